Source: an optimization exercise on an open RTL-to-GDS flow (aim: small area, a short achievable clock period and few clock cycles). Production flows keep margins and buffers that such runs may drop. At most, simulation tests tie the RTL to the original design; equivalence was not proved. The runs stand in the order in which they began. Some may have run side by side, so a run need not build on the results above it, and the first need not be the original design. The series may have gaps, and a smaller design here may also do less where the tests do not look. Function not checked in runs 3 and 4: the RTL went through the layout flow alone. Power figures rest on the tool's default switching activity, not on a simulated workload.

[design.v]
module fp32_fma (
    input         clk,
    input  [31:0] a,
    input  [31:0] b,
    input  [31:0] c,
    output [31:0] result
);
wire        sa = a[31], sb = b[31], sc = c[31];
wire [7:0]  ea = a[30:23], eb = b[30:23], ec = c[30:23];
wire [22:0] fa = a[22:0],  fb = b[22:0],  fc = c[22:0];
wire a_zero = (ea == 8'd0);
wire b_zero = (eb == 8'd0);
wire c_zero = (ec == 8'd0);
wire sp  = sa ^ sb;
wire sub = sp ^ sc;
wire [23:0] x = {1'b1, fa};
wire [23:0] y = {1'b1, fb};
wire [25:0] yy = {2'b00, y};
wire [47:0] row [0:12];
genvar gi;
generate
    for (gi = 0; gi < 12; gi = gi + 1) begin : g_booth
        wire y2 = yy[2*gi+1];
        wire y1 = yy[2*gi];
        wire y0 = (gi == 0) ? 1'b0 : yy[2*gi-1];
        wire one = y1 ^ y0;
        wire two = (y2 & ~y1 & ~y0) | (~y2 & y1 & y0);
        wire neg = y2;
        wire [24:0] mag = ({25{one}} & {1'b0, x}) | ({25{two}} & {x, 1'b0});
        wire [24:0] ppx = mag ^ {25{neg}};
        wire [27:0] r0 = (gi == 0) ? {~neg, neg, neg, ppx} : {1'b1, ~neg, ppx};
        wire        pn = (gi == 0) ? 1'b0 : yy[2*gi-1];
        wire [47:0] rr = ({20'd0, r0} << (2*gi)) | ({47'd0, pn} << ((gi == 0) ? 0 : 2*gi-2));
        assign row[gi] = rr;
    end
endgenerate
assign row[12] = ({24'd0, x & {24{y[23]}}} << 24) | ({47'd0, y[23]} << 22);
function [95:0] csa;
    input [47:0] p, q, r;
    reg [47:0] s, k;
    begin
        s = p ^ q ^ r;
        k = (p & q) | (p & r) | (q & r);
        csa = {k[46:0], 1'b0, s};
    end
endfunction
wire [95:0] t1a = csa(row[0], row[1], row[2]);
wire [95:0] t1b = csa(row[3], row[4], row[5]);
wire [95:0] t1c = csa(row[6], row[7], row[8]);
wire [95:0] t1d = csa(row[9], row[10], row[11]);
wire [95:0] t2a = csa(t1a[47:0], t1a[95:48], t1b[47:0]);
wire [95:0] t2b = csa(t1b[95:48], t1c[47:0], t1c[95:48]);
wire [95:0] t2c = csa(t1d[47:0], t1d[95:48], row[12]);
wire [95:0] t3a = csa(t2a[47:0], t2a[95:48], t2b[47:0]);
wire [95:0] t3b = csa(t2b[95:48], t2c[47:0], t2c[95:48]);
wire [95:0] t4a = csa(t3a[47:0], t3a[95:48], t3b[47:0]);
wire [95:0] t5a = csa(t4a[47:0], t4a[95:48], t3b[95:48]);
wire [9:0] rs_full = {2'b00, ea} + {2'b00, eb} - {2'b00, ec} - 10'd100;
wire [6:0] rs0 = rs_full[9] ? 7'd0 : (rs_full > 10'd76) ? 7'd76 : rs_full[6:0];
reg [47:0] s1_ps, s1_pc;
reg [6:0]  s1_rs;
always @(posedge clk) begin
    s1_ps <= t5a[47:0];
    s1_pc <= t5a[95:48];
    s1_rs <= rs0;
end
wire [47:0] prod = s1_ps + s1_pc;
wire [23:0] mc = c_zero ? 24'd0 : {1'b1, fc};
wire [75:0] c_wide = {1'b0, mc, 51'd0} >> s1_rs;
reg  [23:0] lowmask;
integer j;
always @(*)
    for (j = 0; j < 24; j = j + 1)
        lowmask[j] = ({1'b0, s1_rs} >= 8'd51 + j);
wire c_stk = |(mc & lowmask);
reg [47:0] s2_p;
reg [75:0] s2_c;
always @(posedge clk) begin
    s2_p <= prod;
    s2_c <= {c_wide[75:1], c_stk};
end
wire [75:0] p_win = {27'd0, s2_p, 1'b0};
wire [76:0] sum1 = {1'b0, p_win} + ({1'b0, s2_c} ^ {77{sub}}) + {76'd0, sub};
wire [75:0] sum2 = s2_c - p_win;
wire        neg  = sub & sum1[76];
wire [75:0] mag  = neg ? sum2 : sum1[75:0];
reg [75:0] s3_m;
reg        s3_neg;
always @(posedge clk) begin
    s3_m   <= mag;
    s3_neg <= neg;
end
wire [79:0] v = {s3_m, 4'b0000};
wire [9:0]  gnz;
generate
    for (gi = 0; gi < 10; gi = gi + 1) begin : g_nz
        assign gnz[gi] = |v[8*gi +: 8];
    end
endgenerate
reg [3:0]  kc;     
reg [79:0] vs;
integer k;
always @(*) begin
    kc = 4'd9;
    for (k = 0; k < 9; k = k + 1)
        if (gnz[k + 1]) kc = 4'd8 - k[3:0];
    vs = v << {kc, 3'b000};
end
wire zero_sum = ~|s3_m;
reg [31:0] s4_v;
reg        s4_stk;
reg [3:0]  s4_kc;
reg        s4_zero;
reg        s4_neg;
always @(posedge clk) begin
    s4_v    <= vs[79:48];
    s4_stk  <= |vs[47:0];
    s4_kc   <= kc;
    s4_zero <= zero_sum;
    s4_neg  <= s3_neg;
end
reg [2:0] kf;      
always @(*) begin
    casez (s4_v[31:24])
        8'b1???????: kf = 3'd0;
        8'b01??????: kf = 3'd1;
        8'b001?????: kf = 3'd2;
        8'b0001????: kf = 3'd3;
        8'b00001???: kf = 3'd4;
        8'b000001??: kf = 3'd5;
        8'b0000001?: kf = 3'd6;
        default:     kf = 3'd7;
    endcase
end
wire [31:0] nv    = s4_v << kf;
wire [23:0] mant  = nv[31:8];
wire        guard = nv[7];
wire        stick = (|nv[6:0]) | s4_stk;
wire        inc   = guard & (stick | mant[0]);
wire [24:0] mant_r = {1'b0, mant} + {24'd0, inc};
wire [10:0] e_pre = {3'd0, ea} + {3'd0, eb} - 11'd99 - {4'd0, s4_kc, 3'd0} - {8'd0, kf};
reg [24:0] s5_m;
reg [10:0] s5_e;
reg        s5_zero;
reg        s5_neg;
always @(posedge clk) begin
    s5_m    <= mant_r;
    s5_e    <= e_pre;
    s5_zero <= s4_zero;
    s5_neg  <= s4_neg;
end
wire [10:0] e_r = s5_e + {10'd0, s5_m[24]};
wire rsign = s5_neg ? sc : sp;
wire a_inf = (ea == 8'hff) && (fa == 23'd0);
wire b_inf = (eb == 8'hff) && (fb == 23'd0);
wire c_inf = (ec == 8'hff) && (fc == 23'd0);
wire a_nan = (ea == 8'hff) && (fa != 23'd0);
wire b_nan = (eb == 8'hff) && (fb != 23'd0);
wire c_nan = (ec == 8'hff) && (fc != 23'd0);
wire prod_inf  = a_inf | b_inf;
wire prod_zero = a_zero | b_zero;
wire res_nan = a_nan | b_nan | c_nan |
               (a_inf & b_zero) | (a_zero & b_inf) |
               (prod_inf & c_inf & sub);
wire c_big = ~c_zero & rs_full[9];
reg [31:0] res;
always @(*) begin
    if (res_nan)
        res = 32'h7fc00000;
    else if (prod_inf)
        res = {sp, 8'hff, 23'd0};
    else if (c_inf)
        res = {sc, 8'hff, 23'd0};
    else if (prod_zero && c_zero)
        res = {sp & sc, 31'd0};
    else if (prod_zero || c_big)
        res = c;
    else if (s5_zero)
        res = 32'd0;
    else if (~e_r[10] && (e_r[9:0] >= 10'd255))
        res = {rsign, 8'hff, 23'd0};
    else if (e_r[10] || (e_r[9:0] == 10'd0))
        res = {rsign, 31'd0};
    else
        res = {rsign, e_r[7:0], s5_m[22:0]};
end
assign result = res;
endmodule
module core2float (
    input             clk_i,
    input             rst_i,
    input             strobe_i,
    input      [31:0] dev_addr_i,
    input             rw_i,
    input      [3:0]  byte_enable_i,
    input      [31:0] data_i,
    output reg        data_ready_o,
    output reg [31:0] data_o,
    output reg [31:0] float_a_data,
    output reg [31:0] float_b_data,
    output     [31:0] float_c_data,
    input      [31:0] float_result
);
wire [13:0] waddr = dev_addr_i[15:2];
wire raddr_status = (dev_addr_i[11:0] == 12'h8);
wire wr      = strobe_i & rw_i;
wire w_go    = wr & (waddr == 14'h1);
wire w_clear = wr & (waddr == 14'h3);
wire w_a     = wr & (waddr[13:10] == 4'd0) & (waddr[9:2] != 8'd0);
wire w_b     = wr & (waddr[13:10] != 4'd0);
wire rd_res  = strobe_i & ~rw_i & ~raddr_status;
reg [3:0] lanes;
always @(*) begin
    case (byte_enable_i)
        4'b1111: lanes = 4'b1111;
        4'b0001: lanes = 4'b0001;
        4'b0010: lanes = 4'b0010;
        4'b0100: lanes = 4'b0100;
        4'b1000: lanes = 4'b1000;
        default: lanes = 4'b0000;
    endcase
end
reg [31:0] result_q;    
reg        acc_valid;   
reg        done;        
reg [3:0]  busy;        
integer l;
always @(posedge clk_i) begin
    if (rst_i) begin
        float_a_data <= 32'd0;
        float_b_data <= 32'd0;
    end else begin
        for (l = 0; l < 4; l = l + 1) begin
            if (w_a & lanes[l]) float_a_data[8*l +: 8] <= data_i[8*l +: 8];
            if (w_b & lanes[l]) float_b_data[8*l +: 8] <= data_i[8*l +: 8];
        end
    end
end
always @(posedge clk_i) begin
    if (rst_i) begin
        busy <= 4'd0;
        done <= 1'b0;
        acc_valid <= 1'b0;
        result_q <= 32'd0;
        data_ready_o <= 1'b0;
    end else begin
        busy <= {busy[2:0], w_go};
        data_ready_o <= strobe_i;
        if (busy[0]) done <= 1'b1;
        else if (rd_res) done <= 1'b0;
        if (busy[3]) begin
            result_q <= float_result;
            acc_valid <= 1'b1;
        end else if (w_clear) begin
            acc_valid <= 1'b0;
        end
    end
end
wire [31:0] result_next = busy[3] ? float_result : result_q;
always @(posedge clk_i)
    data_o <= raddr_status ? {31'd0, done} : result_next;
assign float_c_data = acc_valid ? result_q : 32'd0;
endmodule
module dsa_top (
    input         clk,
    input         rst,
    input         strobe_i,
    input  [31:0] dev_addr_i,
    input         rw_i,
    input  [3:0]  byte_enable_i,
    input  [31:0] data_i,
    output        data_ready_o,
    output [31:0] data_o
);
wire [31:0] f_a, f_b, f_c, f_result;
core2float Data_feeder (
    .clk_i(clk),
    .rst_i(rst),
    .strobe_i(strobe_i),
    .dev_addr_i(dev_addr_i),
    .rw_i(rw_i),
    .byte_enable_i(byte_enable_i),
    .data_i(data_i),
    .data_ready_o(data_ready_o),
    .data_o(data_o),
    .float_a_data(f_a),
    .float_b_data(f_b),
    .float_c_data(f_c),
    .float_result(f_result)
);
fp32_fma float (
    .clk(clk),
    .a(f_a),
    .b(f_b),
    .c(f_c),
    .result(f_result)
);
endmodule
[run.sh]
#!/bin/bash
# synth_recipe.tcl (not shown) runs the flow's synth.tcl, then flattens the netlist and writes it again
# the make line also repeats each setting of config.mk as NAME=value (left out here)
make -C /OpenROAD-flow-scripts/flow DESIGN_CONFIG=/design/flow/config.mk WORK_HOME=/design/flow/orfs CLKGATE_MAP_FILE= SYNTH_SCRIPT=/design/flow/synth_recipe.tcl finish
[config.mk]
export PLATFORM = sky130hd
export DESIGN_NAME = dsa_top
export DESIGN_NICKNAME = dsa_top
export VERILOG_FILES = /design/flow/design.v
export SDC_FILE = /design/flow/constraint.sdc
export NUM_CORES = 4
export LEC_CHECK = 0
export CAP_MARGIN = 20
export CORE_MARGIN = 2
export CORE_UTILIZATION = 40
export SLEW_MARGIN = 20
[constraint.sdc]
create_clock -name core_clock -period 12.5 [get_ports {clk}]
set_input_delay 2.5000 -clock core_clock [delete_from_list [all_inputs] [get_ports {clk}]]
set_output_delay 2.5000 -clock core_clock [all_outputs]
set_load 0.01 [all_outputs]
==> impl_results.md, run 1 <==
- First-pass GRT wire length: about 240000 µm
- Reg2reg path depth: 19
- # H-tree levels: 2
- Via total after detailed routing: 41823
- Setup Skew: 0.02885 ns
- Layout cells sized above 1: around 5.4%
- Hold path cells: 0
- Total track usage: 26.00%
- Worst path top cell family by delay: compound AO/OA/AOI/OAI gates
- CTS tree: built
- Final nets: ~6200
- P per Cell Area: 132.0 nW/µm²
- Routed wire per std cell: around 22 µm
- Most instantiated cells after synthesis: nand2_1, nor2_1, dfxtp_1, a21oi_1, inv_1
- Row count: 123
- Number of max-cap violations: 0
- Post-cts resize count: 0
- Final worst-path cycle share: 55.95%
- Minimum clock period: between 6 and 7 ns
- Sequential area share after synthesis: 22.47%
- Critical path startpoint category: register
- Starting Density: between 40% and 50%
- Final Cell Area: between 40000 and 50000 µm²
- Iter 0 DRT Violations: just over 4000
- Worst path max stage delay: 0.78 ns
- Final Worst Setup Slack: 5.506 ns
- Capturing point of the worst reg2reg path: float.s3_m[72]$_DFF_P_
- CP arrival: 7.60 ns
- CTS Hold Bufs: 0
- Final setup fails: 0
- Unrepaired setup endpoints after global routing: false
- Root Driver: clkbuf_16
- Synth Warn #: 2
- Post-Syn Area: 45250 µm²
- Clock Sinks: slightly above 500
- Worst r2r src: Data_feeder.float_a_data[31]$_SDFFE_PP0P_
- Largest net degree at the start of global routing: 65
- Die extent in x: 340.3 µm
- Crit. End Element: register
- Internal power: 3.927 mW
- FF-to-FF setup slack: 5.51 ns
- # IOs: roughly 110
- Residual DRC: 0
- Critical Path RT: 13.11 ns
- Max FO, Critical Path: 63
- Ys async rst share: 0%
- Leak pwr: 20.29 nW
- Area after DPL: 46980 µm²
- Initial antenna violation count: 4
- Switching Fraction: 39.42%
- Setup Fix Bufs, Post-CTS: 0
- Post-Syn Nets: 6420
- CTS max path bufs: 3
- EDFF count, synth: 0
- Slowest-stage cell, CP: or4_1
- Synth area leader: dfxtp_1
- Clock share of power: 28.5%
- CTS buffer count: 57
- HP Class: register to register
- Psw: 2.555 mW
- Fmax: 143.0 MHz
- TritonRoute pass-1 iters: 9
- Outcome: finished clean
- Dpl hpwl: 117100 µm
- Routed Antenna Nets: 0
- Die height: 340.3 µm
- Distinct cells, synth: 96
- Die area: 115800 µm²
- Slew Limit Fails: 0
- GPL Wtd Cong: 0.9830
- Total Wirelength: roughly 160000 µm
- Slew @ Worst Pin: 1.127 ns
- Share of the synthesized area in the top cell type: 22.47%
- Setup CP Type: register to register
- Core Area: ~110000 µm²
- Hold EP: float.s2_p[1]$_DFF_P_
- Sequential share of power: roughly 33%
- Via density: 5.835
- Yosys reg bits: 508
- Reg clk slew, reported paths: 0.06 ns
- Worst hold start: float.s1_ps[1]$_DFF_P_
- Pre-CTS setup slack: 5.573 ns
- Setup TNS: 0 ns
- Clk latency of the worst-skew pair: 0.68 ns
- Top FF cell, synth: dfxtp_1
- VDD IR max: between 0.00015 and 0.0002 V
- Logic pwr share: 38.4%
- Grt total ovfl: 0
- Buf/Inv on CP: 4
- Average size of a mapped cell: about 7.8 µm²
- Final Hold Fails: 0
- Area delta synth->final: 8.483%
- Rel. slew slack: 24.87%
- Port bufs: 88
- Top post-synthesis cells by area: dfxtp_1, fa_1, ha_1
- Critical path cell sequence: xnor2_1 -> inv_1 -> ha_4 -> buf_4 -> ha_1 -> fa_1 -> a211oi_1 -> o211ai_1 -> a22oi_1 -> a211oi_1 -> a41o_1 -> a21oi_1 -> or4_1 -> nand2_4 -> inv_2 -> buf_4 -> a31o_2 -> o211ai_1 -> xnor2_1
- Syn Inst Count: 5830
- Count leader, synth: nand2_1
- Vias in the first global route: 38809
[state kept, by name, summed over array words and instances, names as in the netlist, 7 cells and up]
name and cells:
float.s4_v 32, float.s1_pc 42, Data_feeder.float_a_data 32, float.s5_e 11, float.s1_ps 48, float.s5_m 24
Data_feeder.result_q 32, float.s3_m 76, Data_feeder.float_b_data 32, float.s2_p 48, float.s1_rs 7, Data_feeder.data_o 32
float.s2_c 75
[layout make-up]
type	count	area (µm²)
multi-input cells	4414	31660
flip-flops and latches	508	10190
well taps	1500	1877
clock buffers	68	1538
repair buffers	177	1567
fillers	11364	63260
inverters	458	1719
clock inverters	39	534.3
diodes	3	7.507
[routing by layer]
layer  wire, µm  share of wire, %  GRT usage (%)
met2      68940                44          40.59
met1      67700                44          36.15
met5         47             0.030              0
met3      10710               6.9          3.022
met4       7807               5.0          11.42
[layout by cell type, fill, tap and decap left out, types with 14 or more instances in the layout]
master / Yosys / layout
mux2i_1: 151 / 151
o21bai_1: 41 / 41
or3_1: 18 / 18
nor2_1: 624 / 615
a21o_1: 98 / 98
a22o_1: 26 / 26
nand4_1: 44 / 44
nand2b_1: 34 / 34
nor2b_1: 36 / 36
mux2_2: 15 / 15
a31oi_1: 39 / 39
and2_1: 43 / 43
xor2_1: 163 / 163
mux4_2: 33 / 33
ha_1: 256 / 255
dfxtp_2: 0 / 18
buf_4: 4 / 89
o22ai_1: 29 / 29
fa_1: 262 / 262
nor4_1: 43 / 43
o211ai_1: 21 / 21
inv_1: 455 / 454
a21oi_1: 461 / 461
o31ai_1: 21 / 21
clkbuf_16: 0 / 57
or4_1: 19 / 19
a211oi_1: 52 / 52
nand2_1: 665 / 665
and2_0: 14 / 14
and3_1: 27 / 27
a22oi_1: 150 / 150
xnor2_1: 130 / 130
o21ai_0: 389 / 388
clkdlybuf4s50_1: 0 / 87
o21a_1: 32 / 32
nand3_1: 93 / 93
nor3_1: 86 / 86
dfxtp_1: 508 / 490
o221ai_1: 18 / 18
a221oi_1: 118 / 118
[stage by stage]
step	util (%)	power [mW]	std cells	hold WS [ns]
floorplan	-	3.883	5830	0.3096
global placement	41.82	4.594	7056	0.3126
detailed placement	41.82	4.611	7056	0.3121
CTS	43.66	6.485	7163	0.3274
global route	43.69	6.842	7164	0.3340
finish	43.70	6.482	7167	0.3280
[how the worst max path moves through the flow]
stage,from,to,cells past startpoint
after floorplan,Data_feeder.acc_valid$_SDFFE_PP0P_,float.s3_m[73]$_DFF_P_,23
after global placement,Data_feeder.float_a_data[31]$_SDFFE_PP0P_,float.s3_m[72]$_DFF_P_,19
after detailed placement,Data_feeder.float_a_data[31]$_SDFFE_PP0P_,float.s3_m[72]$_DFF_P_,19
after CTS,Data_feeder.float_a_data[31]$_SDFFE_PP0P_,float.s3_m[72]$_DFF_P_,19
after global routing,Data_feeder.float_a_data[31]$_SDFFE_PP0P_,float.s3_m[72]$_DFF_P_,19
final,Data_feeder.float_a_data[31]$_SDFFE_PP0P_,float.s3_m[72]$_DFF_P_,19
[power by group through the flow]
stage	registers (mW)	clock network, mW	logic (mW)
finish	2.14	1.85	2.49
global route	2.16	1.96	2.72
global placement	2.17	0	2.42
CTS	2.14	1.89	2.45
floorplan	2.03	0	1.85
detailed placement	2.17	0	2.44
[cell families (layout without fill, tap and decap cells)]
logic type	count (synthesis)	after routing	share of synthesized area, %
muxes	199	199	5.356
xor gates and xnor gates	293	293	5.671
adders and majority gates	518	518	18.67
and+or+nand+nor	1793	1793	17.43
buffers and inverters	908	742	7.687
other	0	3	0
DFF	508	508	22.47
AOI/OAI and AO/OA	1611	1611	22.71
Testbench counts, summed over its fixed seeds: cycles 10,304.
==> run 2: changes to the inputs <==
--- a/design.v
+++ b/design.v
@@ -75,12 +75,12 @@
 wire c_stk = |(mc & lowmask);
 reg [47:0] s2_p;
-reg [75:0] s2_c;
+reg [75:0] s2_cx;
 always @(posedge clk) begin
-    s2_p <= prod;
-    s2_c <= {c_wide[75:1], c_stk};
+    s2_p  <= prod;
+    s2_cx <= {c_wide[75:1], c_stk} ^ {76{sub}};
 end
 wire [75:0] p_win = {27'd0, s2_p, 1'b0};
-wire [76:0] sum1 = {1'b0, p_win} + ({1'b0, s2_c} ^ {77{sub}}) + {76'd0, sub};
-wire [75:0] sum2 = s2_c - p_win;
+wire [76:0] sum1 = {1'b0, p_win} + {sub, s2_cx} + {76'd0, sub};
+wire [75:0] sum2 = ~(p_win + s2_cx);
 wire        neg  = sub & sum1[76];
 wire [75:0] mag  = neg ? sum2 : sum1[75:0];
@@ -140,16 +140,4 @@
 wire [24:0] mant_r = {1'b0, mant} + {24'd0, inc};
 wire [10:0] e_pre = {3'd0, ea} + {3'd0, eb} - 11'd99 - {4'd0, s4_kc, 3'd0} - {8'd0, kf};
-reg [24:0] s5_m;
-reg [10:0] s5_e;
-reg        s5_zero;
-reg        s5_neg;
-always @(posedge clk) begin
-    s5_m    <= mant_r;
-    s5_e    <= e_pre;
-    s5_zero <= s4_zero;
-    s5_neg  <= s4_neg;
-end
-wire [10:0] e_r = s5_e + {10'd0, s5_m[24]};
-wire rsign = s5_neg ? sc : sp;
 wire a_inf = (ea == 8'hff) && (fa == 23'd0);
 wire b_inf = (eb == 8'hff) && (fb == 23'd0);
@@ -164,24 +152,52 @@
                (prod_inf & c_inf & sub);
 wire c_big = ~c_zero & rs_full[9];
+wire x_nan  = res_nan;
+wire x_inf  = ~res_nan & (prod_inf | c_inf);
+wire x_sinf = prod_inf ? sp : sc;
+wire x_zero = ~res_nan & ~prod_inf & ~c_inf & prod_zero & c_zero;
+wire x_c    = ~res_nan & ~prod_inf & ~c_inf & ~c_zero & (prod_zero | c_big);
+reg [24:0] s5_m;
+reg [7:0]  s5_e;
+reg        s5_e_ovf0, s5_e_ovf1, s5_e_unf0, s5_e_unf1;
+reg        s5_zero, s5_neg;
+reg        s5_nan, s5_inf, s5_sinf, s5_z, s5_c;
+always @(posedge clk) begin
+    s5_m      <= mant_r;
+    s5_e      <= e_pre[7:0];
+    s5_e_ovf0 <= ~e_pre[10] & (e_pre[9:0] >= 10'd255);
+    s5_e_ovf1 <= ~e_pre[10] & (e_pre[9:0] >= 10'd254);
+    s5_e_unf0 <= e_pre[10] | (e_pre == 11'd0);
+    s5_e_unf1 <= e_pre[10];
+    s5_zero   <= s4_zero;
+    s5_neg    <= s4_neg;
+    s5_nan    <= x_nan;
+    s5_inf    <= x_inf;
+    s5_sinf   <= x_sinf;
+    s5_z      <= x_zero;
+    s5_c      <= x_c;
+end
+wire       rc    = s5_m[24];
+wire [7:0] e_r   = s5_e + {7'd0, rc};
+wire       e_ovf = rc ? s5_e_ovf1 : s5_e_ovf0;
+wire       e_unf = rc ? s5_e_unf1 : s5_e_unf0;
+wire       rsign = s5_neg ? sc : sp;
 reg [31:0] res;
 always @(*) begin
-    if (res_nan)
+    if (s5_nan)
         res = 32'h7fc00000;
-    else if (prod_inf)
-        res = {sp, 8'hff, 23'd0};
-    else if (c_inf)
-        res = {sc, 8'hff, 23'd0};
-    else if (prod_zero && c_zero)
+    else if (s5_inf)
+        res = {s5_sinf, 8'hff, 23'd0};
+    else if (s5_z)
         res = {sp & sc, 31'd0};
-    else if (prod_zero || c_big)
+    else if (s5_c)
         res = c;
     else if (s5_zero)
         res = 32'd0;
-    else if (~e_r[10] && (e_r[9:0] >= 10'd255))
+    else if (e_ovf)
         res = {rsign, 8'hff, 23'd0};
-    else if (e_r[10] || (e_r[9:0] == 10'd0))
+    else if (e_unf)
         res = {rsign, 31'd0};
     else
-        res = {rsign, e_r[7:0], s5_m[22:0]};
+        res = {rsign, e_r, s5_m[22:0]};
 end
 assign result = res;
--- a/config.mk
+++ b/config.mk
@@ -9,3 +9,4 @@
 export CORE_MARGIN = 2
 export CORE_UTILIZATION = 40
+export SETUP_SLACK_MARGIN = 5
 export SLEW_MARGIN = 20
==> run 2 against run 1 <==
Compared with the run above:
- still clean
- utilization hardly changed
- hold slack worse by 0.00073 ns
- die area is 0.74% lower
- non-clock buffer count is 11 lower
==> impl_results.md, run 2 <==
- Outcome: finished clean
- Internal power: 3.871 mW
- Root Driver: clkbuf_16
- Fmax: around 170 MHz
- Registers with the most flip-flops: float.s2_cx (76), float.s3_m (76)
- Reg2reg path depth: 17
- Critical path startpoint category: register
- Via density: 5.918
- TritonRoute pass-1 iters: 6
- CP arrival: 6.27 ns
- Sequential share of power: about a third
- Residual DRC: 0
- Rel. slew slack: ~22%
- Top FF cell, synth: dfxtp_1
- Largest net degree at the start of global routing: 61
- Post-cts resize count: 0
- Worst r2r src: Data_feeder.float_a_data[31]$_SDFFE_PP0P_
- Die area: 115000 µm²
- Clk latency of the worst-skew pair: between 0.6 and 0.7 ns
- Post-Syn Area: 44910 µm²
- EDFF count, synth: 0
- Leak pwr: approximately 20 nW
- CTS Hold Bufs: 0
- CTS tree: built
- Iter 0 DRT Violations: 4591
- CTS max path bufs: 3
- Final Hold Fails: 0
- # IOs: 105
- Clock share of power: around 28%
- Tot Pwr: 6.335 mW
- Minimum clock period: between 5 and 6 ns
- Final setup fails: 0
- Share of the synthesized area in the top cell type: between 20% and 30%
- Initial antenna violation count: 1
- Final worst-path cycle share: a little under half
- First-pass GRT wire length: around 240000 µm
- Distinct cells, synth: 91
- FILL cells: 11228
- Row count: between 100 and 150
- Multi-input logic area: 31310 µm²
- Ys async rst share: 0%
- Starting Density: between 40% and 50%
- Crit. End Element: register
- Crit path from: Data_feeder.float_a_data[31]$_SDFFE_PP0P_
- CTS buffer count: 57
- Area delta synth->final: 7.984%
- Syn Inst Count: 5704
- Reg clk slew, reported paths: 0.06 ns
- Layout cells sized above 1: 5.643%
- VDD IR max: between 0.0001 and 0.00015 V
- Logic pwr share: 37.4%
- Top post-synthesis cells by area: dfxtp_1, fa_1, ha_1
- Slew Limit Fails: 0
- Area after DPL: 46470 µm²
- Post-Syn Nets: 6248
- Commonest non-fill, non-tap cells in the layout: nand2_1, dfxtp_1, nor2_1
- Number of max-cap violations: 0
- Core Area: 111000 µm²
- Port bufs: 88
- Unrepaired setup endpoints after global routing: false
- Count leader, synth: nand2_1
- Setup TNS: 0 ns
- Max FO, Critical Path: 53
- Vias in the first global route: 38876
- Hold path cells: 0
- Final nets: 6007
- Commonest non-fill, non-tap cell in the layout: nand2_1
- Total track usage: 26.37%
- Worst hold slack: 0.3273 ns
- Critical Path RT: 13.04 ns
- GPL Wtd Cong: 1.014
- Most instantiated cells after synthesis: nand2_1, dfxtp_1, nor2_1, a21oi_1, inv_1
- Setup Skew: 0.02200 ns
- Clock Sinks: 515
- Setup Fix Bufs, Post-CTS: 0
- Average size of a mapped cell: 7.874 µm²
- Die extent in x: between 300 and 400 µm
- Yosys reg bits: about 520
- Setup CP Type: register to register
- Total Wirelength: 155800 µm
- Synth Warn #: 2
- P per Cell Area: 130.6 nW/µm²
- Routed Antenna Nets: 0
- HP Class: register to register
- Reg area: a little over 10000 µm²
- Die height: 339.1 µm
- Via total after detailed routing: 41423
- Sequential area share after synthesis: 22.96%
- Switching Fraction: 38.89%
- Psw: 2.464 mW
- Slew @ Worst Pin: about 1.2 ns
- Final Cell Area: 48500 µm²
- Synth area leader: dfxtp_1
- Dpl hpwl: 116300 µm
- Routed wire per std cell: 22.26 µm
- # H-tree levels: 2
- Worst hold start: float.s4_neg$_DFF_P_
- Grt total ovfl: 0
-- run 2: cell types whose count changed after synthesis, sizes merged, moves of 32 or more --
cell and delta:
o21ai -78, buf +32, mux2i +52, xor2 -56, ha -46, inv -57, xnor2 +41, nor2 -118
nand2 +34
-- run 2: metrics by stage --
step | setup slack [ns] | utilization, % | cells
finish | 6.777 | 43.70 | 7000
global route | 6.590 | 43.70 | 6999
CTS | 6.840 | 43.70 | 6999
detailed placement | 6.857 | 41.88 | 6892
global placement | 6.929 | 41.86 | 6890
floorplan | 7.986 | - | 5704
-- run 2: logic make-up (layout without fill, tap and decap cells) --
kind of cell	count (synthesis)	in the layout	share of synthesized area (%)
xor+xnor	278	278	5.421
mux	247	247	6.405
compound gates	1550	1550	22.01
flops	515	515	22.96
simple gates	1756	1756	17.74
other cells	0	1	0
buf+inv	866	673	7.494
fa+ha+maj	492	492	17.97
-- run 2: area by class of cell --
class                      count  area share, %
multi-input combinational   4323          64.55
tap                         1488          3.839
sequential                   515          21.31
inverter                     400          3.096
timing repair buffer         166          3.034
clock inverter                38         0.9597
antenna                        1       0.005160
clock buffer                  69          3.199
-- run 2: layer usage --
layer | vias to the layer above | part of all wire, % | track usage [%]
li1 | 19362 | - | -
met1 | 19995 | 43 | 36.45
met2 | 1773 | 45 | 41.54
met3 | 293 | 7.4 | 3.662
met4 | 0 | 4.3 | 10.14
met5 | - | 0 | 0
-- run 2: critical path: stages (launching register included) --
cell and delay (ns):
dfxtp_1 0.32, xnor2_1 0.38, inv_1 0.16, ha_4 0.79, ha_1 0.45, inv_1 0.10, fa_1 0.45, nor2b_1 0.15
o21a_1 0.17, o21ai_0 0.13, a21oi_1 0.31, o2111ai_1 0.27, a21o_1 0.28, a311o_1 0.28, nand2_1 0.11, buf_4 0.50
o21ai_0 0.26, xnor2_1 0.40
-- run 2: worst paths after layout --
kind	endpoint	slack, ns
max	float.s3_m[45]$_DFF_P_	6.78
min	float.s5_neg$_DFF_P_	0.33
max reg2reg	float.s3_m[45]$_DFF_P_	6.78
min reg2reg	float.s5_neg$_DFF_P_	0.33
-- run 2: power by group through the flow --
stage	sequential [mW]	clock (mW)	combinational (mW)
after floorplan	2.06	0	1.77
after global placement	2.19	0	2.32
after detailed placement	2.19	0	2.33
after CTS	2.16	1.84	2.35
after global routing	2.19	1.90	2.60
final	2.17	1.80	2.37
Testbench counts for the RTL of run 2, summed over its fixed seeds: cycles 10,304.
==> run 3: changes to the inputs <==
--- a/design.v
+++ b/design.v
@@ -81,8 +81,31 @@
 end
 wire [75:0] p_win = {27'd0, s2_p, 1'b0};
-wire [76:0] sum1 = {1'b0, p_win} + {sub, s2_cx} + {76'd0, sub};
-wire [75:0] sum2 = ~(p_win + s2_cx);
-wire        neg  = sub & sum1[76];
-wire [75:0] mag  = neg ? sum2 : sum1[75:0];
+wire [75:0] hh = p_win ^ s2_cx;
+wire [75:0] gg = p_win & s2_cx;
+wire [75:0] pg_g [0:7];
+wire [75:0] pg_p [0:7];
+assign pg_g[0] = gg;
+assign pg_p[0] = hh;
+generate
+    for (gi = 0; gi < 7; gi = gi + 1) begin : g_pfx
+        genvar bi;
+        for (bi = 0; bi < 76; bi = bi + 1) begin : g_bit
+            if ((bi >> gi) & 1) begin : g_op
+                localparam integer J = ((bi >> gi) << gi) - 1;
+                assign pg_g[gi+1][bi] = pg_g[gi][bi] | (pg_p[gi][bi] & pg_g[gi][J]);
+                assign pg_p[gi+1][bi] = pg_p[gi][bi] & pg_p[gi][J];
+            end else begin : g_pass
+                assign pg_g[gi+1][bi] = pg_g[gi][bi];
+                assign pg_p[gi+1][bi] = pg_p[gi][bi];
+            end
+        end
+    end
+endgenerate
+wire [75:0] cg = pg_g[7];
+wire [75:0] cp = pg_p[7];
+wire [75:0] sum0 = hh ^ {cg[74:0], 1'b0};
+wire [75:0] sum1 = hh ^ ({cg[74:0], 1'b1} | {cp[74:0], 1'b1});
+wire        neg  = sub & ~(cg[75] | cp[75]);
+wire [75:0] mag  = ~sub ? sum0 : neg ? ~sum0 : sum1;
 reg [75:0] s3_m;
 reg        s3_neg;
@@ -158,15 +181,10 @@
 wire x_c    = ~res_nan & ~prod_inf & ~c_inf & ~c_zero & (prod_zero | c_big);
 reg [24:0] s5_m;
-reg [7:0]  s5_e;
-reg        s5_e_ovf0, s5_e_ovf1, s5_e_unf0, s5_e_unf1;
+reg [10:0] s5_e;
 reg        s5_zero, s5_neg;
 reg        s5_nan, s5_inf, s5_sinf, s5_z, s5_c;
 always @(posedge clk) begin
     s5_m      <= mant_r;
-    s5_e      <= e_pre[7:0];
-    s5_e_ovf0 <= ~e_pre[10] & (e_pre[9:0] >= 10'd255);
-    s5_e_ovf1 <= ~e_pre[10] & (e_pre[9:0] >= 10'd254);
-    s5_e_unf0 <= e_pre[10] | (e_pre == 11'd0);
-    s5_e_unf1 <= e_pre[10];
+    s5_e      <= e_pre;
     s5_zero   <= s4_zero;
     s5_neg    <= s4_neg;
@@ -178,7 +196,7 @@
 end
 wire       rc    = s5_m[24];
-wire [7:0] e_r   = s5_e + {7'd0, rc};
-wire       e_ovf = rc ? s5_e_ovf1 : s5_e_ovf0;
-wire       e_unf = rc ? s5_e_unf1 : s5_e_unf0;
+wire [10:0] e_r  = s5_e + {10'd0, rc};
+wire       e_ovf = ~e_r[10] & (e_r[9:0] >= 10'd255);
+wire       e_unf = e_r[10] | (e_r == 11'd0);
 wire       rsign = s5_neg ? sc : sp;
 reg [31:0] res;
@@ -199,5 +217,5 @@
         res = {rsign, 31'd0};
     else
-        res = {rsign, e_r, s5_m[22:0]};
+        res = {rsign, e_r[7:0], s5_m[22:0]};
 end
 assign result = res;
--- a/config.mk
+++ b/config.mk
@@ -8,5 +8,7 @@
 export CAP_MARGIN = 20
 export CORE_MARGIN = 2
-export CORE_UTILIZATION = 40
+export CORE_UTILIZATION = 65
+export GPL_TIMING_DRIVEN = 1
+export PLACE_DENSITY = 0.75
 export SETUP_SLACK_MARGIN = 5
 export SLEW_MARGIN = 20
==> run 3 against run 2 <==
Compared with the run above:
- combinational power is 14% lower
- synthesized cell count is 6.3% lower
- still clean
- clock power hardly changed
- die area is 41% lower
- final area is 5.7% lower
- largest power group is now sequential cells
- final cell count is 14% lower
- global-route usage is 12 points higher
==> impl_results.md, run 3 <==
- Rel. slew slack: 26.05%
- Grt total ovfl: 0
- Critical path startpoint category: register
- FILL cells: 5210
- Slew @ Worst Pin: 1.108 ns
- Reg area: between 10000 and 15000 µm²
- Max FO, Critical Path: 30
- Via density: 6.441
- First-pass GRT wire length: around 210000 µm
- CP arrival: 5.84 ns
- Post-Syn Nets: 5894
- Sequential area share after synthesis: 24.08%
- Count leader, synth: nand2_1
- Clock Sinks: approximately 500
- TritonRoute pass-1 iters: 8
- Top post-synthesis cells by area: dfxtp_1, fa_1, ha_1
- Outcome: finished clean
- Area delta synth->final: 7.087%
- Root Driver: clkbuf_16
- Layout cells sized above 1: 5.873%
- Sequential share of power: approximately 36%
- Final setup fails: 0
- Core Area: 64700 µm²
- Ys async rst share: 0%
- CTS tree: built
- Leak pwr: 18.54 nW
- Initial antenna violation count: 2
- Finished Layout Cells: 6048
- Psw: approximately 2.2 mW
- Commonest non-fill, non-tap cells in the layout: nand2_1, nor2_1, dfxtp_1
- Top FF cell, synth: dfxtp_1
- Mux contribution to synthesized area: between 6 and 7%
- # H-tree levels: 2
- Worst hold slack: 0.3284 ns
- # IOs: 105
- Setup Skew: around 0.060 ns
- Final worst-path cycle share: approximately 43%
- Internal power: 3.771 mW
- Distinct cells, synth: 87
- Synth Warn #: 2
- Crit. End Element: register
- Port bufs: between 80 and 90
- Average size of a mapped cell: 7.991 µm²
- Post-cts resize count: 0
- Number of max-cap violations: 0
- Adder-cell share of the synthesized area: 19.52%
- Clk latency of the worst-skew pair: 0.67 ns
- EDFF count, synth: 0
- Vias in the first global route: 36167
- Die height: 260.4 µm
- Post-Synth Simple-Gate Area: 16.02%
- Die area: 67800 µm²
- Reg clk slew, reported paths: 0.06 ns
- Multi-input logic area: roughly 29000 µm²
- Post-Syn Area: ~43000 µm²
- Largest family of logic cells by synthesized area: compound AO/OA/AOI/OAI gates
- Xor and xnor area share after synthesis: 5.740%
- Clock share of power: 30.0%
- Row count: 93
- Final Hold Fails: 0
- Cells after DPL: 5942
- Critical Path RT: 12.97 ns
- Most instantiated cells after synthesis: nand2_1, dfxtp_1, nor2_1, a21oi_1, inv_1
- Setup TNS: 0 ns
- Final nets: 5692
- Syn Inst Count: 5347
- Iter 0 DRT Violations: 4250
- Yosys reg bits: 514
- Die extent in x: 260.4 µm
- CTS max path bufs: 3
- Setup CP Type: register to register
- Residual DRC: 0
- P per Cell Area: 131.0 nW/µm²
- CTS Hold Bufs: 0
- GPL Wtd Cong: 0.9955
- Starting Density: 66.04%
- Registers with the most flip-flops: float.s2_cx (76), float.s3_m (76)
- Logic pwr share: 34.3%
- Unrepaired setup endpoints after global routing: false
- Slew Limit Fails: 0
- HP Class: register to register
- Routed Antenna Nets: 0
- Total track usage: 38.85%
- Largest net degree at the start of global routing: 99
- VDD IR max: around 0.00015 V
- Setup Fix Bufs, Post-CTS: 0
- Share of the synthesized area in the top cell type: 24.08%
- Switching Fraction: about 37%
- Fmax: between 150 and 200 MHz
- Routed wire per std cell: 22.14 µm
- Synth Area in Compound Gates: 20.93%
- Via total after detailed routing: between 30000 and 40000
- Antenna Cells: 0
- Synth area leader: dfxtp_1
- Total Wirelength: 133900 µm
- Commonest non-fill, non-tap cell in the layout: nand2_1
- Dpl hpwl: 96070 µm
- Minimum clock period: 5.370 ns
- CTS buffer count: 56
run 3: cell count changes after synthesis, moves of 20 or more:
cell | before | now
a21o_1 | 82 | 54
a21oi_1 | 489 | 411
a221oi_1 | 136 | 90
and2_1 | 53 | 28
buf_1 | 81 | 42
clkbuf_1 | 355 | 375
maj3_1 | 20 | 40
nand2_1 | 698 | 597
nand4_1 | 61 | 36
o21ai_0 | 315 | 361
o21bai_1 | 48 | 19
run 3: routing by layer:
| layer | vias to the layer above | global-route usage, % | routed length (µm) |
|---|---|---|---|
| met2 | 2140 | 63.47 | 61000 |
| met4 | 4 | 25.94 | 10570 |
| li1 | 18089 | - | - |
| met1 | 18219 | 47.89 | 50710 |
| met3 | 502 | 5.585 | 11590 |
| met5 | - | 0 | 25 |
run 3: final timing paths:
kind	from	to	slack, ns	cells after the start
worst max-delay path	Data_feeder.float_b_data[1]$_SDFFE_PP0P_	float.s1_ps[17]$_DFF_P_	7.13	14
worst min-delay path	float.s1_ps[4]$_DFF_P_	float.s2_p[4]$_DFF_P_	0.33	0
worst max register to register	Data_feeder.float_b_data[1]$_SDFFE_PP0P_	float.s1_ps[17]$_DFF_P_	7.13	14
worst min register to register	float.s1_ps[4]$_DFF_P_	float.s2_p[4]$_DFF_P_	0.33	0
run 3: cell families (layout without fill, tap and decap cells):
kind of cell,Yosys count,after routing
compound gates,1413,1413
xor+xnor,280,280
fa+ha+maj,515,515
buf+inv,831,677
flops,514,514
mux,241,241
simple gates,1553,1553
run 3: critical path, stage by stage, from the launching register on:
cell      delay, ns
dfxtp_1        0.31
buf_4          0.45
inv_1          0.35
nor2_2         0.88
nor2_1         0.08
a211oi_1       0.25
nor2_1         0.07
a221oi_1       0.30
fa_1           0.47
inv_1          0.07
fa_1           0.45
fa_1           0.50
inv_1          0.05
fa_1           0.40
fa_1           0.54
run 3: cell type report:
cell class | instances | share of cell area (%)
multi-input cells | 4002 | 64.07
flip-flops and latches | 514 | 22.55
repair buffers | 174 | 3.331
clock buffers | 66 | 3.320
inverters | 397 | 3.257
well taps | 855 | 2.338
clock inverters | 40 | 1.127
run 3: power by group through the flow:
stage / Combinational [mW] / Clock [mW] / Sequential, mW
floorplan: 1.55 / 0 / 2.04
global placement: 1.97 / 0 / 2.17
detailed placement: 1.99 / 0 / 2.17
CTS: 2.01 / 1.82 / 2.14
global route: 2.23 / 1.88 / 2.16
finish: 2.05 / 1.80 / 2.14
run 3: metrics by stage:
| step | setup WS (ns) | total power [mW] | util [%] | cell area [µm²] |
|---|---|---|---|---|
| 2_1_floorplan | 8.126 | 3.592 | - | 42730 |
| 3_3_place_gp | 7.253 | 4.135 | 67.57 | 43710 |
| 3_5_place_dp | 7.169 | 4.164 | 67.57 | 43710 |
| 4_1_cts | 7.219 | 5.971 | 70.71 | 45750 |
| 5_1_grt | 6.936 | 6.266 | 70.72 | 45760 |
| 6_report | 7.130 | 5.992 | 70.72 | 45760 |
==> run 4: changes to the inputs <==
--- a/config.mk
+++ b/config.mk
@@ -8,7 +8,5 @@
 export CAP_MARGIN = 20
 export CORE_MARGIN = 2
-export CORE_UTILIZATION = 65
-export GPL_TIMING_DRIVEN = 1
-export PLACE_DENSITY = 0.75
+export CORE_UTILIZATION = 40
 export SETUP_SLACK_MARGIN = 5
 export SLEW_MARGIN = 20
==> run 4 against run 3 <==
Compared with the run above:
- critical path type unchanged
- non-clock buffer count up 4
- final cell count is 9.0% higher
- sequential share of layout area decreased by 0.36 points
- combinational power is 2% lower
- register-to-register slack gained 0.05 ns
- clock-buffer cell count rose by 12
- clock power is 2% higher
- largest cell class unchanged
==> impl_results.md, run 4 <==
- Outcome: finished clean
- Routed wire per std cell: 21.45 µm
- First-pass GRT wire length: about 220000 µm
- Switching Fraction: 35.48%
- Post-Syn Area: approximately 43000 µm²
- Core Area: 105600 µm²
- Max FO, Critical Path: 30
- Grt peak-use layer: met2
- CTS max path bufs: 3
- Most instantiated cells after synthesis: nand2_1, dfxtp_1, nor2_1, a21oi_1, inv_1
- Largest net degree at the start of global routing: 95
- FILL cells: 10485
- Slew Limit Fails: 0
- EDFF count, synth: 0
- Buf/Inv on CP: 4
- GRT met3 Usage: between 3 and 4%
- Crit. End Element: register
- Synth Warn #: 2
- Clock share of power: 30.9%
- TritonRoute pass-1 iters: 8
- Root Driver: clkbuf_16
- Clk latency of the worst-skew pair: roughly 0.64 ns
- Worst path top cell family by delay: adder cells
- Setup TNS: 0 ns
- Vias in the first global route: 36193
- Share of the synthesized area in the top cell type: 24.08%
- Setup Fix Bufs, Post-CTS: 0
- Minimum clock period: 5.321 ns
- Commonest non-fill, non-tap cells in the layout: nand2_1, nor2_1, dfxtp_1
- Via total after detailed routing: 38197
- Average size of a mapped cell: approximately 8 µm²
- Logic pwr share: 33.7%
- Clock Sinks: 514
- Met1 Usage GRT: 33.64%
- Critical path cell sequence: buf_4 -> inv_1 -> nor2_2 -> nor2_1 -> a211oi_1 -> nor2_1 -> a221oi_1 -> fa_1 -> inv_1 -> fa_1 -> fa_1 -> inv_1 -> fa_1 -> fa_1
- CTS Hold Bufs: 0
- Worst path max stage delay: 0.87 ns
- Sequential area share after synthesis: 24.08%
- Die height: 330.8 µm
- CTS buffer count: 59
- Post-Syn Nets: 5894
- Final worst-path cycle share: 42.57%
- VDD IR max: 0.0001344 V
- Reg clk slew, reported paths: 0.06 ns
- CTS tree: built
- Distinct cells, synth: 87
- Via density: ~5.8
- Commonest non-fill, non-tap cell in the layout: nand2_1
- Routed Antenna Nets: 0
- Setup Skew: 0.01800 ns
- Final nets: ~5700
- Leak pwr: 18.60 nW
- Critical path startpoint category: register
- Yosys reg bits: 514
- Top post-synthesis cells by area: dfxtp_1, fa_1, ha_1
- Slew @ Worst Pin: 1.150 ns
- Ys async rst share: 0%
- Port bufs: 88
- Worst hold slack: 0.3265 ns
- Post-cts resize count: 0
- Critical Path RT: about 13 ns
- Count leader, synth: nand2_1
- CP arrival: 5.81 ns
- Top FF cell, synth: dfxtp_1
- Number of max-cap violations: 0
- Area delta synth->final: 8.855%
- Setup CP Type: register to register
- Die area: 109400 µm²
- Slowest-stage cell, CP: nor2_2
- # H-tree levels: 2
- Initial antenna violation count: 8
- Layout cells sized above 1: around 5.9%
- Fmax: 187.9 MHz
- Grt met2 use: 41.35%
- Grt total ovfl: 0
- Unrepaired setup endpoints after global routing: false
- Final setup fails: 0
- Rel. slew slack: 23.34%
- Sequential share of power: 35.4%
- Total track usage: 25.47%
- Iter 0 DRT Violations: 3758
- Synth area leader: dfxtp_1
- Dpl hpwl: 104100 µm
- Registers with the most flip-flops: float.s2_cx (76), float.s3_m (76)
- # IOs: 105
- Die extent in x: 330.8 µm
- Psw: 2.118 mW
- Starting Density: between 40 and 50%
- HP Class: register to register
- Total Wirelength: 141400 µm
- Residual DRC: 0
- Row count: 119
- Final Hold Fails: 0
- P per Cell Area: 128.4 nW/µm²
- GPL Wtd Cong: ~0.95
- Internal power: 3.852 mW
- Critical Path Most Common Cell: fa_1
- Syn Inst Count: ~5300
run 4: final cells by class:
type | count | area (µm²) | area share (%)
Inverter | 397 | 1490 | 3.204
Sequential cell | 514 | 10320 | 22.20
Antenna cell | 3 | 7.507 | 0.01614
Multi-Input combinational cell | 4002 | 29320 | 63.03
Clock inverter | 28 | 377.9 | 0.8124
Tap cell | 1391 | 1740 | 3.742
Clock buffer | 78 | 1700 | 3.656
Timing Repair Buffer | 178 | 1554 | 3.341
run 4: per-stage QoR:
step	utilization (%)	cells	instance area, µm²	power (mW)	worst slack (ns)
3_5_place_dp	42.08	6482	44420	4.129	7.108
6_report	44.06	6591	46510	5.970	7.179
4_1_cts	44.04	6588	46500	5.990	7.174
3_3_place_gp	42.07	6482	44420	4.115	7.141
2_1_floorplan	-	5347	42730	3.592	8.126
5_1_grt	44.06	6591	46510	6.297	6.877
run 4: metal layers:
layer | part of all wire [%] | wire (µm)
met4 | 4.9 | 6930
met5 | 0.024 | 34
met2 | 45 | 64120
met1 | 42 | 59700
met3 | 7.5 | 10620
run 4: final timing paths:
check	startpoint	to	slack, ns	cells past startpoint
worst max-delay path	Data_feeder.float_b_data[1]$_SDFFE_PP0P_	float.s1_ps[17]$_DFF_P_	7.18	14
worst max register to register	Data_feeder.float_b_data[1]$_SDFFE_PP0P_	float.s1_ps[17]$_DFF_P_	7.18	14
worst min register to register	float.s1_ps[1]$_DFF_P_	float.s2_p[1]$_DFF_P_	0.33	0
worst min-delay path	float.s1_ps[1]$_DFF_P_	float.s2_p[1]$_DFF_P_	0.33	0
run 4: power groups by stage:
stage               Combinational [mW]  Clock, mW  Sequential (mW)
finish                            2.01       1.84             2.11
CTS                               1.99       1.89             2.11
global placement                  1.97          0             2.14
detailed placement                1.98          0             2.15
global route                      2.21       1.95             2.14
floorplan                         1.55          0             2.04
run 4: kinds of logic after synthesis:
kind of cell | Yosys count | synth area share (%)
mux | 241 | 6.249
buf+inv | 831 | 7.456
simple gates | 1553 | 16.02
compound gates | 1413 | 20.93
fa+ha+maj | 515 | 19.52
flops | 514 | 24.08
xor+xnor | 280 | 5.740
==> run 5: changes to the inputs <==
--- a/design.v
+++ b/design.v
@@ -121,14 +121,40 @@
     end
 endgenerate
-reg [3:0]  kc;     
-reg [79:0] vs;
+wire [103:0] vp = {v, 24'd0};
+wire [9:0]   por;     
+assign por[0] = gnz[0];
+generate
+    for (gi = 1; gi < 10; gi = gi + 1) begin : g_por
+        assign por[gi] = por[gi-1] | gnz[gi];
+    end
+endgenerate
+wire [9:0] hot;
+generate
+    for (gi = 0; gi < 9; gi = gi + 1) begin : g_hot
+        if (gi == 8) begin : g_top
+            assign hot[gi] = gnz[9];
+        end else begin : g_mid
+            assign hot[gi] = gnz[gi+1] & ~|gnz[9:gi+2];
+        end
+    end
+endgenerate
+assign hot[9] = ~|gnz[9:1];
+reg [3:0]  kc;
+reg [31:0] vs;
+reg        vstk;
 integer k;
 always @(*) begin
-    kc = 4'd9;
-    for (k = 0; k < 9; k = k + 1)
-        if (gnz[k + 1]) kc = 4'd8 - k[3:0];
-    vs = v << {kc, 3'b000};
+    kc = 4'd0;
+    vs = 32'd0;
+    vstk = 1'b0;
+    for (k = 0; k < 9; k = k + 1) begin
+        if (hot[k]) kc = kc | (4'd8 - k[3:0]);
+        vs = vs | ({32{hot[k]}} & vp[8*k+8 +: 32]);
+        if (k >= 3) vstk = vstk | (hot[k] & por[k-3]);
+    end
+    if (hot[9]) kc = 4'd9;
+    vs = vs | ({32{hot[9]}} & vp[31:0]);
 end
-wire zero_sum = ~|s3_m;
+wire zero_sum = ~|gnz;
 reg [31:0] s4_v;
 reg        s4_stk;
@@ -137,6 +163,6 @@
 reg        s4_neg;
 always @(posedge clk) begin
-    s4_v    <= vs[79:48];
-    s4_stk  <= |vs[47:0];
+    s4_v    <= vs;
+    s4_stk  <= vstk;
     s4_kc   <= kc;
     s4_zero <= zero_sum;
--- a/config.mk
+++ b/config.mk
@@ -9,4 +9,3 @@
 export CORE_MARGIN = 2
 export CORE_UTILIZATION = 40
-export SETUP_SLACK_MARGIN = 5
 export SLEW_MARGIN = 20
==> run 5 against run 4 <==
Compared with the run above:
- critical path depth did not move
- final cell count decreased by 0.26%
- clock-buffer cell count down 5
- register-to-register slack gained 0.32 ns
- die area rose by 0.57%
- via count is 0.15% lower
- sequential cell count unchanged
- power fell by 1.8%
- synthesized cell count fell by 0.50%
- largest power group unchanged
==> impl_results.md, run 5 <==
- CTS buffer count: 56
- Unrepaired setup endpoints after global routing: false
- Reg clk slew, reported paths: 0.06 ns
- Registers with the most flip-flops: float.s2_cx (76), float.s3_m (76)
- Commonest non-fill, non-tap cells in the layout: nand2_1, nor2_1, dfxtp_1
- Hold path cells: 0
- Synth Warn #: 2
- Post-Syn Area: 42970 µm²
- Vias in the first global route: around 36000
- HP Class: register to register
- Via density: 5.802
- Post-cts resize count: 0
- Tot Pwr: ~6 mW
- Ys async rst share: 0%
- Setup TNS: 0 ns
- Top post-synthesis cells by area: dfxtp_1, fa_1, ha_1
- CTS Hold Bufs: 0
- Psw: 2.117 mW
- Final Worst Setup Slack: between 7 and 8 ns
- Slew @ Worst Pin: 1.134 ns
- Fmax: 199.8 MHz
- Sequential area share after synthesis: 23.94%
- Share of the synthesized area in the top cell type: 23.94%
- Rel. slew slack: between 20% and 30%
- VDD IR max: 0.0001254 V
- Worst path top cell family by delay: adder cells
- Outcome: finished clean
- Dpl hpwl: 100300 µm
- Synth area leader: dfxtp_1
- Port bufs: just under 90
- EDFF count, synth: 0
- Switching Fraction: 36.13%
- Buf/Inv on CP: 5
- Die height: 331.8 µm
- Area delta synth->final: 8.714%
- GPL Wtd Cong: between 0.9 and 1
- Layout cells sized above 1: 6.093%
- Total Wirelength: around 140000 µm
- Grt total ovfl: 0
- Final Hold Fails: 0
- Capturing point of the worst reg2reg path: float.s1_ps[14]$_DFF_P_
- FILL cells: approximately 11000
- Clock Sinks: between 500 and 600
- Via total after detailed routing: ~38000
- CP arrival: about 5.5 ns
- Critical path startpoint category: register
- Yosys reg bits: between 500 and 600
- Final nets: around 5700
- # IOs: 105
- Largest net degree at the start of global routing: 96
- P per Cell Area: 125.4 nW/µm²
- Root Driver: clkbuf_16
- TritonRoute pass-1 iters: 11
- Post-Synth Simple-Gate Area: 16.23%
- Iter 0 DRT Violations: 4216
- Worst r2r src: Data_feeder.float_b_data[9]$_SDFFE_PP0P_
- Clk latency of the worst-skew pair: 0.67 ns
- Slew Limit Fails: 0
- Die extent in x: 331.8 µm
- Routed Antenna Nets: 0
- Average size of a mapped cell: 8.078 µm²
- First-pass GRT wire length: 214300 µm
- Pre-CTS setup slack: around 7 ns
- Setup CP Type: register to register
- Slowest-stage cell, CP: dfxtp_1
- Synth Area in Compound Gates: 21.43%
- Max FO, Critical Path: 21
- Clock share of power: 30.0%
- Final setup fails: 0
- Row count: 120
- Total track usage: 24.40%
- Critical path cell sequence: buf_4 -> inv_1 -> nand2_1 -> o21ai_0 -> nand2_1 -> o221ai_1 -> fa_1 -> fa_1 -> inv_1 -> fa_1 -> inv_1 -> fa_1 -> inv_1 -> ha_1
- Worst hold start: float.s1_ps[3]$_DFF_P_
- Critical Path RT: 13.02 ns
- Top FF cell, synth: dfxtp_1
- Worst path max stage delay: 0.64 ns
- Core Area: 106800 µm²
- CTS tree: built
- Xor and xnor area share after synthesis: under 10%
- Minimum clock period: ~5 ns
- Commonest non-fill, non-tap cell in the layout: nand2_1
- Mux contribution to synthesized area: 5.940%
- Largest family of logic cells by synthesized area: compound AO/OA/AOI/OAI gates
- Adder-cell share of the synthesized area: roughly 19%
- Sequential share of power: a little under two fifths
- Logic pwr share: 33.4%
- Crit. End Element: register
- Die area: 110100 µm²
- Internal power: approximately 3.7 mW
- Distinct cells, synth: 88
- Hold EP: float.s2_p[3]$_DFF_P_
- Initial antenna violation count: 6
- Leak pwr: between 15 and 20 nW
- Worst hold slack: 0.3031 ns
- Routed wire per std cell: 20.91 µm
- Most instantiated cells after synthesis: nand2_1, nor2_1, dfxtp_1, inv_1, clkbuf_1
- # H-tree levels: 2
- Count leader, synth: nand2_1
- Setup Skew: 0.03999 ns
- Setup Fix Bufs, Post-CTS: 0
- Syn Inst Count: between 5000 and 6000
- Number of max-cap violations: 0
- Residual DRC: 0
- Final worst-path cycle share: 40.04%
- FF-to-FF setup slack: 7.49 ns
- Post-Syn Nets: 5869
- CTS max path bufs: 3
- Reg2reg path depth: 14
- Starting Density: 40.26%
[run 5: cell types whose count changed after synthesis, sizes merged, moves of 15 or more]
cell,before,now
xnor2,190,169
a222oi,0,24
mux2i,197,157
nand3,86,108
a221o,8,37
xor2,90,106
a21oi,412,367
nand2,597,574
nor3,65,50
o21ai,365,339
mux4,18,36
o22ai,42,58
a22oi,138,153
[run 5: metrics by stage]
stage                     area (µm²)  std cells  utilization, %
after floorplan                42970       5320               -
after global placement         44740       6469           41.91
after detailed placement       44740       6469           41.91
after CTS                      46720       6573           43.76
after global routing           46720       6573           43.76
final                          46720       6574           43.76
[run 5: power by group through the flow]
stage	clock (mW)	sequential (mW)	combinational, mW
finish	1.76	2.15	1.96
global route	1.87	2.17	2.17
CTS	1.80	2.14	1.95
detailed placement	0	2.18	1.94
global placement	0	2.17	1.92
floorplan	0	2.06	1.51
[run 5: layout make-up]
cell class	count	area, µm²	share of cell area, %
multi-input combinational	3975	29590	63.34
sequential	514	10320	22.10
tap	1403	1755	3.757
timing repair buffer	182	1584	3.391
clock buffer	73	1565	3.350
inverter	395	1485	3.179
clock inverter	31	412.9	0.8838
antenna	1	2.502	0.005356
[run 5: cell families (layout without fill, tap and decap cells)]
logic type / Yosys count / in the layout
AND/OR/NAND/NOR: 1563 / 1563
XOR/XNOR: 275 / 275
flip-flops: 514 / 514
AO/OA/AOI/OAI: 1413 / 1413
other: 0 / 1
multiplexers: 207 / 207
buffers and inverters: 831 / 681
adder cells (fa/ha/maj): 517 / 517
[run 5: how the worst max path moves through the flow]
stage / from / end / cells after the start
after floorplan: Data_feeder.float_b_data[17]$_SDFFE_PP0P_ / float.s1_ps[33]$_DFF_P_ / 16
after detailed placement: dev_addr_i[13] / Data_feeder.float_a_data[19]$_SDFFE_PP0P_ / 7
after global routing: Data_feeder.float_b_data[9]$_SDFFE_PP0P_ / float.s1_ps[14]$_DFF_P_ / 14
final: Data_feeder.float_b_data[9]$_SDFFE_PP0P_ / float.s1_ps[14]$_DFF_P_ / 14
after CTS: float.s4_v[29]$_DFF_P_ / float.s5_m[24]$_DFF_P_ / 13
after global placement: dev_addr_i[13] / Data_feeder.float_a_data[16]$_SDFFE_PP0P_ / 7
[run 5: layer usage]
layer	part of all wire [%]	wire, µm	vias up	track usage [%]
met1	43	59780	18255	33.09
li1	-	-	18145	-
met3	6.1	8367	264	2.446
met2	46	63680	1469	40.19
met5	0.041	57	-	0
met4	4.1	5589	8	9.055
Testbench counts for the RTL of run 5, summed over its fixed seeds: cycles 10,304.
==> run 6: changes to the inputs <==
==> flow/run.sh (new file) <==
#!/bin/bash
# Standard ORFS layout (standard.sh), with timing repair aimed at a
# slack margin, so that repair_timing works on paths that already meet the
# clock period. The SDC, clock period and every other setting are the standard flow's.
set -euo pipefail
export SETUP_SLACK_MARGIN=${MARGIN:-8.5}
bash standard.sh > standard.log 2>&1
==> standard.sh (new file) <==
#!/bin/bash
# synth_recipe.tcl (not shown) runs the flow's synth.tcl, then flattens the netlist and writes it again
# the make line also repeats each setting of config.mk as NAME=value (left out here)
make -C /OpenROAD-flow-scripts/flow DESIGN_CONFIG=/design/flow/config.mk WORK_HOME=/design/flow/orfs CLKGATE_MAP_FILE= SYNTH_SCRIPT=/design/flow/synth_recipe.tcl "${@:-finish}"
removed: run.sh
==> run 6 against run 5 <==
Compared with the run above:
- still clean
- sequential share of layout area is 1.7 points lower
- clock power is 4% higher
- via count is 6.5% higher
- utilization is 4.1 points higher
- clock skew is 0.0021 ns lower
- synthesized cell count stayed put
- wire length is 11% higher
- clock-buffer cell count is 2 lower
- critical path depth stayed put
- sequential cell count stayed put
- largest cell class unchanged
==> impl_results.md, run 6 <==
- Outcome: finished clean
- Via density: 6.005
- Post-Syn Nets: approximately 6000
- Leak pwr: 20.71 nW
- Max FO, Critical Path: 6
- Starting Density: 40.26%
- Most instantiated cells after synthesis: nand2_1, nor2_1, dfxtp_1, inv_1, clkbuf_1
- Total Wirelength: 152200 µm
- Total track usage: 26.15%
- VDD IR max: about 0.00013 V
- Post-Syn Area: 42970 µm²
- CTS tree: built
- Yosys reg bits: between 500 and 600
- Antenna Cells: 0
- Top FF cell, synth: dfxtp_1
- Final worst-path cycle share: 33.16%
- Share of the synthesized area in the top cell type: between 20% and 30%
- Dpl hpwl: 100400 µm
- Final setup fails: 0
- GPL Wtd Cong: ~0.98
- Port bufs: 88
- Finished Layout Cells: 6767
- Grt total ovfl: 0
- Fmax: 241.3 MHz
- Setup Skew: 0.03787 ns
- Synth area leader: dfxtp_1
- Commonest non-fill, non-tap cell in the layout: nand2_1
- Critical Path RT: 13.08 ns
- Residual DRC: 0
- Metal3 WL: 12760 µm
- Area after DPL: 44700 µm²
- # IOs: 105
- Count leader, synth: nand2_1
- Number of max-cap violations: 0
- Reg2reg path depth: 14
- Vias in the first global route: 37849
- Synth Warn #: 2
- Ys async rst share: 0%
- Registers with the most flip-flops: float.s2_cx (76), float.s3_m (76)
- Setup CP Type: register to register
- Multi-input logic area: between 30000 and 40000 µm²
- Clock Sinks: 514
- Routed Antenna Nets: 0
- Minimum clock period: between 4 and 5 ns
- Root Driver: clkbuf_16
- CTS buffer count: 57
- Distinct cells, synth: 88
- Hold path cells: 0
- Cells after DPL: 6461
- CTS max path bufs: 3
- Via total after detailed routing: 40637
- Slew @ Worst Pin: 1.146 ns
- P per Cell Area: about 120 nW/µm²
- Critical path startpoint category: register
- Clk latency of the worst-skew pair: 0.67 ns
- First-pass GRT wire length: 228000 µm
- Slew Limit Fails: 0
- Largest net degree at the start of global routing: 71
- Setup TNS: 0 ns
- Row count: 120
- Iter 0 DRT Violations: roughly 5000
- TritonRoute pass-1 iters: 14
- Unrepaired setup endpoints after global routing: true
- Tot Pwr: 6.136 mW
- Die area: 110100 µm²
- CP arrival: 4.73 ns
- Die height: between 300 and 400 µm
- Reg clk slew, reported paths: 0.06 ns
- Initial antenna violation count: 1
- Met2 WL: 68590 µm
- Average size of a mapped cell: 8.078 µm²
- Final nets: 5868
- Highest layer used for signal routing: met5
- Rel. slew slack: 22.99%
- FILL cells: 10166
- Final Cell Area: 51070 µm²
- Top post-synthesis cells by area: dfxtp_1, fa_1, ha_1
- EDFF count, synth: 0
- Reg area: 10430 µm²
- Area delta synth->final: 18.85%
- CTS Hold Bufs: 0
- Crit. End Element: register
- Syn Inst Count: 5320
- Wire length on met1: 61630 µm
- Final Hold Fails: 0
- Routed wire per std cell: ~22 µm
- Commonest non-fill, non-tap cells in the layout: nand2_1, nor2_1, dfxtp_1
- Sequential area share after synthesis: 23.94%
- # H-tree levels: 2
- Layout cells sized above 1: around 15%
- Core Area: 106800 µm²
- Pre-CTS setup slack: 7.116 ns
- Die extent in x: 331.8 µm
- HP Class: register to register
- Final Worst Setup Slack: 8.356 ns
run 6: timing repair:
action,4_1_cts,5_1_grt
cloned,36,11
setup buffers,97,58
endpoints found under the setup margin,202,133
resized for setup,486,219
hold endpoints to repair,0,0
pin swaps,107,125
run 6: worst paths after layout:
path	from	end	slack (ns)
setup / recovery	Data_feeder.float_b_data[11]$_SDFFE_PP0P_	float.s1_ps[28]$_DFF_P_	8.36
hold / removal	float.s1_ps[0]$_DFF_P_	float.s2_p[0]$_DFF_P_	0.32
setup reg to reg	Data_feeder.float_b_data[11]$_SDFFE_PP0P_	float.s1_ps[28]$_DFF_P_	8.36
hold reg to reg	float.s1_ps[0]$_DFF_P_	float.s2_p[0]$_DFF_P_	0.32
run 6: per-layer routing:
metal  up-vias  track usage, %
met1     19326           34.03
met3       551           3.789
met4         2           12.90
met5         -               0
met2      2167           42.45
li1      18591               -
run 6: critical path: stages (launching register included):
cell and delay, ns:
dfxtp_4 0.35, buf_12 0.14, xor2_4 0.17, and2_4 0.18, clkbuf_16 0.16, a22oi_1 0.17, o21ai_1 0.12, fa_1 0.52
inv_1 0.06, fa_1 0.57, inv_2 0.07, fa_2 0.45, fa_1 0.54, inv_1 0.05, fa_2 0.50
run 6: cell families (layout without fill, tap and decap cells):
logic type / after synthesis / in the layout / share of synthesized area [%]
AND/OR/NAND/NOR: 1563 / 1575 / 16.23
AO/OA/AOI/OAI: 1413 / 1413 / 21.43
buffers and inverters: 831 / 863 / 7.387
adder cells (fa/ha/maj): 517 / 517 / 19.47
flip-flops: 514 / 514 / 23.94
XOR/XNOR: 275 / 275 / 5.605
multiplexers: 207 / 207 / 5.940
run 6: stage by stage:
stage / hold WS (ns) / utilization (%)
global route: 0.3354 / 47.84
CTS: 0.3257 / 46.51
global placement: 0.3119 / 41.87
detailed placement: 0.3121 / 41.87
finish: 0.3249 / 47.84
floorplan: 0.3096 / -
run 6: power by group:
part / leakage, nW / total [mW] / internal, mW / switching (mW)
registers: 4.24 / 2.15 / 1.90 / 0.251
clock network: 0.975 / 1.83 / 1.08 / 0.743
logic: 15.5 / 2.16 / 0.927 / 1.23
total: 20.7 / 6.14 / 3.91 / 2.22
run 6: cell type report:
cell class / count / share of cell area, %
timing repair inverter: 2 / 0.03185
sequential: 514 / 20.43
clock inverter: 33 / 1.019
tap: 1403 / 3.437
inverter: 395 / 3.045
clock buffer: 71 / 2.994
timing repair buffer: 362 / 8.104
multi-input combinational: 3987 / 60.94
==> run 7: changes to the inputs <==
--- a/design.v
+++ b/design.v
@@ -55,15 +55,16 @@
 wire [95:0] t3b = csa(t2b[95:48], t2c[47:0], t2c[95:48]);
 wire [95:0] t4a = csa(t3a[47:0], t3a[95:48], t3b[47:0]);
-wire [95:0] t5a = csa(t4a[47:0], t4a[95:48], t3b[95:48]);
 wire [9:0] rs_full = {2'b00, ea} + {2'b00, eb} - {2'b00, ec} - 10'd100;
 wire [6:0] rs0 = rs_full[9] ? 7'd0 : (rs_full > 10'd76) ? 7'd76 : rs_full[6:0];
-reg [47:0] s1_ps, s1_pc;
+reg [47:0] s1_r0, s1_r1, s1_r2;
 reg [6:0]  s1_rs;
 always @(posedge clk) begin
-    s1_ps <= t5a[47:0];
-    s1_pc <= t5a[95:48];
+    s1_r0 <= t4a[47:0];
+    s1_r1 <= t4a[95:48];
+    s1_r2 <= t3b[95:48];
     s1_rs <= rs0;
 end
-wire [47:0] prod = s1_ps + s1_pc;
+wire [95:0] t5a = csa(s1_r0, s1_r1, s1_r2);
+wire [47:0] prod = t5a[47:0] + t5a[95:48];
 wire [23:0] mc = c_zero ? 24'd0 : {1'b1, fc};
 wire [75:0] c_wide = {1'b0, mc, 51'd0} >> s1_rs;
@@ -187,5 +188,5 @@
 wire        stick = (|nv[6:0]) | s4_stk;
 wire        inc   = guard & (stick | mant[0]);
-wire [24:0] mant_r = {1'b0, mant} + {24'd0, inc};
+wire        rcy   = inc & (&mant);
 wire [10:0] e_pre = {3'd0, ea} + {3'd0, eb} - 11'd99 - {4'd0, s4_kc, 3'd0} - {8'd0, kf};
 wire a_inf = (ea == 8'hff) && (fa == 23'd0);
@@ -206,10 +207,13 @@
 wire x_zero = ~res_nan & ~prod_inf & ~c_inf & prod_zero & c_zero;
 wire x_c    = ~res_nan & ~prod_inf & ~c_inf & ~c_zero & (prod_zero | c_big);
-reg [24:0] s5_m;
+reg [23:0] s5_m;
+reg        s5_inc, s5_rcy;
 reg [10:0] s5_e;
 reg        s5_zero, s5_neg;
 reg        s5_nan, s5_inf, s5_sinf, s5_z, s5_c;
 always @(posedge clk) begin
-    s5_m      <= mant_r;
+    s5_m      <= mant;
+    s5_inc    <= inc;
+    s5_rcy    <= rcy;
     s5_e      <= e_pre;
     s5_zero   <= s4_zero;
@@ -221,5 +225,6 @@
     s5_c      <= x_c;
 end
-wire       rc    = s5_m[24];
+wire [23:0] mant_r = s5_m + {23'd0, s5_inc};
+wire       rc    = s5_rcy;
 wire [10:0] e_r  = s5_e + {10'd0, rc};
 wire       e_ovf = ~e_r[10] & (e_r[9:0] >= 10'd255);
@@ -243,5 +248,5 @@
         res = {rsign, 31'd0};
     else
-        res = {rsign, e_r[7:0], s5_m[22:0]};
+        res = {rsign, e_r[7:0], mant_r[22:0]};
 end
 assign result = res;
==> flow/run.sh (replaced) <==
#!/bin/bash
# Standard ORFS layout (standard.sh) with two changes to how the
# layout is optimised; the SDC, clock period and all other settings are the standard flow's:
#  - timing repair aims at a slack margin, so that repair_timing also works
#    on paths that already meet the clock period;
#  - the port buffers that ORFS inserts on every input and output are buf_4
#    cells instead of the default delay buffer.
set -euo pipefail
export SETUP_SLACK_MARGIN=9.0
export BUFFER_PORTS_ARGS="-buffer_cell sky130_fd_sc_hd__buf_4"
bash standard.sh > standard.log 2>&1
==> run 7 against run 6 <==
Compared with the run above:
- largest cell class unchanged
- still clean
- utilization is 0.85 points higher
- hold slack better by 0.0010 ns
- first-iteration DRC count is 0.48% higher
- power is 1.6% lower
- largest power group is now sequential cells
==> impl_results.md, run 7 <==
- Outcome: finished clean
- Syn Inst Count: 5356
- Commonest non-fill, non-tap cells in the layout: nand2_1, dfxtp_1, nor2_1
- Worst path top cell family by delay: adder cells
- Finished Layout Cells: 6820
- First-pass GRT wire length: 236300 µm
- Final Hold Fails: 0
- CTS buffer count: 59
- # IOs: 105
- Synth Warn #: 2
- Vias in the first global route: 38571
- Most instantiated cells after synthesis: nand2_1, dfxtp_1, nor2_1, o21ai_0, a21oi_1
- Layout cells sized above 1: 18.39%
- VDD IR max: 0.0001309 V
- Crit. End Element: register
- Die height: 333.8 µm
- Setup TNS: 0 ns
- Largest net degree at the start of global routing: 70
- Dpl hpwl: between 100000 and 150000 µm
- Yosys reg bits: 542
- Worst hold start: float.s3_neg$_DFF_P_
- Fmax: approximately 270 MHz
- Synth area leader: dfxtp_1
- CP arrival: 4.18 ns
- Initial antenna violation count: 2
- Slew Limit Fails: 0
- Routed Antenna Nets: 0
- Die area: 111400 µm²
- Buf/Inv on CP: 5
- Final worst-path cycle share: 29.30%
- Port bufs: 88
- Core Area: 107500 µm²
- Root Driver: clkbuf_16
- Worst hold slack: 0.3260 ns
- Critical path startpoint category: register
- FILL cells: 10107
- Setup Skew: 0.04634 ns
- Setup CP Type: register to register
- Area delta synth->final: 20.30%
- Leak pwr: 20.89 nW
- CTS max path bufs: 3
- Crit path from: Data_feeder.float_b_data[13]$_SDFFE_PP0P_
- Clk latency of the worst-skew pair: 0.68 ns
- Final nets: 5915
- Distinct cells, synth: 92
- Worst r2r src: Data_feeder.float_b_data[13]$_SDFFE_PP0P_
- Worst path max stage delay: 0.61 ns
- Total Wirelength: 159400 µm
- Minimum clock period: 3.662 ns
- Clock Sinks: 542
- Post-Syn Area: ~44000 µm²
- Critical Path RT: roughly 13 ns
- Starting Density: 40.48%
- Tot Pwr: a little over 6 mW
- Average size of a mapped cell: 8.124 µm²
- HP Class: register to register
- EDFF count, synth: 0
- Max FO, Critical Path: 6
- Count leader, synth: nand2_1
- Antenna Cells: 0
- Grt total ovfl: 0
- Iter 0 DRT Violations: 5030
- Top FF cell, synth: dfxtp_1
- CTS tree: built
- Post-Syn Nets: approximately 6000
- Commonest non-fill, non-tap cell in the layout: nand2_1
- Reg clk slew, reported paths: 0.06 ns
- P per Cell Area: between 100 and 150 nW/µm²
- Registers with the most flip-flops: float.s2_cx (76), float.s3_m (76)
- Slew @ Worst Pin: 1.222 ns
- GPL Wtd Cong: 0.9692
- CTS Hold Bufs: 0
- TritonRoute pass-1 iters: 9
- Top post-synthesis cells by area: dfxtp_1, fa_1, ha_1
- Die extent in x: between 300 and 400 µm
- Residual DRC: 0
- Share of the synthesized area in the top cell type: 24.94%
- Rel. slew slack: 17.91%
- Ys async rst share: 0%
- Critical path cell sequence: buf_12 -> xor2_4 -> and2_4 -> buf_12 -> a22oi_2 -> o21ai_1 -> fa_2 -> inv_2 -> fa_1 -> inv_2 -> fa_2 -> inv_1 -> fa_1
- Slowest-stage cell, CP: fa_2
- # H-tree levels: 2
- Row count: between 100 and 150
- Routed wire per std cell: approximately 23 µm
- Cells after DPL: 6493
- Via density: about 6.1
- Via total after detailed routing: 41265
- Total track usage: 27.09%
- Unrepaired setup endpoints after global routing: true
- Final setup fails: 0
- Number of max-cap violations: 0
- Sequential area share after synthesis: 24.94%
==> run 7: final timing paths <==
| kind | endpoint | slack, ns | cells past startpoint |
|---|---|---|---|
| setup / recovery | float.s1_r0[19]$_DFF_P_ | 8.84 | 13 |
| hold / removal | float.s4_neg$_DFF_P_ | 0.33 | 0 |
| setup reg to reg | float.s1_r0[19]$_DFF_P_ | 8.84 | 13 |
| hold reg to reg | float.s4_neg$_DFF_P_ | 0.33 | 0 |
==> run 7: metrics by stage <==
stage	instance area [µm²]	worst slack, ns	util [%]
4_1_cts	50650	8.824	47.11
5_1_grt	52350	8.788	48.69
3_3_place_gp	45080	7.609	41.93
2_1_floorplan	43830	8.702	-
3_5_place_dp	45080	7.633	41.93
6_report	52350	8.838	48.69
==> run 7: worst register-to-register path, cell delays in order (launching register included) <==
cell     delay (ns)
dfxtp_4        0.36
buf_12         0.13
xor2_4         0.17
and2_4         0.16
buf_12         0.14
a22oi_2        0.11
o21ai_1        0.12
fa_2           0.61
inv_2          0.06
fa_1           0.58
inv_2          0.07
fa_2           0.56
inv_1          0.05
fa_1           0.42
==> run 7: cell type report <==
| type | instances | area [µm²] | share of cell area [%] |
|---|---|---|---|
| clock buffer | 78 | 1678 | 3.205 |
| multi-input combinational | 4091 | 31920 | 60.97 |
| tap | 1403 | 1755 | 3.353 |
| timing repair buffer | 361 | 4262 | 8.141 |
| sequential | 542 | 11030 | 21.07 |
| inverter | 312 | 1257 | 2.402 |
| clock inverter | 33 | 447.9 | 0.8557 |
==> run 7: layer usage <==
layer | GRT usage, % | wire [µm] | vias to the layer above
li1 | - | - | 18771
met1 | 35.74 | 64000 | 19610
met2 | 42.57 | 70300 | 2325
met3 | 4.018 | 14520 | 559
met4 | 14.90 | 10610 | 0
met5 | 0 | 0 | -
==> run 7: logic make-up after synthesis <==
family | share of synthesized area, %
mux | 5.265
buf+inv | 6.596
simple gates | 16.84
flops | 24.94
xor+xnor | 5.575
compound gates | 21.57
fa+ha+maj | 19.22
==> run 7: what timing repair did <==
item                                    CTS  global route
endpoints found under the setup margin  288           237
setup buffers                           103            62
pin swaps                               102           108
gates cloned                             40            11
hold endpoints to repair                  0             0
gates resized for setup                 475           289
==> run 7: power breakdown <==
part           leakage, nW  internal [mW]  switching, mW
Clock                 1.02           1.10          0.786
Sequential            4.48           1.98          0.250
Combinational         15.4          0.794           1.13
Total                 20.9           3.88           2.16
Testbench counts for the RTL of run 7, summed over its fixed seeds: cycles 10,304.
==> run 8: changes to the inputs <==
==> flow/run.sh (replaced) <==
#!/bin/bash
# Standard ORFS layout (standard.sh), with timing repair aimed at a
# slack margin, so that repair_timing works on paths that already meet the
# clock period. The SDC, clock period and every other setting are the standard flow's.
set -euo pipefail
export SETUP_SLACK_MARGIN=${MARGIN:-8.5}
bash standard.sh > standard.log 2>&1
==> run 8 against run 7 <==
Compared with the run above:
- still clean
- critical path depth down 4
- final area down 8.5%
- clock power down 3%
- global-route usage down 2.5 points
==> impl_results.md, run 8 <==
- Outcome: finished clean
- P per Cell Area: 123.0 nW/µm²
- Final nets: 5719
- CP arrival: approximately 4.5 ns
- Registers with the most flip-flops: float.s2_cx (76), float.s3_m (76)
- Final setup fails: 0
- Layout cells sized above 1: 7.107%
- Syn Inst Count: 5356
- Core Area: 107500 µm²
- Final worst-path cycle share: 31.67%
- VDD IR max: 0.0001033 V
- Final Hold Fails: 0
- # IOs: around 110
- Clk latency of the worst-skew pair: 0.67 ns
- Unrepaired setup endpoints after global routing: true
- Clock Sinks: 542
- Residual DRC: 0
- Setup Skew: slightly above 0.05 ns
- Sequential area share after synthesis: 24.94%
- GPL Wtd Cong: 0.9659
- # H-tree levels: 2
- Total track usage: 24.60%
- Fmax: approximately 250 MHz
- Slew Limit Fails: 0
- TritonRoute pass-1 iters: 6
- Synth area leader: dfxtp_1
- CTS buffer count: 60
- EDFF count, synth: 0
- Top post-synthesis cells by area: dfxtp_1, fa_1, ha_1
- Largest net degree at the start of global routing: 98
- Root Driver: clkbuf_16
- Vias in the first global route: about 36000
- Metal3 WL: 10900 µm
- Initial antenna violation count: 1
- Total Wirelength: 141900 µm
- Commonest non-fill, non-tap cell in the layout: nand2_1
- First-pass GRT wire length: 217600 µm
- Routed Antenna Nets: 0
- Post-Syn Area: ~44000 µm²
- Slew @ Worst Pin: 1.139 ns
- Most instantiated cells after synthesis: nand2_1, dfxtp_1, nor2_1, o21ai_0, a21oi_1
- Area delta synth->final: 10.08%
- HP Class: register to register
- Grt total ovfl: 0
- Distinct cells, synth: 92
- Critical path startpoint category: register
- Wire length on met1: 61310 µm
- Average size of a mapped cell: a little over 8 µm²
- Die extent in x: around 330 µm
- Met2 WL: 64070 µm
- Via density: around 6
- Reg area: approximately 11000 µm²
- Die height: 333.8 µm
- CTS max path bufs: 3
- Yosys reg bits: 542
- Leak pwr: 19.06 nW
- Iter 0 DRT Violations: 4320
- Row count: 120
- FILL cells: around 11000
- Minimum clock period: 3.958 ns
- CTS tree: built
- Top FF cell, synth: dfxtp_1
- Highest layer used for signal routing: met4
- Crit. End Element: register
- Worst hold slack: 0.2936 ns
- Ys async rst share: 0%
- Critical Path RT: 13.00 ns
- Multi-input logic area: just over 30000 µm²
- Max FO, Critical Path: 45
- Post-Syn Nets: about 5900
- Synth Warn #: 2
- Reg clk slew, reported paths: 0.07 ns
- Port bufs: a little under 90
- Via total after detailed routing: 38871
- Number of max-cap violations: 0
- Setup CP Type: register to register
- Count leader, synth: nand2_1
- Die area: 111400 µm²
- FF-to-FF setup slack: ~8.5 ns
- Routed wire per std cell: 21.43 µm
- Commonest non-fill, non-tap cells in the layout: nand2_1, dfxtp_1, nor2_1
- Setup TNS: 0 ns
- Starting Density: 40.48%
- Dpl hpwl: 102100 µm
- Rel. slew slack: roughly a quarter
- Share of the synthesized area in the top cell type: 24.94%
- Antenna Cells: 0
==> run 8: cell types whose count changed in the layout (fill, tap and decap cells not counted), moves of 33 or more <==
cell,before,now
inv_1,267,300
fa_2,61,1
buf_4,204,65
o21ai_1,69,16
buf_6,64,8
fa_1,205,265
buf_12,49,11
dlygate4sd2_1,0,33
a221oi_2,33,0
dfxtp_1,463,510
clkdlybuf4s50_1,0,54
a221oi_1,26,61
o21ai_0,310,381
==> run 8: worst paths after layout <==
check	from	to	depth (start not counted)
worst max-delay path	Data_feeder.float_b_data[8]$_SDFFE_PP0P_	float.s1_r0[20]$_DFF_P_	9
worst min-delay path	float.s1_r0[2]$_DFF_P_	float.s2_p[2]$_DFF_P_	0
worst max register to register	Data_feeder.float_b_data[8]$_SDFFE_PP0P_	float.s1_r0[20]$_DFF_P_	9
worst min register to register	float.s1_r0[2]$_DFF_P_	float.s2_p[2]$_DFF_P_	0
==> run 8: cell type report <==
cell class	count	area share [%]
multi-input cells	4076	63.14
well taps	1403	3.665
flip-flops and latches	542	22.80
clock inverters	30	0.7627
repair buffers	179	3.672
clock buffers	81	3.466
inverters	312	2.494
==> run 8: cell families after synthesis <==
kind of cell	count (synthesis)	synth area share, %
AO/OA/AOI/OAI	1450	21.57
AND/OR/NAND/NOR	1618	16.84
XOR/XNOR	277	5.575
buffers and inverters	743	6.596
multiplexers	209	5.265
flip-flops	542	24.94
adder cells (fa/ha/maj)	517	19.22
==> run 8: worst max-delay path, stage by stage (launching register included) <==
cell      delay, ns
dfxtp_2        0.46
clkbuf_8       0.40
and2_4         0.35
a21oi_1        0.11
o221ai_1       0.39
fa_1           0.54
fa_1           0.51
fa_1           0.51
inv_1          0.06
fa_1           0.41
==> run 8: stage by stage <==
| step | util [%] | instance area [µm²] | cells | total power, mW | setup slack [ns] |
|---|---|---|---|---|---|
| after floorplan | - | 43550 | 5356 | 3.514 | 8.434 |
| after global placement | 41.98 | 45130 | 6490 | 4.066 | 7.045 |
| after detailed placement | 41.98 | 45130 | 6490 | 4.074 | 7.003 |
| after CTS | 44.08 | 47390 | 6605 | 5.911 | 8.450 |
| after global routing | 44.56 | 47900 | 6623 | 6.202 | 8.440 |
| final | 44.56 | 47900 | 6623 | 5.892 | 8.542 |
==> run 8: power breakdown <==
part / total, mW / internal [mW] / switching (mW)
Clock: 1.82 / 1.04 / 0.778
Combinational: 1.84 / 0.760 / 1.08
Sequential: 2.23 / 1.99 / 0.243
Total: 5.89 / 3.79 / 2.10
==> run 8: metal layers <==
metal	GRT usage, %	vias to the layer above
met5	0	-
met4	8.846	0
met3	3.392	269
met2	39.33	1688
met1	33.83	18565
li1	-	18349
==> run 8: timing repair <==
item                                    in CTS  in global routing
endpoints found under the setup margin     165                126
hold buffers                                 0                  0
hold endpoints to repair                     0                  0
setup buffers                                3                 14
gates cloned                                 1                  4
pin swaps                                    5                  9
gates resized for setup                     99                 91
==> run 9: changes to the inputs <==
--- a/design.v
+++ b/design.v
@@ -261,5 +261,5 @@
     input      [31:0] data_i,
     output reg        data_ready_o,
-    output reg [31:0] data_o,
+    output     [31:0] data_o,
     output reg [31:0] float_a_data,
     output reg [31:0] float_b_data,
@@ -314,15 +314,13 @@
         if (busy[0]) done <= 1'b1;
         else if (rd_res) done <= 1'b0;
-        if (busy[3]) begin
-            result_q <= float_result;
-            acc_valid <= 1'b1;
-        end else if (w_clear) begin
-            acc_valid <= 1'b0;
-        end
+        if (busy[3]) result_q <= float_result;
+        if (w_clear) acc_valid <= 1'b0;
+        else if (busy[3]) acc_valid <= 1'b1;
     end
 end
-wire [31:0] result_next = busy[3] ? float_result : result_q;
+reg rd_status;
 always @(posedge clk_i)
-    data_o <= raddr_status ? {31'd0, done} : result_next;
+    rd_status <= raddr_status;
+assign data_o = rd_status ? {31'd0, done} : result_q;
 assign float_c_data = acc_valid ? result_q : 32'd0;
 endmodule
==> flow/run.sh (replaced) <==
#!/bin/bash
# Standard ORFS layout (standard.sh) with two changes to how the
# layout is optimised; the SDC, clock period and all other settings are the standard flow's:
#  - timing repair aims at a slack margin, so that repair_timing also works
#    on paths that already meet the clock period;
#  - the port buffers that ORFS inserts on every input and output are buf_4
#    cells instead of the default delay buffer.
set -euo pipefail
export SETUP_SLACK_MARGIN=8.75
export BUFFER_PORTS_ARGS="-buffer_cell sky130_fd_sc_hd__buf_4"
bash standard.sh > standard.log 2>&1
==> run 9 against run 8 <==
Compared with the run above:
- still clean on timing, DRC and antenna
- maximum frequency is 0.22% higher
- hold slack better by 0.033 ns
- via count grew 0.58%
- synthesized cell count fell by 0.90%
- final cell count about the same
- synthesized area decreased by 2.3%
- first-iteration DRC count shrank 10%
==> impl_results.md, run 9 <==
- Outcome: finished clean
- Die extent in x: 330.0 µm
- Post-Syn Nets: 5854
- First-pass GRT wire length: 222100 µm
- Commonest non-fill, non-tap cell in the layout: nand2_1
- Commonest non-fill, non-tap cells in the layout: nand2_1, dfxtp_1, nor2_1
- Final nets: 5736
- Count leader, synth: nand2_1
- Via total after detailed routing: 39098
- Hold path cells: 0
- Root Driver: clkbuf_16
- Port bufs: a little under 90
- Minimum clock period: 3.950 ns
- Iter 0 DRT Violations: 3869
- GPL Wtd Cong: around 0.96
- Final Hold Fails: 0
- Dpl hpwl: slightly above 100000 µm
- CTS max path bufs: 3
- FILL cells: around 10000
- Crit. End Element: output pin
- Yosys reg bits: roughly 500
- # H-tree levels: 2
- Slew @ Worst Pin: 1.170 ns
- VDD IR max: 0.0001192 V
- Critical path startpoint category: register
- Critical path cell sequence: mux2_4 -> buf_6
- Clk latency of the worst-skew pair: 0.66 ns
- Slew Limit Fails: 0
- Row count: 119
- Worst hold slack: 0.3262 ns
- Synth area leader: dfxtp_1
- Worst path max stage delay: 0.37 ns
- Total track usage: 26.13%
- Most instantiated cells after synthesis: nand2_1, dfxtp_1, nor2_1, a21oi_1, o21ai_0
- Worst r2r src: float.s2_p[1]$_DFF_P_
- Total Wirelength: 147600 µm
- Starting Density: about two fifths
- FF-to-FF setup slack: slightly below 9 ns
- Routed Antenna Nets: 0
- Clock Sinks: between 500 and 600
- Initial antenna violation count: 2
- Post-Syn Area: around 43000 µm²
- Unrepaired setup endpoints after global routing: true
- Critical Path RT: 10.00 ns
- Setup CP Type: register to output pin
- Layout cells sized above 1: between 10% and 20%
- Buf/Inv on CP: 1
- CTS buffer count: 56
- Die area: 108900 µm²
- Hold EP: float.s2_p[0]$_DFF_P_
- Antenna Cells: 0
- Share of the synthesized area in the top cell type: 24.06%
- Final setup fails: 0
- Multi-input logic area: 30180 µm²
- CTS tree: built
- HP Class: register to register
- Reg2reg path depth: 10
- Tot Pwr: 5.563 mW
- Registers with the most flip-flops: float.s2_cx (76), float.s3_m (76)
- EDFF count, synth: 0
- Reg area: 10370 µm²
- Setup TNS: 0 ns
- CP arrival: between 1 and 1.5 ns
- Grt total ovfl: 0
- Residual DRC: 0
- Worst path top cell family by delay: flip-flops
- Worst hold start: float.s1_r0[0]$_DFF_P_
- Number of max-cap violations: 0
- Largest net degree at the start of global routing: between 60 and 70
- Top FF cell, synth: dfxtp_1
- Final worst-path cycle share: 31.60%
- Capturing point of the worst reg2reg path: float.s3_m[23]$_DFF_P_
- Slowest-stage cell, CP: dfxtp_4
- Die height: about 330 µm
- TritonRoute pass-1 iters: 18
- Distinct cells, synth: 99
- Reg clk slew, reported paths: 0.06 ns
- Ys async rst share: 0%
- Syn Inst Count: 5308
- Leak pwr: 19.24 nW
- Sequential area share after synthesis: between 20% and 30%
- Top post-synthesis cells by area: dfxtp_1, fa_1, nand2_1
- Rel. slew slack: 21.27%
- # IOs: 105
- Core Area: 105400 µm²
- Average size of a mapped cell: 8.009 µm²
- Via density: 5.900
- Setup Skew: about 0.026 ns
- Vias in the first global route: about 36000
- Synth Warn #: 2
- P per Cell Area: 116.5 nW/µm²
- Routed wire per std cell: between 20 and 25 µm
- Max FO, Critical Path: 3
- Fmax: between 200 and 300 MHz
- Area delta synth->final: 12.31%
## run 9: changes by cell type after synthesis, sizes merged, moves of 24 or more
cell	change
nand2	+104
o21ai	-28
a221o	-40
dfxtp	-31
a21oi	+26
nor2b	-25
nor2	-31
a22oi	+51
and2	-26
a222oi	-24
## run 9: worst register-to-register path: cells and delay by family (launching register included)
kind / cells / cell delay (ns)
AO/OA/AOI/OAI: 8 / 2.45
adder cells (fa/ha/maj): 1 / 0.34
flip-flops: 1 / 0.45
XOR/XNOR: 1 / 0.33
## run 9: what timing repair did
action / in CTS / in global routing
hold buffers: 0 / 0
gates resized for setup: 167 / 131
setup endpoints to repair: 132 / 158
buffers inserted: 20 / 51
cloned: 9 / 13
pin swaps: 4 / 19
## run 9: report_power, final
part / internal [mW] / switching, mW / leakage (nW)
Sequential: 1.88 / 0.244 / 4.21
Combinational: 0.718 / 0.975 / 14.1
Clock: 1.00 / 0.743 / 0.924
## run 9: through the flow
step	worst slack, ns	cell area (µm²)	instances	utilization [%]
3_3_place_gp	7.864	43930	6430	41.68
5_1_grt	8.508	47740	6627	45.29
3_5_place_dp	7.867	43930	6430	41.68
2_1_floorplan	8.715	42600	5308	-
4_1_cts	8.518	46620	6563	44.23
6_report	8.550	47740	6627	45.29
## run 9: per-layer routing
metal | vias up | wire [µm] | track usage [%]
li1 | 18259 | - | -
met1 | 18669 | 61520 | 34.22
met2 | 1729 | 66240 | 41.81
met3 | 437 | 10580 | 3.807
met4 | 4 | 9210 | 13.63
met5 | - | 67 | 0
## run 9: final cells by class
| type | instances | area share, % |
|---|---|---|
| well taps | 1391 | 3.645 |
| clock buffers | 73 | 3.215 |
| flip-flops and latches | 511 | 21.72 |
| inverters | 312 | 2.503 |
| repair buffers | 238 | 4.885 |
| multi-input cells | 4071 | 63.20 |
| clock inverters | 31 | 0.8281 |
## run 9: cells by family after synthesis
logic type,after synthesis,share of synthesized area [%]
adders and majority gates,494,19.12
and+or+nand+nor,1585,16.39
muxes,218,5.577
buffers and inverters,740,6.696
DFF,511,24.06
xor gates and xnor gates,273,5.624
AOI/OAI and AO/OA,1487,22.53
## run 9: worst max path at each step
stage                                                   from  depth (start not counted)                                        to  slack [ns]
global route                   Data_feeder.rd_status$_DFF_P_                          3                                data_o[27]        8.51
detailed placement  Data_feeder.float_b_data[9]$_SDFFE_PP0P_                          9                   float.s1_r0[14]$_DFF_P_        7.87
global placement    Data_feeder.float_b_data[9]$_SDFFE_PP0P_                          9                   float.s1_r0[14]$_DFF_P_        7.86
CTS                            Data_feeder.rd_status$_DFF_P_                          2                                 data_o[0]        8.52
finish                         Data_feeder.rd_status$_DFF_P_                          2                                 data_o[0]        8.55
floorplan                                      dev_addr_i[5]                          5  Data_feeder.float_a_data[0]$_SDFFE_PP0P_        8.72
Testbench counts for the RTL of run 9, summed over its fixed seeds: cycles 10,304.
==> run 10: changes to the inputs <==
--- a/design.v
+++ b/design.v
@@ -261,5 +261,5 @@
     input      [31:0] data_i,
     output reg        data_ready_o,
-    output     [31:0] data_o,
+    output reg [31:0] data_o,
     output reg [31:0] float_a_data,
     output reg [31:0] float_b_data,
@@ -319,8 +319,7 @@
     end
 end
-reg rd_status;
+wire [31:0] result_next = busy[3] ? float_result : result_q;
 always @(posedge clk_i)
-    rd_status <= raddr_status;
-assign data_o = rd_status ? {31'd0, done} : result_q;
+    data_o <= raddr_status ? {31'd0, done} : result_next;
 assign float_c_data = acc_valid ? result_q : 32'd0;
 endmodule
==> run 10 against run 9 <==
Compared with the run above:
- first-iteration DRC count up 20%
- critical path type is now register to register
- power up 5.8%
- synthesized cell count up 0.64%
- final area up 2.5%
- die area up 1.3%
- sequential cell count up 31
- maximum frequency up 6.9%
- largest cell class unchanged
- clock-buffer cell count up 3
==> impl_results.md, run 10 <==
- Critical Path Most Common Cell: fa_1
- FF-to-FF setup slack: ~9 ns
- Critical path cell sequence: buf_12 -> xor2_1 -> and2_1 -> buf_4 -> a22oi_1 -> o21ai_0 -> fa_1 -> fa_1 -> fa_1 -> inv_1 -> fa_1
- Ys async rst share: 0%
- Post-Syn Area: ~43000 µm²
- Number of max-cap violations: 0
- Core Area: 106900 µm²
- # IOs: 105
- Commonest non-fill, non-tap cell in the layout: nand2_1
- Final nets: 5782
- Area after DPL: 44590 µm²
- Post-Synth Simple-Gate Area: 16.77%
- Post-Syn Nets: 5888
- Setup CP Type: register to register
- Commonest non-fill, non-tap cells in the layout: nand2_1, dfxtp_1, nor2_1
- Synth area leader: dfxtp_1
- Iter 0 DRT Violations: around 4700
- Final worst-path cycle share: 29.55%
- Slew Limit Fails: 0
- Reg2reg path depth: 11
- Vias in the first global route: about 36000
- Grt total ovfl: 0
- Via total after detailed routing: 39437
- First-pass GRT wire length: 220900 µm
- Adder-cell share of the synthesized area: 19.33%
- Slowest-stage cell, CP: fa_1
- Most instantiated cells after synthesis: nand2_1, dfxtp_1, nor2_1, o21ai_0, a21oi_1
- Switching Fraction: 34.78%
- Routed wire per std cell: ~22 µm
- Final Cell Area: 48930 µm²
- Crit. End Element: register
- Total Wirelength: 148700 µm
- Largest net degree at the start of global routing: roughly 100
- Top post-synthesis cells by area: dfxtp_1, fa_1, ha_1
- Count leader, synth: nand2_1
- Total track usage: roughly 25%
- Reg clk slew, reported paths: around 0.06 ns
- Synth Area in Compound Gates: 21.15%
- Routed Antenna Nets: 0
- CP arrival: about 4.2 ns
- Die area: 110300 µm²
- Worst path max stage delay: roughly 0.55 ns
- CTS max path bufs: 3
- Yosys reg bits: 542
- Mux contribution to synthesized area: 5.327%
- Area delta synth->final: 13.59%
- Cells after DPL: 6483
- TritonRoute pass-1 iters: 6
- Final Worst Setup Slack: approximately 8.8 ns
- Pre-CTS setup slack: 7.587 ns
- Residual DRC: 0
- Capturing point of the worst reg2reg path: float.s1_r0[26]$_DFF_P_
- Port bufs: 88
- Synth Warn #: 2
- Registers with the most flip-flops: float.s2_cx (76), float.s3_m (76)
- Syn Inst Count: ~5300
- P per Cell Area: approximately 120 nW/µm²
- Leak pwr: 19.60 nW
- EDFF count, synth: 0
- # H-tree levels: 2
- Psw: 2.048 mW
- Share of the synthesized area in the top cell type: 25.19%
- Outcome: finished clean
- Row count: between 100 and 150
- Rel. slew slack: 25.93%
- Setup Skew: 0.05946 ns
- Antenna Cells: 0
- Minimum clock period: 3.693 ns
- CTS buffer count: 60
- Finished Layout Cells: 6690
- Internal power: around 3.8 mW
- Xor and xnor area share after synthesis: 5.652%
- Clock Sinks: 542
- Worst r2r src: Data_feeder.float_b_data[5]$_SDFFE_PP0P_
- Hold path cells: 0
- Final Hold Fails: 0
- Top FF cell, synth: dfxtp_1
- Critical path startpoint category: register
- Fmax: 270.8 MHz
- Root Driver: clkbuf_16
- GPL Wtd Cong: around 0.94
- Logic pwr share: a little under 30%
- Tot Pwr: 5.888 mW
- Largest family of logic cells by synthesized area: compound AO/OA/AOI/OAI gates
- Setup TNS: 0 ns
- Fin util: a little under half
- Die extent in x: 332.2 µm
- Worst hold slack: ~0.33 ns
- Final setup fails: 0
- Die height: 332.2 µm
- Starting Density: 40.30%
- Distinct cells, synth: a little over 90
- Initial antenna violation count: 2
- Unrepaired setup endpoints after global routing: true
- Critical Path RT: roughly 13 ns
- Hold EP: float.s2_p[2]$_DFF_P_
- Slew @ Worst Pin: 1.110 ns
- Average size of a mapped cell: 8.064 µm²
- Clock share of power: 32.9%
- Dpl hpwl: approximately 100000 µm
- Layout cells sized above 1: roughly an eighth
- Sequential area share after synthesis: approximately a quarter
- Buf/Inv on CP: 3
- FILL cells: 10419
- VDD IR max: 0.0001065 V
- CTS tree: built
- Sequential share of power: 38.0%
- Worst hold start: float.s1_r0[2]$_DFF_P_
- HP Class: register to register
- Worst path top cell family by delay: adder cells
- Max FO, Critical Path: 17
- Via density: 5.895
- Clk latency of the worst-skew pair: 0.70 ns
-- run 10: changes by cell type after synthesis, moves of 15 or more --
cell      before  now
nor2_1       420  492
a31oi_1       43   25
maj3_1        20   40
and2_1        42   59
dfxtp_1      511  542
nor2b_1       63   79
nand2_1      749  632
o221ai_1      25   49
nand4_1       35   50
o21ai_0      361  404
mux2i_1      175  158
a22oi_1      204  182
-- run 10: layout make-up --
type	count	area [µm²]	share of cell area, %
clock buffer	76	1672	3.416
clock inverter	37	524.3	1.071
inverter	322	1249	2.552
multi-input combinational	4063	30260	61.85
sequential	542	10950	22.38
tap	1403	1755	3.587
timing repair buffer	247	2521	5.152
-- run 10: power by group through the flow --
stage | Clock, mW | Sequential (mW) | Combinational (mW)
6_report | 1.94 | 2.24 | 1.71
2_1_floorplan | 0 | 2.14 | 1.22
5_1_grt | 2.04 | 2.26 | 1.88
3_3_place_gp | 0 | 2.27 | 1.63
4_1_cts | 1.97 | 2.24 | 1.67
3_5_place_dp | 0 | 2.27 | 1.64
-- run 10: cells by family after synthesis --
| logic type | after synthesis |
|---|---|
| compound gates | 1438 |
| xor+xnor | 278 |
| fa+ha+maj | 514 |
| buf+inv | 745 |
| flops | 542 |
| mux | 211 |
| simple gates | 1614 |
-- run 10: timing repair --
action | 4_1_cts | 5_1_grt
hold buffers | 0 | 0
setup buffers | 19 | 43
setup endpoints to repair | 150 | 126
resized for setup | 159 | 146
pin swaps | 11 | 29
gates cloned | 10 | 21
-- run 10: how the worst max path moves through the flow --
stage | startpoint | to | slack (ns) | cells after the start
2_1_floorplan | dev_addr_i[9] | Data_feeder.data_o[15]$_SDFF_PN0_ | 8.70 | 5
3_3_place_gp | Data_feeder.float_b_data[17]$_SDFFE_PP0P_ | float.s1_r0[19]$_DFF_P_ | 7.64 | 13
3_5_place_dp | Data_feeder.float_b_data[17]$_SDFFE_PP0P_ | float.s1_r0[19]$_DFF_P_ | 7.59 | 13
4_1_cts | float.s2_p[0]$_DFF_P_ | float.s3_m[14]$_DFF_P_ | 8.73 | 12
5_1_grt | float.s3_m[73]$_DFF_P_ | float.s4_v[24]$_DFF_P_ | 8.69 | 9
6_report | Data_feeder.float_b_data[5]$_SDFFE_PP0P_ | float.s1_r0[26]$_DFF_P_ | 8.81 | 11
-- run 10: metal layers --
| layer | track usage (%) | wire, µm | up-vias |
|---|---|---|---|
| li1 | - | - | 18358 |
| met1 | 34.44 | 62160 | 18784 |
| met2 | 40.45 | 66710 | 1911 |
| met3 | 2.948 | 11860 | 384 |
| met4 | 10.52 | 7947 | 0 |
| met5 | 0 | 0 | - |
Testbench counts for the RTL of run 10, summed over its fixed seeds: cycles 10,304.
==> run 11: changes to the inputs <==
--- a/config.mk
+++ b/config.mk
@@ -8,4 +8,5 @@
 export CAP_MARGIN = 20
 export CORE_MARGIN = 2
-export CORE_UTILIZATION = 40
+export CORE_UTILIZATION = 55
+export PLACE_DENSITY = 0.65
 export SLEW_MARGIN = 20
==> run 11 against run 10 <==
Compared with the run above:
- still clean
- synthesized area unchanged
- sequential power about the same
- sequential cell count is the same
- register-to-register slack worse by 0.03 ns
- maximum frequency shrank 0.88%
- critical path type unchanged
==> impl_results.md, run 11 <==
- Commonest non-fill, non-tap cell in the layout: nand2_1
- Minimum clock period: 3.726 ns
- Synth Warn #: 2
- Starting Density: 55.61%
- Rel. slew slack: roughly 25%
- Critical path startpoint category: register
- Top post-synthesis cells by area: dfxtp_1, fa_1, ha_1
- Commonest non-fill, non-tap cells in the layout: nand2_1, dfxtp_1, nor2_1
- Final nets: 5767
- GPL Wtd Cong: a little under 1
- Die height: 283.9 µm
- Total Wirelength: 146100 µm
- Fmax: approximately 270 MHz
- Slowest-stage cell, CP: fa_1
- Critical Path Most Common Cell: fa_1
- Post-Syn Area: 43080 µm²
- Setup Skew: 0.05186 ns
- Critical path cell sequence: buf_12 -> and2_4 -> clkbuf_4 -> a21oi_1 -> o221ai_1 -> fa_1 -> fa_1 -> fa_1 -> inv_1 -> fa_1
- Crit. End Element: register
- Die area: 80580 µm²
- Synth area leader: dfxtp_1
- Iter 0 DRT Violations: 4546
- CTS buffer count: 59
- Routed Antenna Nets: 0
- Dpl hpwl: 99530 µm
- HP Class: register to register
- Sequential area share after synthesis: between 20 and 30%
- Final Hold Fails: 0
- Total track usage: 34.00%
- Worst path max stage delay: 0.55 ns
- Number of max-cap violations: 0
- Average size of a mapped cell: 8.064 µm²
- Most instantiated cells after synthesis: nand2_1, dfxtp_1, nor2_1, o21ai_0, a21oi_1
- Area after DPL: between 40000 and 50000 µm²
- Die extent in x: 283.9 µm
- Largest net degree at the start of global routing: 78
- Core Area: 77470 µm²
- Count leader, synth: nand2_1
- Initial antenna violation count: 0
- # H-tree levels: 2
- EDFF count, synth: 0
- Distinct cells, synth: 93
- P per Cell Area: 122.0 nW/µm²
- Via density: between 6 and 7
- Leak pwr: 19.39 nW
- Critical Path RT: 13.01 ns
- Clk latency of the worst-skew pair: 0.68 ns
- Final setup fails: 0
- Unrepaired setup endpoints after global routing: true
- # IOs: 105
- Worst hold start: float.s1_r0[2]$_DFF_P_
- Grt total ovfl: 0
- Yosys reg bits: 542
- Row count: 102
- Setup CP Type: register to register
- Registers with the most flip-flops: float.s2_cx (76), float.s3_m (76)
- Root Driver: clkbuf_16
- CTS max path bufs: 3
- Layout cells sized above 1: 11.63%
- Antenna Cells: 0
- Worst r2r src: Data_feeder.float_b_data[8]$_SDFFE_PP0P_
- Final Cell Area: 48310 µm²
- Setup TNS: 0 ns
- First-pass GRT wire length: 216700 µm
- Slew Limit Fails: 0
- Port bufs: 88
- Final worst-path cycle share: between 20% and 30%
- Post-Syn Nets: 5888
- Residual DRC: 0
- Outcome: finished clean
- Via total after detailed routing: 39835
- Routed wire per std cell: 23.15 µm
- CTS tree: built
- Max FO, Critical Path: 13
- Vias in the first global route: 36288
- Share of the synthesized area in the top cell type: 25.19%
- Slew @ Worst Pin: 1.118 ns
- TritonRoute pass-1 iters: 10
- Top FF cell, synth: dfxtp_1
- Syn Inst Count: 5342
- VDD IR max: 0.0001298 V
- Crit path from: Data_feeder.float_b_data[8]$_SDFFE_PP0P_
- Reg clk slew, reported paths: about 0.06 ns
- Area delta synth->final: 12.15%
- Clock Sinks: 542
- Ys async rst share: 0%
- CP arrival: between 4 and 5 ns
==> run 11: cell types whose count changed in the layout (fill, tap and decap cells not counted), sizes merged <==
cell / previous run / this run
clkbuf: 88 / 83
clkinvlp: 11 / 12
inv: 321 / 329
bufinv: 9 / 8
clkinv: 18 / 13
buf: 231 / 216
and2: 73 / 74
bufbuf: 4 / 5
==> run 11: worst paths after layout <==
path / endpoint / slack [ns] / depth (start not counted)
setup reg to reg: float.s1_r0[18]$_DFF_P_ / 8.77 / 10
hold reg to reg: float.s2_p[2]$_DFF_P_ / 0.30 / 0
setup / recovery: float.s1_r0[18]$_DFF_P_ / 8.77 / 10
hold / removal: float.s2_p[2]$_DFF_P_ / 0.30 / 0
==> run 11: cell type report <==
type	instances	area, µm²
Multi-Input combinational cell	4064	30270
Fill cell	6834	29150
Sequential cell	542	10970
Timing Repair Buffer	232	2412
Clock buffer	72	1595
Tap cell	1040	1301
Inverter	322	1245
Clock inverter	40	515.5
==> run 11: critical path, delay by kind of cell, from the launching register on <==
kind | cells | cell delay (ns)
AND/OR/NAND/NOR | 1 | 0.21
AO/OA/AOI/OAI | 2 | 0.40
buffers and inverters | 3 | 0.56
flip-flops | 1 | 0.43
adder cells (fa/ha/maj) | 4 | 1.98
==> run 11: metal layers <==
layer / track usage, % / share of wire, % / routed length [µm] / up-vias
li1: - / - / - / 18331
met1: 43.50 / 39 / 56280 / 18741
met5: 0 / 0 / 0 / -
met2: 54.90 / 45 / 65650 / 2189
met4: 19.31 / 8.0 / 11660 / 0
met3: 5.105 / 8.6 / 12560 / 574
==> run 11: kinds of logic (layout without fill, tap and decap cells) <==
group / after synthesis / after routing / synth area share [%]
multiplexers: 211 / 211 / 5.327
adder cells (fa/ha/maj): 514 / 514 / 19.33
XOR/XNOR: 278 / 278 / 5.652
flip-flops: 542 / 542 / 25.19
AO/OA/AOI/OAI: 1438 / 1439 / 21.15
AND/OR/NAND/NOR: 1614 / 1622 / 16.77
buffers and inverters: 745 / 666 / 6.578
==> run 11: power by group <==
part	switching (mW)	internal (mW)	leakage, nW
sequential	0.249	1.98	4.46
clock	0.791	1.09	1.01
combinational	1.06	0.731	13.9
total	2.09	3.80	19.4
==> run 11: repair_timing <==
action | 4_1_cts | 5_1_grt
setup buffers | 15 | 34
endpoints found under the setup margin | 129 | 122
pin swaps | 12 | 37
resized for setup | 170 | 156
hold buffers | 0 | 0
cloned | 13 | 20
==> run 11: stage by stage <==
| stage | cells | power, mW | util [%] | hold WS [ns] | setup slack (ns) |
|---|---|---|---|---|---|
| after detailed placement | 6118 | 3.941 | 56.95 | 0.3121 | 7.730 |
| after CTS | 6258 | 5.846 | 60.92 | 0.2974 | 8.751 |
| final | 6312 | 5.895 | 62.37 | 0.3034 | 8.774 |
| after global placement | 6118 | 3.926 | 56.95 | 0.3121 | 7.644 |
| after global routing | 6312 | 6.173 | 62.37 | 0.3052 | 8.664 |
| after floorplan | 5342 | 3.366 | - | 0.3096 | 8.702 |
==> run 12: changes to the inputs <==
--- a/flow/run.sh
+++ b/flow/run.sh
@@ -7,5 +7,5 @@
 #    cells instead of the default delay buffer.
 set -euo pipefail
-export SETUP_SLACK_MARGIN=8.75
+export SETUP_SLACK_MARGIN=8.6
 export BUFFER_PORTS_ARGS="-buffer_cell sky130_fd_sc_hd__buf_4"
 bash standard.sh > standard.log 2>&1
--- a/config.mk
+++ b/config.mk
@@ -8,5 +8,4 @@
 export CAP_MARGIN = 20
 export CORE_MARGIN = 2
-export CORE_UTILIZATION = 55
-export PLACE_DENSITY = 0.65
+export CORE_UTILIZATION = 40
 export SLEW_MARGIN = 20
==> run 12 against run 11 <==
Compared with the run above:
- still clean on timing, DRC and antenna
- sequential share of layout area increased by 0.18 points
- utilization decreased by 18 points
- sequential cell count unchanged
- critical path depth increased by 1
- final cell count increased by 4.9%
- critical path type unchanged
- critical endpoint is now float.s1_r0[15]$_DFF_P_
==> impl_results.md, run 12 <==
- Routed wire per std cell: between 20 and 25 µm
- Dpl hpwl: ~100000 µm
- CTS buffer count: 59
- Distinct cells, synth: 93
- VDD IR max: 0.0001223 V
- Yosys reg bits: 542
- Final Cell Area: 47780 µm²
- P per Cell Area: 121.4 nW/µm²
- Via density: ~5.9
- Syn Inst Count: 5342
- CP arrival: 4.35 ns
- Top post-synthesis cells by area: dfxtp_1, fa_1, ha_1
- Critical path startpoint category: register
- Top FF cell, synth: dfxtp_1
- Die extent in x: 332.2 µm
- Slew Limit Fails: 0
- TritonRoute pass-1 iters: 8
- Most instantiated cells after synthesis: nand2_1, dfxtp_1, nor2_1, o21ai_0, a21oi_1
- Fin util: 44.69%
- Port bufs: 88
- Area delta synth->final: 10.91%
- Final setup fails: 0
- Final worst-path cycle share: between 30% and 40%
- Die area: about 110000 µm²
- Reg clk slew, reported paths: 0.07 ns
- Commonest non-fill, non-tap cells in the layout: nand2_1, dfxtp_1, nor2_1
- Final nets: 5715
- Vias in the first global route: 36170
- Core Area: 106900 µm²
- Share of the synthesized area in the top cell type: 25.19%
- Initial antenna violation count: 4
- Count leader, synth: nand2_1
- Grt met2 use: between 40% and 50%
- Fmax: 259.6 MHz
- CTS tree: built
- Finished Layout Cells: around 6600
- Outcome: finished clean
- Critical Path RT: 13.00 ns
- Starting Density: between 40% and 50%
- Setup CP Type: register to register
- Area after DPL: 44590 µm²
- Max FO, Critical Path: 20
- Sequential area share after synthesis: about a quarter
- Residual DRC: 0
- Setup Skew: between 0.05 and 0.06 ns
- Total Wirelength: 143800 µm
- Synth area leader: dfxtp_1
- Clock Sinks: 542
- Iter 0 DRT Violations: 4408
- Rel. slew slack: 21.90%
- Number of max-cap violations: 0
- GRT met3 Usage: 2.972%
- Largest net degree at the start of global routing: between 90 and 100
- Post-Syn Nets: 5888
- Unrepaired setup endpoints after global routing: true
- Die height: around 330 µm
- HP Class: register to register
- Via total after detailed routing: ~39000
- # H-tree levels: 2
- Root Driver: clkbuf_16
- First-pass GRT wire length: 218500 µm
- GPL Wtd Cong: 0.9534
- Average size of a mapped cell: 8.064 µm²
- Synth Warn #: 2
- CTS Hold Bufs: 0
- Leak pwr: 18.93 nW
- Ys async rst share: 0%
- Cells after DPL: 6486
- Registers with the most flip-flops: float.s2_cx (76), float.s3_m (76)
- Final Hold Fails: 0
- Commonest non-fill, non-tap cell in the layout: nand2_1
- # IOs: 105
- Total track usage: 24.81%
- Layout cells sized above 1: between 9 and 10%
- Crit. End Element: register
- Clk latency of the worst-skew pair: between 0.6 and 0.7 ns
- Minimum clock period: roughly 3.9 ns
- EDFF count, synth: 0
- Grt total ovfl: 0
- Slew @ Worst Pin: 1.170 ns
- Grt peak-use layer: met2
- Setup TNS: 0 ns
- Tot Pwr: 5.802 mW
- Row count: 120
- Antenna Cells: 0
- Routed Antenna Nets: 0
- Post-Syn Area: 43080 µm²
- CTS max path bufs: 3
- Met1 Usage GRT: 33.60%
[run 12: cell types whose count changed in the layout (fill, tap and decap cells not counted), sizes merged, moves of 2 or more]
cell,before,now
buf,216,176
bufbuf,5,1
and2,74,72
clkbuf,83,77
inv,329,327
clkinvlp,12,14
or2,13,11
bufinv,8,6
[run 12: power breakdown]
group | total (mW) | internal, mW | leakage (nW) | switching [mW]
clock | 1.87 | 1.06 | 0.980 | 0.814
combinational | 1.69 | 0.704 | 13.5 | 0.984
sequential | 2.24 | 1.98 | 4.45 | 0.259
total | 5.80 | 3.75 | 18.9 | 2.06
[run 12: area by class of cell]
type / instances / area, µm²
well taps: 1403 / 1755
inverters: 322 / 1239
repair buffers: 183 / 1743
multi-input cells: 4061 / 30020
flip-flops and latches: 542 / 10940
fillers: 10504 / 59120
clock inverters: 39 / 476.7
clock buffers: 71 / 1612
[run 12: final timing paths]
check / startpoint / to / slack (ns) / cells after the start
worst max-delay path: Data_feeder.float_b_data[3]$_SDFFE_PP0P_ / float.s1_r0[15]$_DFF_P_ / 8.65 / 11
worst min-delay path: float.s1_r0[0]$_DFF_P_ / float.s2_p[0]$_DFF_P_ / 0.33 / 0
worst max register to register: Data_feeder.float_b_data[3]$_SDFFE_PP0P_ / float.s1_r0[15]$_DFF_P_ / 8.65 / 11
worst min register to register: float.s1_r0[0]$_DFF_P_ / float.s2_p[0]$_DFF_P_ / 0.33 / 0
[run 12: cell families after synthesis]
group | after synthesis | synth area share [%]
adder cells (fa/ha/maj) | 514 | 19.33
AND/OR/NAND/NOR | 1614 | 16.77
multiplexers | 211 | 5.327
AO/OA/AOI/OAI | 1438 | 21.15
buffers and inverters | 745 | 6.578
XOR/XNOR | 278 | 5.652
flip-flops | 542 | 25.19
[run 12: per-stage QoR]
stage	hold WS, ns	worst slack (ns)
after floorplan	0.3096	8.625
after global placement	0.3131	7.787
after detailed placement	0.3121	7.767
after CTS	0.3311	8.601
after global routing	0.3369	8.548
final	0.3275	8.648
[run 12: what timing repair did]
item,in CTS,in global routing
pin swaps,3,12
setup endpoints to repair,111,114
cloned,2,13
gates resized for setup,99,102
buffers inserted,4,6
[run 12: layer usage]
metal	share of wire, %	vias to the layer above
li1	-	18233
met1	43	18647
met2	45	1671
met3	7.0	296
met4	4.9	6
met5	0.030	-
[run 12: critical path: stages, from the launching register on]
cell	delay, ns
dfxtp_4	0.47
buf_6	0.26
xor2_1	0.21
and2_4	0.27
buf_4	0.25
a221oi_2	0.10
fa_1	0.58
inv_1	0.06
fa_1	0.48
inv_1	0.05
fa_1	0.49
fa_1	0.47
==> run 13: changes to the inputs <==
--- a/flow/run.sh
+++ b/flow/run.sh
@@ -7,5 +7,5 @@
 #    cells instead of the default delay buffer.
 set -euo pipefail
-export SETUP_SLACK_MARGIN=8.6
+export SETUP_SLACK_MARGIN=8.75
 export BUFFER_PORTS_ARGS="-buffer_cell sky130_fd_sc_hd__buf_4"
 bash standard.sh > standard.log 2>&1
--- a/config.mk
+++ b/config.mk
@@ -6,4 +6,5 @@
 export NUM_CORES = 4
 export LEC_CHECK = 0
+export ABC_AREA = 1
 export CAP_MARGIN = 20
 export CORE_MARGIN = 2
==> run 13 against run 12 <==
Compared with the run above:
- sequential cell count stayed put
- power is 30% higher
- final cell count is 12% higher
- wire length is 7.0% higher
- synthesized area is 0.36% higher
- die area is 0.35% higher
- clock skew is 0.032 ns lower
- via count is 6.6% higher
- critical path type unchanged
- largest cell class unchanged
==> impl_results.md, run 13 <==
- Outcome: finished clean
- Registers with the most flip-flops: float.s2_cx (76), float.s3_m (76)
- Final nets: 6489
- Pre-CTS setup slack: 7.572 ns
- Worst setup endpoint: float.s1_r0[25]$_DFF_P_
- Via total after detailed routing: 41399
- Capturing point of the worst reg2reg path: float.s1_r0[25]$_DFF_P_
- Final worst-path cycle share: 30.57%
- Row count: between 100 and 150
- Adder-cell share of the synthesized area: 18.34%
- Rel. slew slack: 20.74%
- Reg2reg path depth: 10
- Final setup fails: 0
- Root Driver: clkbuf_16
- Commonest non-fill, non-tap cell in the layout: nand2_1
- Total Wirelength: 153800 µm
- Cells after DPL: around 7200
- Setup Skew: 0.02399 ns
- Post-Synth Simple-Gate Area: 25.17%
- Reg clk slew, reported paths: 0.06 ns
- Critical path startpoint category: register
- HP Class: register to register
- Finished Layout Cells: 7394
- Grt total ovfl: 0
- Final Cell Area: 48260 µm²
- Top post-synthesis cells by area: dfxtp_1, fa_1, nand2_1
- VDD IR max: 0.0001099 V
- Yosys reg bits: 542
- Largest net degree at the start of global routing: 90
- Setup TNS: 0 ns
- Hold path cells: 0
- Residual DRC: 0
- CTS buffer count: 66
- FILL cells: between 10000 and 15000
- Number of max-cap violations: 0
- Die height: 332.8 µm
- Area delta synth->final: 11.63%
- Synth Warn #: 2
- Unrepaired setup endpoints after global routing: true
- Largest family of logic cells by synthesized area: simple AND/OR/NAND/NOR gates
- Worst r2r src: Data_feeder.float_b_data[11]$_SDFFE_PP0P_
- # IOs: 105
- Ys async rst share: 0%
- Final Worst Setup Slack: 8.679 ns
- Final Hold Fails: 0
- Worst hold start: float.s3_neg$_DFF_P_
- Core Area: between 100000 and 150000 µm²
- Minimum clock period: 3.822 ns
- Port bufs: 88
- Post-Syn Nets: 6541
- Xor and xnor area share after synthesis: under 10%
- GPL Wtd Cong: 0.9556
- Count leader, synth: nand2_1
- Area after DPL: 44710 µm²
- Distinct cells, synth: 60
- CTS max path bufs: 3
- Starting Density: 40.33%
- Synth area leader: dfxtp_1
- CTS tree: built
- Die area: roughly 110000 µm²
- Via density: 5.599
- Crit path from: Data_feeder.float_b_data[11]$_SDFFE_PP0P_
- Post-Syn Area: ~43000 µm²
- Clk latency of the worst-skew pair: 0.64 ns
- Commonest non-fill, non-tap cells in the layout: nand2_1, inv_1, nand3_1
- Slew @ Worst Pin: 1.176 ns
- Vias in the first global route: between 30000 and 40000
- Dpl hpwl: 112900 µm
- Top FF cell, synth: dfxtp_1
- FF-to-FF setup slack: 8.68 ns
- First-pass GRT wire length: 231600 µm
- Antenna Cells: 0
- Most instantiated cells after synthesis: nand2_1, inv_1, nand3_1, dfxtp_1, nor2_1
- CP arrival: 4.30 ns
- Share of the synthesized area in the top cell type: 25.10%
- Die extent in x: 332.8 µm
- Total track usage: 26.86%
- Critical Path RT: approximately 13 ns
- Average size of a mapped cell: 7.212 µm²
- Syn Inst Count: 5995
- Max FO, Critical Path: 23
- Routed Antenna Nets: 0
- Sequential area share after synthesis: 25.10%
- Synth Area in Compound Gates: between 10% and 20%
- Clock Sinks: 542
- # H-tree levels: 3
- Leak pwr: approximately 22 nW
- Initial antenna violation count: 2
- Fmax: 261.7 MHz
- Mux contribution to synthesized area: 0.02315%
- Iter 0 DRT Violations: 4057
- TritonRoute pass-1 iters: 8
- P per Cell Area: 156.0 nW/µm²
- Slew Limit Fails: 0
- Layout cells sized above 1: 8.262%
- Setup CP Type: register to register
- EDFF count, synth: 0
- Routed wire per std cell: 20.81 µm
- Crit. End Element: register
run 13: worst max-delay path: stages, from the launching register on:
cell and delay (ns):
dfxtp_4 0.42, or2_2 0.40, nand2_2 0.14, nand2_8 0.17, o22ai_1 0.21, xor2_1 0.20, fa_1 0.47, fa_1 0.50
fa_1 0.60, inv_1 0.07, fa_1 0.48
run 13: report_power, final:
group          internal (mW)  switching (mW)  leakage [nW]
Combinational           1.05            2.15          16.7
Sequential              2.07           0.278          4.45
Clock                   1.19           0.797          1.09
run 13: cell type report:
cell class,instances,area [µm²],share of cell area [%]
Clock buffer,81,1832,3.796
Inverter,776,3053,6.326
Multi-Input combinational cell,4392,28910,59.91
Tap cell,1403,1755,3.637
Timing Repair inverter,6,42.54,0.08815
Timing Repair Buffer,159,1381,2.862
Clock inverter,35,401.6,0.8322
Sequential cell,542,10880,22.55
run 13: cell families (layout without fill, tap and decap cells):
logic type,count (synthesis),in the layout
mux,1,1
fa+ha+maj,474,474
flops,542,542
buf+inv,1066,1057
compound gates,1002,1002
simple gates,2503,2508
xor+xnor,407,407
run 13: timing repair:
action / 4_1_cts / 5_1_grt
hold buffers: 0 / 0
setup buffers: 17 / 14
resized for setup: 136 / 90
pin swaps: 5 / 3
endpoints found under the setup margin: 163 / 136
cloned: 8 / 7
run 13: how the worst min path moves through the flow:
stage,end
6_report,float.s4_neg$_DFF_P_
5_1_grt,float.s2_p[2]$_DFF_P_
4_1_cts,float.s4_neg$_DFF_P_
3_5_place_dp,float.s4_neg$_DFF_P_
3_3_place_gp,float.s2_p[0]$_DFF_P_
2_1_floorplan,float.s2_p[0]$_DFF_P_
run 13: per-stage QoR:
step	total power [mW]	util [%]	hold slack (ns)
floorplan	4.461	-	0.3096
global placement	5.457	41.70	0.3123
detailed placement	5.467	41.70	0.3146
CTS	7.502	44.43	0.3272
global route	8.016	45.02	0.3272
finish	7.531	45.02	0.3243
run 13: per-layer routing:
layer	global-route usage (%)	vias to the layer above	routed length, µm
met5	0	-	13
met4	15.08	2	9452
met3	4.349	453	11130
met2	43.91	1790	70640
met1	33.69	19554	62600
li1	-	19600	-
==> run 14: changes to the inputs <==
--- a/flow/run.sh
+++ b/flow/run.sh
@@ -7,5 +7,5 @@
 #    cells instead of the default delay buffer.
 set -euo pipefail
-export SETUP_SLACK_MARGIN=8.75
+export SETUP_SLACK_MARGIN=8.85
 export BUFFER_PORTS_ARGS="-buffer_cell sky130_fd_sc_hd__buf_4"
 bash standard.sh > standard.log 2>&1
==> run 14 against run 13 <==
Compared with the run above:
- still clean on timing, DRC and antenna
- power decreased by 0.92%
- maximum frequency rose by 3.4%
- global-route usage shrank 0.16 points
- final area rose by 1.7%
- clock skew up 0.025 ns
- die area unchanged
- non-clock buffer count rose by 23
- final cell count grew 0.39%
- first-iteration DRC count is 9.8% higher
- sequential cell count stayed put
- synthesized cell count unchanged
- critical endpoint is now float.s1_r0[11]$_DFF_P_
- largest cell class unchanged
- largest power group unchanged
==> impl_results.md, run 14 <==
- Worst path top cell family by delay: adder cells
- Initial antenna violation count: 5
- Buf/Inv on CP: 4
- Cells after DPL: 7233
- Ys async rst share: 0%
- Largest net degree at the start of global routing: 80
- CTS buffer count: 60
- Slowest-stage cell, CP: fa_1
- Worst path max stage delay: 0.52 ns
- Post-Syn Nets: ~6500
- Unrepaired setup endpoints after global routing: true
- VDD IR max: around 0.00012 V
- HP Class: register to register
- Top FF cell, synth: dfxtp_1
- Via total after detailed routing: 41710
- Critical path startpoint category: register
- Top post-synthesis cells by area: dfxtp_1, fa_1, nand2_1
- Critical Path Most Common Cell: fa_1
- Sequential share of power: 31.3%
- Registers with the most flip-flops: float.s2_cx (76), float.s3_m (76)
- Reg2reg path depth: 12
- P per Cell Area: ~150 nW/µm²
- Count leader, synth: nand2_1
- Clock share of power: 25.8%
- Routed wire per std cell: 20.87 µm
- Metal3 WL: around 12000 µm
- Crit. End Element: register
- Final worst-path cycle share: 29.58%
- Switching Fraction: between 40 and 50%
- Distinct cells, synth: 60
- TritonRoute pass-1 iters: 7
- Synth area leader: dfxtp_1
- Die area: 110700 µm²
- Critical Path RT: 13.03 ns
- Residual DRC: 0
- Final Hold Fails: 0
- Area delta synth->final: 13.52%
- Finished Layout Cells: 7423
- First-pass GRT wire length: 231600 µm
- Starting Density: 40.33%
- Grt total ovfl: 0
- Logic pwr share: 42.9%
- Psw: 3.171 mW
- Met2 WL: slightly above 70000 µm
- Routed Antenna Nets: 0
- # IOs: 105
- Worst r2r src: Data_feeder.float_b_data[9]$_SDFFE_PP0P_
- Final nets: 6515
- Die extent in x: 332.8 µm
- Syn Inst Count: roughly 6000
- CTS tree: built
- CP arrival: 4.23 ns
- Iter 0 DRT Violations: 4454
- Via density: 5.619
- Number of max-cap violations: 0
- Worst hold start: float.s4_zero$_DFF_P_
- Final setup fails: 0
- FILL cells: 10840
- EDFF count, synth: 0
- Fmax: 270.5 MHz
- Share of the synthesized area in the top cell type: 25.10%
- Yosys reg bits: 542
- Tot Pwr: 7.462 mW
- Row count: 120
- Total track usage: 26.70%
- Total Wirelength: 154900 µm
- Slew @ Worst Pin: about 1.1 ns
- FF-to-FF setup slack: 8.80 ns
- Most instantiated cells after synthesis: nand2_1, inv_1, nand3_1, dfxtp_1, nor2_1
- Synth Warn #: 2
- Hold EP: float.s5_zero$_DFF_P_
- Critical path cell sequence: inv_8 -> nand2_2 -> nand2_4 -> o22ai_2 -> xor2_1 -> fa_1 -> inv_1 -> fa_1 -> inv_1 -> fa_1 -> inv_1 -> fa_1
- Wire length on met1: roughly 62000 µm
- Slew Limit Fails: 0
- Commonest non-fill, non-tap cell in the layout: nand2_1
- GPL Wtd Cong: 0.9705
- Setup CP Type: register to register
- Average size of a mapped cell: between 7 and 8 µm²
- Minimum clock period: 3.698 ns
- Setup TNS: 0 ns
- Clock Sinks: around 540
- Commonest non-fill, non-tap cells in the layout: nand2_1, inv_1, nand3_1
- CTS Hold Bufs: 0
- Layout cells sized above 1: around 9.6%
- Internal power: 4.290 mW
- Leak pwr: 22.45 nW
- Hold path cells: 0
- # H-tree levels: 2
- Reg clk slew, reported paths: roughly 0.060 ns
- Post-Syn Area: around 43000 µm²
- CTS max path bufs: 3
- Port bufs: 88
- Highest layer used for signal routing: met5
- Clk latency of the worst-skew pair: 0.67 ns
- Dpl hpwl: 112300 µm
- Setup Skew: 0.04871 ns
- Sequential area share after synthesis: 25.10%
- Rel. slew slack: approximately 29%
- Max FO, Critical Path: 24
- Capturing point of the worst reg2reg path: float.s1_r0[11]$_DFF_P_
- Core Area: 107200 µm²
- Vias in the first global route: 39540
- Root Driver: clkbuf_16
- Outcome: finished clean
- Die height: around 330 µm
==> run 14: cell counts after synthesis <==
Identical to the previous run, type by type.
==> run 14: cells by family after synthesis <==
| group | Yosys count | synth area share (%) |
|---|---|---|
| fa+ha+maj | 474 | 18.34 |
| simple gates | 2503 | 25.17 |
| flops | 542 | 25.10 |
| buf+inv | 1066 | 9.588 |
| compound gates | 1002 | 13.52 |
| xor+xnor | 407 | 8.262 |
| mux | 1 | 0.02315 |
==> run 14: area by class of cell <==
cell class | instances | area (µm²) | area share, %
inverters | 776 | 3202 | 6.524
flip-flops and latches | 542 | 10910 | 22.23
repair buffers | 182 | 1577 | 3.212
well taps | 1403 | 1755 | 3.577
clock inverters | 29 | 399.1 | 0.8133
multi-input cells | 4400 | 29420 | 59.94
clock buffers | 83 | 1759 | 3.584
repair inverters | 7 | 52.55 | 0.1071
diodes | 1 | 2.502 | 0.005099
==> run 14: what timing repair did <==
| action | 4_1_cts | 5_1_grt |
|---|---|---|
| pin swaps | 6 | 37 |
| setup endpoints to repair | 170 | 217 |
| cloned | 10 | 16 |
| hold endpoints to repair | 0 | 0 |
| buffers inserted | 25 | 26 |
| gates resized for setup | 180 | 158 |
==> run 14: worst max path at each step <==
| stage | from | to | slack (ns) | cells past startpoint |
|---|---|---|---|---|
| 5_1_grt | Data_feeder.float_b_data[1]$_SDFFE_PP0P_ | float.s1_r0[22]$_DFF_P_ | 8.78 | 12 |
| 3_3_place_gp | Data_feeder.float_b_data[19]$_SDFFE_PP0P_ | float.s1_r0[36]$_DFF_P_ | 7.66 | 12 |
| 2_1_floorplan | Data_feeder.float_b_data[19]$_SDFFE_PP0P_ | float.s1_r0[36]$_DFF_P_ | 8.82 | 15 |
| 4_1_cts | Data_feeder.float_b_data[9]$_SDFFE_PP0P_ | float.s1_r0[25]$_DFF_P_ | 8.77 | 10 |
| 3_5_place_dp | Data_feeder.float_b_data[19]$_SDFFE_PP0P_ | float.s1_r0[36]$_DFF_P_ | 7.62 | 12 |
| 6_report | Data_feeder.float_b_data[9]$_SDFFE_PP0P_ | float.s1_r0[11]$_DFF_P_ | 8.80 | 12 |
==> run 14: layer usage <==
metal  vias to the layer above  track usage (%)
li1                      19665                -
met5                         -                0
met2                      1930            43.32
met1                     19606            33.80
met3                       507            3.428
met4                         2            16.34
==> run 14: per-stage QoR <==
step	instance area (µm²)	worst slack (ns)	hold slack, ns	util [%]
floorplan	43280	8.816	0.3096	-
global placement	44740	7.660	0.3120	41.73
detailed placement	44740	7.615	0.3121	41.73
CTS	47850	8.766	0.3255	44.64
global route	49080	8.780	0.3323	45.78
finish	49080	8.803	0.3224	45.78
==> run 14: power groups by stage <==
stage          logic (mW)  clock network, mW  registers (mW)
2_1_floorplan        2.22                  0            2.24
3_3_place_gp         3.06                  0            2.36
3_5_place_dp         3.07                  0            2.36
4_1_cts              3.12               1.96            2.33
5_1_grt              3.55               2.03            2.36
6_report             3.20               1.93            2.33

## what the ideal ports hide
In the flow no input, the clock included, has a driving cell. The finished layouts below were timed again as built, in two steps.
Step 1: set_driving_cell puts a clkbuf_16 on clk and a buf_2 on each other input, an assumption about the parent block.
Step 2 adds t to the input delays and takes it off the output delays; t is the mean of the earliest and latest rising clock arrival at the registers after step 1. Input paths then give back, and output paths get back, about the clock's delay inside the block.
a / b / c = no drivers / after step 1 / after step 2; a / b = the first two.
run	t, ns	slack for setup (ns)	worst hold slack (ns)	clock arrival spread, ns
run 1	0.742	5.506 / 5.506 / 5.506	0.328 / 0.328 / 0.328	0.029 / 0.029
run 2	0.755	6.777 / 6.777 / 6.777	0.327 / 0.327 / 0.327	0.026 / 0.026
run 3	0.698	7.130 / 7.130 / 7.130	0.328 / 0.328 / 0.328	0.065 / 0.065
run 4	0.706	7.179 / 7.179 / 7.179	0.326 / 0.326 / 0.326	0.018 / 0.018
run 5	0.724	7.495 / 7.495 / 7.137	0.303 / 0.303 / 0.303	0.043 / 0.043
run 6	0.722	8.356 / 8.356 / 7.861	0.325 / 0.325 / 0.325	0.038 / 0.038
run 7	0.740	8.838 / 8.795 / 8.360	0.326 / 0.326 / 0.326	0.047 / 0.047
run 8	0.718	8.542 / 8.542 / 7.898	0.294 / 0.294 / 0.294	0.050 / 0.051
run 9	0.711	8.550 / 8.484 / 8.282	0.326 / 0.326 / 0.326	0.028 / 0.028
run 10	0.745	8.807 / 8.762 / 8.157	0.326 / 0.326 / 0.326	0.063 / 0.064
run 11	0.714	8.774 / 8.774 / 8.228	0.303 / 0.303 / 0.303	0.052 / 0.052
run 12	0.730	8.648 / 8.648 / 8.074	0.327 / 0.327 / 0.327	0.057 / 0.056
run 13	0.695	8.678 / 8.678 / 8.039	0.324 / 0.324 / 0.324	0.024 / 0.024
run 14	0.716	8.802 / 8.802 / 8.353	0.322 / 0.322 / 0.322	0.049 / 0.049
After both steps every run listed still meets setup and hold. The setup slack of run 10, which loses most, moves by -0.045 ns with the drivers and by -0.650 ns with both steps.
